Context: an optimization exercise on an open-source flow, tuned for small area, a short achievable clock period and few clock cycles. The choices shown serve that exercise and are no tape-out recipe. The RTL was checked by simulation tests, not by an equivalence proof against the original design. The runs stand in the order in which they began. Some may have run side by side, so a run need not build on the results above it, and the first need not be the original design. Not every run is shown, and edits may drop behaviour that the tests do not exercise.

==> design.v <==
`timescale 1ns / 1ps
module ALU(
    input [31:0] inA,
    input [31:0] inB,
    input [3:0] op,
    input [4:0] shift,
    output [31:0] result,
    output aluZero
    );
assign result=(op==4'b0000) ? inA + inB :
              (op==4'b0001) ? inA - inB :
              (op==4'b0010) ? inA & inB :
              (op==4'b0011) ? inA | inB :
              (op==4'b0100) ? inA ^ inB :
              (op==4'b0101) ? ~(inA | inB) :
              (op==4'b0110) ? inB << shift :
              (op==4'b0111) ? inB >> shift :
              (op==4'b1000) ? $signed($signed(inB) >>> $signed(shift)) :
              (op==4'b1001) ? inB << 16 :
              (op==4'b1010) ? {31'b0, $signed(inA) < $signed(inB)} : 
              (op==4'b1011) ? {31'b0,inA < inB} : 
              32'b0;
assign aluZero = (result == 0) ? 1 : 0;
endmodule
`timescale 1ns / 1ps
module BC(
    input [5:0] op,
    input [4:0] rt,
    input [31:0] rd1,
    input [31:0] rd2,
    output if_branch
    );
wire _beq = op==6'b000100;
wire _bne = op==6'b000101;
wire _bgez = op==6'b000001 & rt==5'b00001;
wire _bgtz = op==6'b000111;
wire _blez = op==6'b000110;
wire _bltz = op==6'b000001 & rt==5'b00000;
assign if_branch = (_beq & rd1==rd2) |
                  (_bne & rd1!=rd2) |
                  (_bgez & ($signed(rd1)>=$signed(0))) |
                  (_bgtz & ($signed(rd1)>$signed(0))) |
                  (_blez & ($signed(rd1)<=$signed(0))) |
                  (_bltz & ($signed(rd1)<$signed(0)));
endmodule
`timescale 1ns / 1ps
module DM(
    input [31:0] memData,
    input [31:0] address,
    input [31:0] memIn,
    input WE,
    input if_byte,
    input if_half,
    input load_extend,
    output [31:0] memDataRead,
    output [31:0] memTowrite,
    output [3:0] byteen
    );
wire [4:0] shift = {address[1:0],3'b000};
wire [31:0] rdTmp = memData >> shift;
assign memTowrite = memIn << shift;
assign memDataRead = (if_byte == 1) ? (load_extend) ? {{24{rdTmp[7]}},rdTmp[7:0]} : {24'b0,rdTmp[7:0]} :
                      (if_half == 1) ? (load_extend) ? {{16{rdTmp[15]}},rdTmp[15:0]} : {16'b0,rdTmp[15:0]} : 
                      memData;
assign byteen = (WE==0) ? 4'b0000 :
                (if_byte) ? 4'b0001 << address[1:0] :
                (if_half) ? 4'b0011 << address[1:0] :
                4'b1111;
endmodule
`timescale 1ns / 1ps
module Dreg(
  input clk,
  input reset,
  input flush,
  input clear,
  input [31:0] inStr,
  input [31:0] PC,
  output reg [31:0] inStr_out,
  output reg [31:0] PC_out
    );
always @(posedge clk) begin
  if(reset==1) begin
    PC_out<=0;
    inStr_out<=0;
  end
  else if(flush==1) begin
    PC_out<=PC_out;
    inStr_out<=inStr_out;
  end
  else if(clear==1) begin
    PC_out<=0;
    inStr_out<=0;
  end
  else begin
    PC_out<=PC;
    inStr_out<=inStr;
  end
end
endmodule
`timescale 1ns / 1ps
module Ereg(
  input clk,
  input reset,
  input flush,
  input [31:0] PC,
  input [31:0] inStr,
  input [31:0] regOut1,
  input [31:0] regOut2,
  input [31:0] extend,
  input [4:0] shamt,
  output reg [31:0] PC_out,
  output reg [31:0] inStr_out,
  output reg [31:0] regOut1_out,
  output reg [31:0] regOut2_out,
  output reg [31:0] extend_out,
  output reg [4:0] shamt_out
    );
always @(posedge clk) begin
  if(flush==1 || reset==1) begin
    PC_out<=0;
    inStr_out<=0;
    regOut1_out<=0;
    regOut2_out<=0;
    extend_out<=0;
    shamt_out<=0;
  end
  else begin
    PC_out<=PC;
    inStr_out<=inStr;
    regOut1_out<=regOut1;
    regOut2_out<=regOut2;
    extend_out<=extend;
    shamt_out<=shamt;
  end
end
endmodule
`timescale 1ns / 1ps
module GRF(
    input clk,
    input reset,
    input WE,
    input [4:0] A1,
    input [4:0] A2,
    input [4:0] A3,
    input [31:0] WD,
    input [31:0] PC,
    output [31:0] RD1,
    output [31:0] RD2
    );
reg [31:0] grf [0:31];
assign RD1 = (A3!=0 & A1==A3 & WE) ? WD : grf[A1];
assign RD2 = (A3!=0 & A2==A3 & WE) ? WD : grf[A2];
integer i;
always @(posedge clk) begin
  if(reset==1) begin
    for(i=0;i<32;i=i+1) begin
      grf[i]<=32'b0000_0000;
    end
  end
  else begin
    if(WE && A3!=0) begin
      grf[A3] <= WD;
    end
    else begin
      grf[A3] <= grf[A3];
    end
  end
end
endmodule
`timescale 1ns / 1ps
module HLU(
  input clk,
  input reset,
  input [31:0] inA,
  input [31:0] inB,
  input dst,
  input write,
  input [3:0] hluType,
  input unSigned,
  output reg busy,
  output [31:0] result
    );
reg [31:0] HI, LO;
reg [31:0] tmpHI, tmpLO;
reg [9:0] count;
reg [3:0] hl_type;
assign result = dst ? HI : LO;
always @(posedge clk) begin
  if(reset==1) begin
    HI<=0;
    LO<=0;
    busy<=0;
    count<=0;
    hl_type<=0;
    tmpHI<=0;
    tmpLO<=0;
  end
  else if(write==1) begin
    if(dst==1)  HI<=inA;
    else LO<=inA;
  end
  else begin
    if(busy==0) begin
      if(hluType==4'b0001) begin
        hl_type<=hluType;
        busy<=1;
        count<=0;
        if(unSigned) {tmpHI, tmpLO} <= inA * inB;
        else  {tmpHI, tmpLO} <= $signed(inA) * $signed(inB);
      end
      else if(hluType==4'b0010) begin
        hl_type<=hluType;
        busy<=1;
        count<=0;
        if(inB!=0) begin
          if(unSigned) begin
              tmpLO <= inA / inB;
              tmpHI <= inA % inB;
          end
          else begin
              tmpLO <= $signed(inA) / $signed(inB);
              tmpHI <= $signed(inA) % $signed(inB);
          end
        end
        else begin
          tmpLO<=tmpLO;
          tmpHI<=tmpHI;
        end
      end
      else begin
        hl_type<=0;
        busy<=0;
        count<=0;
      end
    end
    else begin
      if(hl_type==4'b0001) begin
        if(count==5) begin
          LO<=tmpLO;
          HI<=tmpHI;
          busy<=0;
          count<=0;
          hl_type<=0;
        end
        else begin
          busy<=1;
          count<=count+1;
        end
      end
      else if(hl_type==4'b0010) begin
        if(count==10) begin
          LO<=tmpLO;
          HI<=tmpHI;
          busy<=0;
          count<=0;
          hl_type<=0;
        end
        else begin
          busy<=1;
          count<=count+1;
        end
      end
      else begin
        hl_type<=0;
        busy<=0;
        count<=0;
      end
    end
  end
end
endmodule
`timescale 1ns / 1ps
module IFU(
    input clk,
    input reset,
    input flush,
    input [31:0] PCnext,
    output reg [31:0] PC
    );
always @(posedge clk) begin
  if(reset==1) begin
    PC <=32'h0000_3000;
  end
  else if(flush==1) begin
    PC <= PC;
  end
  else begin
    PC <= PCnext;
  end
end
endmodule
`timescale 1ns / 1ps
module Mreg(
  input clk,
  input reset,
  input [31:0] PC,
  input [31:0] inStr,
  input [31:0] aluResult,
  input [31:0] hluResult,
  input [31:0] regOut1,
  input [31:0] regOut2,
  output reg [31:0] PC_out,
  output reg [31:0] inStr_out,
  output reg [31:0] aluResult_out,
  output reg [31:0] hluResult_out,
  output reg [31:0] regOut1_out,
  output reg [31:0] regOut2_out
    );
always @(posedge clk) begin
  if(reset==1) begin
    PC_out<=0;
    inStr_out<=0;
    aluResult_out<=0;
    hluResult_out<=0;
    regOut1_out<=0;
    regOut2_out<=0;
  end
  else begin
    PC_out<=PC;
    inStr_out<=inStr;
    aluResult_out<=aluResult;
    hluResult_out<=hluResult;
    regOut1_out<=regOut1;
    regOut2_out<=regOut2;
  end
end
endmodule
`timescale 1ns / 1ps
module NPC(
    input [31:0] D_PC,
    input [31:0] F_PC,
    input [25:0] imm,
    input [15:0] offest,
    input if_branch,
    input if_jump,
    input [31:0] rs,
    input jumpSrc,
    output [31:0] PCnext
    );
wire [31:0] PCadd4 = F_PC + 32'h0000_0004;
wire [31:0] PC_branch = D_PC + 32'h0000_0004 + {{14{offest[15]}},offest,2'b00};
wire [31:0] PC_jump = (jumpSrc==1) ? rs : {D_PC[31:28],imm,2'b00};
assign PCnext = (if_jump == 1) ? PC_jump :
                (if_branch == 1) ? PC_branch : 
                PCadd4;
endmodule
`timescale 1ns / 1ps
module SU(
  input [31:0] D_inStr,
  input [31:0] E_inStr,
  input [31:0] M_inStr,
  input hl_busy,
  output stall
    );
wire [3:0] D_T_use_rt, D_T_use_rs;
wire D_calr, D_cali, D_store, D_load, D_jump_imm, D_jump_reg, D_branch_r, D_branch_i, D_shift_reg, D_shift_shamt;
wire D_cal_hl, D_read_hl, D_write_hl;
wire [4:0] D_rs_addr,D_rt_addr;
wire [4:0] D_rs,D_rt;
ctrl D_classifyer(
  .inStr(D_inStr),
  .rs(D_rs),
  .rt(D_rt),
  .calr(D_calr),
  .cali(D_cali),
  .store(D_store),
  .load(D_load),
  .jump_imm(D_jump_imm),
  .jump_reg(D_jump_reg),
  .branch_r(D_branch_r),
  .branch_i(D_branch_i),
  .shift_reg(D_shift_reg),
  .shift_shamt(D_shift_shamt),
  .cal_hl(D_cal_hl),
  .read_hl(D_read_hl),
  .write_hl(D_write_hl)
);
assign D_T_use_rt = (D_branch_r) ? 4'd0 :
                    (D_calr | D_shift_reg | D_shift_shamt | D_cal_hl) ? 4'd1 :
                    (D_store) ? 4'd2 :
                    4'd3;
assign D_T_use_rs = (D_branch_r | D_branch_i | D_jump_reg) ? 4'd0 :
                    (D_calr | D_cali | D_store | D_load | D_shift_reg | D_cal_hl |D_write_hl) ? 4'd1 :
                    4'd3;
wire [3:0] E_T_new;
wire E_calr, E_cali, E_store, E_load, E_jump_imm, E_jump_reg, E_branch_r, E_branch_i, E_shift_reg, E_shift_shamt;
wire E_cal_hl, E_read_hl, E_write_hl;
wire [4:0] E_rs_addr,E_rt_addr;
wire [4:0] E_dst;
ctrl E_classifyer(
  .inStr(E_inStr),
  .dst(E_dst),
  .calr(E_calr),
  .cali(E_cali),
  .store(E_store),
  .load(E_load),
  .jump_imm(E_jump_imm),
  .jump_reg(E_jump_reg),
  .branch_r(E_branch_r),
  .branch_i(E_branch_i),
  .shift_reg(E_shift_reg),
  .shift_shamt(E_shift_shamt),
  .cal_hl(E_cal_hl),
  .read_hl(E_read_hl),
  .write_hl(E_write_hl)
);
assign E_T_new = (E_calr | E_cali | E_shift_reg | E_shift_shamt | E_read_hl) ? 4'd1 :
                  (E_load) ? 4'd2 :
                  4'd0;
wire [3:0] M_T_new;
wire M_calr, M_cali, M_store, M_load, M_jump_imm, M_jump_reg, M_branch_r, M_branch_i, M_shift_reg, M_shift_shamt;
wire [4:0] M_rs_addr,M_rt_addr;
wire [4:0] M_dst;
ctrl M_classifyer(
  .inStr(M_inStr),
  .dst(M_dst),
  .calr(M_calr),
  .cali(M_cali),
  .store(M_store),
  .load(M_load),
  .jump_imm(M_jump_imm),
  .jump_reg(M_jump_reg),
  .branch_r(M_branch_r),
  .branch_i(M_branch_i),
  .shift_reg(M_shift_reg),
  .shift_shamt(M_shift_shamt)
);
assign M_T_new = (M_load) ? 4'd1 :
                  4'd0;
wire E_stall_rs = (E_dst==D_rs & D_rs!=0) & (E_T_new>D_T_use_rs);
wire E_stall_rt = (E_dst==D_rt & D_rt!=0) & (E_T_new>D_T_use_rt);
wire M_stall_rs = (M_dst==D_rs & D_rs!=0) & (M_T_new>D_T_use_rs);
wire M_stall_rt = (M_dst==D_rt & D_rt!=0) & (M_T_new>D_T_use_rt);
wire E_hl_busy = (D_write_hl | D_read_hl | D_cal_hl) & (E_cal_hl | hl_busy);
assign stall = E_stall_rs | E_stall_rt | M_stall_rs | M_stall_rt | E_hl_busy;
endmodule
`timescale 1ns / 1ps
module Wreg(
  input clk,
  input reset,
  input [31:0] PC,
  input [31:0] inStr,
  input [31:0] memOut,
  input [31:0] aluResult,
  input [31:0] hluResult,
  input [31:0] regOut1,
  input [31:0] regOut2,
  output reg [31:0] PC_out,
  output reg [31:0] inStr_out,
  output reg [31:0] memOut_out,
  output reg [31:0] aluResult_out,
  output reg [31:0] hluResult_out,
  output reg [31:0] regOut1_out,
  output reg [31:0] regOut2_out
    );
always @(posedge clk) begin
  if(reset==1) begin
    PC_out<=0;
    inStr_out<=0;
    memOut_out<=0;
    aluResult_out<=0;
    hluResult_out<=0;
    regOut1_out<=0;
    regOut2_out<=0;
  end
  else begin
    PC_out<=PC;
    inStr_out<=inStr;
    memOut_out<=memOut;
    aluResult_out<=aluResult;
    hluResult_out<=hluResult;
    regOut1_out<=regOut1;
    regOut2_out<=regOut2;
  end
end
endmodule
`timescale 1ns / 1ps
module ctrl(
    input [31:0] inStr,
    output regWrite,
    output regDst,
    output regRa,
    output regSrc,
    output regPc,
    output aluSrc,
    output extendType,
    output shiftSrc,
    output memWrite,
    output jump,
    output jumpSrc,
    output [3:0] aluControl,
    output if_byte,
    output if_half,
    output load_extend,
    output resultSrc,
    output hluDst,
    output hluWrite,
    output hluUnsigned,
    output [3:0] hluControl,
    output [4:0] rs,
    output [4:0] rt,
    output [4:0] rd,
    output [4:0] dst,
    output calr,
    output cali,
    output store,
    output load,
    output jump_imm,
    output jump_reg,
    output branch_r,
    output branch_i,
    output shift_reg,
    output shift_shamt,
    output cal_hl,
    output read_hl,
    output write_hl
    );
wire [5:0] op = inStr[31:26];
wire [5:0] func = inStr[5:0];
assign rd = inStr[15:11];
assign rt = inStr[20:16];
assign rs = inStr[25:21];
wire _add = (op==6'b000000) & (func==6'b100000);
wire _addu = (op==6'b000000) & (func==6'b100001);
wire _sub = (op==6'b000000) & (func==6'b100010);
wire _subu = (op==6'b000000) & (func==6'b100011);
wire _and = (op==6'b000000) & (func==6'b100100);
wire _or = (op==6'b000000) & (func==6'b100101);
wire _xor = (op==6'b000000) & (func==6'b100110);
wire _nor = (op==6'b000000) & (func==6'b100111);
wire _sll = (op==6'b000000) & (func==6'b000000);
wire _sllv = (op==6'b000000) & (func==6'b000100);
wire _srl = (op==6'b000000) & (func==6'b000010);
wire _srlv = (op==6'b000000) & (func==6'b000110);
wire _sra = (op==6'b000000) & (func==6'b000011);
wire _srav = (op==6'b000000) & (func==6'b000111);
wire _slt = (op==6'b000000) & (func==6'b101010);
wire _sltu = (op==6'b000000) & (func==6'b101011);
wire _jr = (op==6'b000000) & (func==6'b001000);
wire _jalr = (op==6'b000000) & (func==6'b001001);
wire _addi = op==6'b001000;
wire _addiu = op==6'b001001;
wire _slti = op==6'b001010;
wire _sltiu = op==6'b001011;
wire _andi = op==6'b001100;
wire _ori = op==6'b001101;
wire _xori = op==6'b001110;
wire _lui = op==6'b001111;
wire _beq = op==6'b000100;
wire _bne = op==6'b000101;
wire _bgez = op==6'b000001;
wire _bgtz = op==6'b000111;
wire _blez = op==6'b000110;
wire _bltz = op==6'b000001;
wire _j = op==6'b000010;
wire _jal = op==6'b000011;
wire _sw = op==6'b101011;
wire _sh = op==6'b101001;
wire _sb = op==6'b101000;
wire _lw = op==6'b100011;
wire _lh = op==6'b100001;
wire _lb = op==6'b100000;
wire _lbu = op==6'b100100;
wire _lhu = op==6'b100101;
wire _mfhi = (op==6'b000000) & (func==6'b010000);
wire _mflo = (op==6'b000000) & (func==6'b010010);
wire _mthi = (op==6'b000000) & (func==6'b010001);
wire _mtlo = (op==6'b000000) & (func==6'b010011);
wire _mult = (op==6'b000000) & (func==6'b011000);
wire _multu = (op==6'b000000) & (func==6'b011001);
wire _div = (op==6'b000000) & (func==6'b011010);
wire _divu = (op==6'b000000) & (func==6'b011011);
assign regWrite = _add | _addu | _sub | _or | _sll |
                  _sllv | _slt | _ori | _lui | _sltu |
                  _jal | _jalr | _lw | _lh | _lb | _subu |
                  _and | _srl | _srlv | _addi | _addiu |
                  _slti | _andi | _xor | _xori | _nor |
                  _sltiu | _sra | _srav | _lbu | _lhu |
                  _mfhi | _mflo;
assign regDst = _add | _addu | _sub | _or | _sll |
                _sllv | _slt | _sltu | _jal | _jalr |
                _subu | _and | _srl | _srlv | _xor |
                _nor | _sra | _srav | _mfhi | _mflo;
assign regRa = _jal;
assign regSrc = _lw | _lh | _lb | _lhu | _lbu;
assign regPc = _jal | _jalr;
assign aluSrc = _ori | _lui | _sw | _sh | _sb |
                _lw | _lh | _lb | _addi | _addiu |
                _slti | _andi | _xori | _sltiu |
                _lhu | _lbu;
assign extendType = _ori | _xori | _andi;
assign shiftSrc = _sll | _srl | _sra;
assign memWrite = _sw | _sh | _sb;
assign jump = _j | _jr | _jal | _jalr;
assign jumpSrc = _jr | _jalr;
assign if_byte = _sb | _lb | _lbu;
assign if_half = _sh | _lh | _lhu;
assign load_extend = _lb | _lh;
assign aluControl = (_add | _addu | _addi | _addiu |
                          _sw | _sh | _sb |
                          _lw | _lh | _lb | _lhu | _lbu) ? 4'b0000 :
                    (_sub | _subu | _beq | _bne) ? 4'b0001 :
                    (_and | _andi) ? 4'b0010 :
                    (_ori | _or) ? 4'b0011 :
                    (_xor | _xori) ? 4'b0100 :
                    (_nor) ? 4'b0101 :
                    (_sll | _sllv) ? 4'b0110 :
                    (_srl | _srlv) ? 4'b0111 :
                    (_sra | _srav) ? 4'b1000 :
                    (_lui) ? 4'b1001 :
                    (_slt | _slti) ? 4'b1010 :
                    (_sltu | _sltiu) ? 4'b1011 :
                    4'b0000;
assign resultSrc = _mfhi | _mflo;
assign hluDst = _mfhi | _mthi;
assign hluWrite = _mthi | _mtlo;
assign hluUnsigned = _multu | _divu;
assign hluControl = (_mult | _multu) ? 4'b0001 :
                    (_div | _divu) ? 4'b0010 :
                    4'b0000;
assign calr = _add | _addu | _sub | _subu | _and |
              _or | _xor | _nor | _slt | _sltu;
assign cali = _addi | _addiu | _slti | _sltiu | _andi |
              _ori | _xori | _lui;
assign store = _sw | _sh | _sb;
assign load = _lw | _lh | _lb | _lhu | _lbu;
assign jump_imm = _j | _jal;
assign jump_reg = _jr | _jalr;
assign branch_r = _beq | _bne;
assign branch_i = _bgez | _bgtz | _blez | _bltz;
assign shift_shamt = _sll | _srl | _sra;
assign shift_reg = _sllv | _srlv | _srav;
assign dst = regRa==1 ? 5'b11111 :
              regDst==1 ? rd :
              regWrite==1 ? rt  :
              5'b00000 ;
assign cal_hl = _mult | _multu | _div | _divu;
assign read_hl = _mfhi | _mflo;
assign write_hl = _mthi | _mtlo;
endmodule
`timescale 1ns / 1ps
module mips(
    input clk,
    input reset,
    input [31:0] i_inst_rdata,
    input [31:0] m_data_rdata,
    output [31:0] i_inst_addr,
    output [31:0] m_data_addr,
    output [31:0] m_data_wdata,
    output [3 :0] m_data_byteen,
    output [31:0] m_inst_addr,
    output w_grf_we,
    output [4:0] w_grf_addr,
    output [31:0] w_grf_wdata,
    output [31:0] w_inst_addr
    );
wire flush;
wire [4:0] E_for_addr, M_for_addr, W_for_addr;
wire [31:0] E_for_data, M_for_data, W_for_data;
wire [31:0] F_PC;
wire [31:0] F_inStr;
wire [31:0] F_PCnext;
assign i_inst_addr = F_PC;
assign F_inStr = i_inst_rdata;
wire [31:0] D_PC;
wire [31:0] D_inStr;
wire [5:0] D_func = D_inStr[5:0];
wire [4:0] D_shamt = D_inStr[10:6];
wire [4:0] D_rd = D_inStr[15:11];
wire [4:0] D_rt = D_inStr[20:16];
wire [4:0] D_rs = D_inStr[25:21];
wire [5:0] D_op = D_inStr[31:26];
wire [15:0] D_offest = D_inStr[15:0];
wire [25:0] D_imm = D_inStr[25:0];
wire [31:0] D_for_data_rs;
wire [31:0] D_for_data_rt;
wire [31:0] D_nextPc;
wire [4:0] D_regAddr1;
wire [4:0] D_regAddr2;
wire [31:0] D_regOut1;
wire [31:0] D_regOut2;
wire D_if_branch;
wire D_if_jump;
wire D_jumpSrc;
wire [31:0] D_PCnext;
wire [31:0] D_extend;
wire D_extendType;
wire [31:0] D_aluIn1;
wire [31:0] D_aluIn2;
wire [31:0] E_for_data_rs;
wire [31:0] E_for_data_rt;
wire [4:0] E_for_addr_rs;
wire [4:0] E_for_addr_rt;
wire [31:0] E_inStr;
wire [31:0] E_PC;
wire [31:0] E_regOut1;
wire [31:0] E_regOut2;
wire [31:0] E_extend;
wire [4:0] E_shamt;
wire [4:0] E_shiftIn;
wire [31:0] E_aluIn1;
wire [31:0] E_aluIn2;
wire [3:0] E_aluOp;
wire [31:0] E_aluResult;
wire E_aluSrc, E_regPc, E_shiftSrc;
wire E_resultSrc;
wire E_hluDst, E_hluWrite, E_hluUsigned;
wire E_hluBusy;
wire [3:0] E_hluControl;
wire [31:0] E_hluIn1;
wire [31:0] E_hluIn2;
wire [31:0] E_hluResult;
wire [31:0] M_for_data_rs;
wire [31:0] M_for_data_rt;
wire [4:0] M_for_addr_rs;
wire [4:0] M_for_addr_rt;
wire [31:0] M_inStr;
wire [31:0] M_PC;
wire [31:0] M_regOut1;
wire [31:0] M_regOut2;
wire [31:0] M_aluResult;
wire [31:0] M_hluResult;
wire M_resultSrc;
wire [31:0] M_memIn;
wire [31:0] M_memTowrite;
wire [31:0] M_memAddr;
wire [31:0] M_memOut;
wire [3:0] M_memByteen;
wire [31:0] M_memRead = m_data_rdata;
wire M_regPc, M_regSrc, M_memWrite;
wire M_if_byte, M_if_half, M_load_extend;
assign m_data_addr = M_memAddr;
assign m_data_wdata = M_memTowrite;
assign m_data_byteen = M_memByteen;
assign m_inst_addr = M_PC;
wire [31:0] W_inStr;
wire [31:0] W_PC;
wire [4:0] W_regAddr;
wire [31:0] W_regData;
wire [31:0] W_memOut;
wire [31:0] W_aluResult;
wire [31:0] W_hluResult;
wire [31:0] W_regOut1;
wire [31:0] W_regOut2;
wire W_resultSrc;
wire W_regWrite, W_regSrc, W_regPc;
assign w_grf_we = W_regWrite;
assign w_grf_addr = W_regAddr;
assign w_grf_wdata = W_regData;
assign w_inst_addr = W_PC;
SU su(
  .D_inStr(D_inStr),
  .E_inStr(E_inStr),
  .M_inStr(M_inStr),
  .hl_busy(E_hluBusy),
  .stall(flush)
);
assign F_PCnext = D_PCnext;
IFU F_IFU(
  .clk(clk),
  .reset(reset),
  .flush(flush),
  .PCnext(F_PCnext),
  .PC(F_PC)
);
Dreg Dreg(
  .clk(clk),
  .reset(reset),
  .flush(flush),
  .clear(1'b0),
  .inStr(F_inStr),
  .PC(F_PC),
  .inStr_out(D_inStr),
  .PC_out(D_PC)
);
ctrl D_ctrl(
  .inStr(D_inStr),
  .extendType(D_extendType),
  .jump(D_if_jump),
  .jumpSrc(D_jumpSrc)
);
assign D_extend = (D_extendType==1) ? {16'b000000,D_offest} : 
                {{16{D_offest[15]}},D_offest};
GRF D_GRF(
  .clk(clk),
  .reset(reset),
  .WE(W_regWrite),
  .A1(D_rs),
  .A2(D_rt),
  .A3(W_regAddr),
  .WD(W_regData),
  .PC(W_PC),
  .RD1(D_regOut1),
  .RD2(D_regOut2)
);
NPC D_NPC(
  .D_PC(D_PC),
  .F_PC(F_PC),
  .imm(D_imm),
  .offest(D_offest),
  .if_branch(D_if_branch),
  .if_jump(D_if_jump),
  .rs(D_for_data_rs),
  .jumpSrc(D_jumpSrc),
  .PCnext(D_PCnext)
);
BC D_BC(
  .op(D_op),
  .rt(D_rt),
  .rd1(D_for_data_rs),
  .rd2(D_for_data_rt),
  .if_branch(D_if_branch)
);
Ereg Ereg(
  .clk(clk),
  .reset(reset),
  .flush(flush),
  .PC(D_PC),
  .inStr(D_inStr),
  .regOut1(D_for_data_rs),
  .regOut2(D_for_data_rt),
  .extend(D_extend),
  .shamt(D_shamt),
  .PC_out(E_PC),
  .inStr_out(E_inStr),
  .regOut1_out(E_regOut1),
  .regOut2_out(E_regOut2),
  .extend_out(E_extend),
  .shamt_out(E_shamt)
);
assign D_for_data_rs = (D_rs==0) ? 32'b0 :
                        (D_rs==E_for_addr) ? E_for_data :
                        (D_rs==M_for_addr) ? M_for_data :
                        D_regOut1;
assign D_for_data_rt = (D_rt==0) ? 32'b0 :
                        (D_rt==E_for_addr) ? E_for_data :
                        (D_rt==M_for_addr) ? M_for_data :
                        D_regOut2;
ctrl E_ctrl(
  .inStr(E_inStr),
  .aluSrc(E_aluSrc),
  .aluControl(E_aluOp),
  .regPc(E_regPc),
  .shiftSrc(E_shiftSrc),
  .resultSrc(E_resultSrc),
  .hluDst(E_hluDst),
  .hluWrite(E_hluWrite),
  .hluUnsigned(E_hluUsigned),
  .hluControl(E_hluControl),
  .dst(E_for_addr),
  .rs(E_for_addr_rs),
  .rt(E_for_addr_rt)
);
ALU E_ALU(
  .inA(E_aluIn1),
  .inB(E_aluIn2),
  .op(E_aluOp),
  .shift(E_shiftIn),
  .result(E_aluResult),
  .aluZero(E_aluZero)
);
HLU E_HLU(
  .clk(clk),
  .reset(reset),
  .inA(E_hluIn1),
  .inB(E_hluIn2),
  .dst(E_hluDst),
  .write(E_hluWrite),
  .hluType(E_hluControl),
  .unSigned(E_hluUsigned),
  .busy(E_hluBusy),
  .result(E_hluResult)
);
Mreg Mreg(
  .clk(clk),
  .reset(reset),
  .PC(E_PC),
  .inStr(E_inStr),
  .aluResult(E_aluResult),
  .hluResult(E_hluResult),
  .regOut1(E_for_data_rs),
  .regOut2(E_for_data_rt),
  .PC_out(M_PC),
  .inStr_out(M_inStr),
  .aluResult_out(M_aluResult),
  .hluResult_out(M_hluResult),
  .regOut1_out(M_regOut1),
  .regOut2_out(M_regOut2)
);
assign E_for_data_rs = (E_for_addr_rs==0) ? 0 :
                        (E_for_addr_rs==M_for_addr) ? M_for_data :
                        (E_for_addr_rs==W_for_addr) ? W_for_data :
                        E_regOut1;
assign E_for_data_rt = (E_for_addr_rt==0) ? 0 :
                        (E_for_addr_rt==M_for_addr) ? M_for_data :
                        (E_for_addr_rt==W_for_addr) ? W_for_data :
                        E_regOut2;
assign E_for_data = E_regPc ? E_PC + 8 :
                    32'b0;
assign E_aluIn1 = E_for_data_rs;
assign E_aluIn2 = (E_aluSrc) ? E_extend : E_for_data_rt;
assign E_shiftIn = (E_shiftSrc==1) ? E_shamt : E_for_data_rs[4:0];
assign E_hluIn1 = E_for_data_rs;
assign E_hluIn2 = E_for_data_rt;
ctrl M_ctrl(
  .inStr(M_inStr),
  .regSrc(M_regSrc),
  .regPc(M_regPc),
  .memWrite(M_memWrite),
  .if_byte(M_if_byte),
  .if_half(M_if_half),
  .load_extend(M_load_extend),
  .resultSrc(M_resultSrc),
  .rs(M_for_addr_rs),
  .rt(M_for_addr_rt),
  .dst(M_for_addr)
);
DM M_DM(
  .memData(M_memRead),
  .address(M_memAddr),
  .memIn(M_memIn),
  .WE(M_memWrite),
  .if_byte(M_if_byte),
  .if_half(M_if_half),
  .load_extend(M_load_extend),
  .memDataRead(M_memOut),
  .memTowrite(M_memTowrite),
  .byteen(M_memByteen)
);
Wreg Wreg(
  .clk(clk),
  .reset(reset),
  .PC(M_PC),
  .inStr(M_inStr),
  .memOut(M_memOut),
  .aluResult(M_aluResult),
  .hluResult(M_hluResult),
  .regOut1(M_for_data_rs),
  .regOut2(M_for_data_rt),
  .PC_out(W_PC),
  .inStr_out(W_inStr),
  .memOut_out(W_memOut),
  .aluResult_out(W_aluResult),
  .hluResult_out(W_hluResult),
  .regOut1_out(W_regOut1),
  .regOut2_out(W_regOut2)
);
assign M_memAddr = M_aluResult;
assign M_memIn = M_for_data_rt;
assign M_for_data_rs = (M_for_addr_rs==0) ? 0 :
                        (M_for_addr_rs==W_for_addr) ? W_for_data :
                        M_regOut1;
assign M_for_data_rt = (M_for_addr_rt==0) ? 0 :
                        (M_for_addr_rt==W_for_addr) ? W_for_data :
                        M_regOut2;
assign M_for_data = M_regPc ? M_PC + 8 :
                    M_resultSrc ? M_hluResult :
                    M_aluResult;
ctrl W_ctrl(
  .inStr(W_inStr),
  .regWrite(W_regWrite),
  .regSrc(W_regSrc),
  .regPc(W_regPc),
  .resultSrc(W_resultSrc),
  .dst(W_for_addr)
);
assign W_regAddr = W_for_addr;
assign W_for_data = W_regData;
assign W_regData = (W_regPc==1) ? W_PC+8 :
                    (W_regSrc==1) ? W_memOut :
                    (W_resultSrc) ? W_hluResult :
                    W_aluResult;
endmodule
==> run.sh <==
#!/bin/bash
# synth_recipe.tcl (not shown) runs the flow's synth.tcl, then flattens the netlist and writes it again
# the make line also repeats each setting of config.mk as NAME=value (left out here)
make -C /OpenROAD-flow-scripts/flow DESIGN_CONFIG=/design/flow/config.mk WORK_HOME=/design/flow/orfs CLKGATE_MAP_FILE= SYNTH_SCRIPT=/design/flow/synth_recipe.tcl finish
==> config.mk <==
export PLATFORM = sky130hd
export DESIGN_NAME = mips
export DESIGN_NICKNAME = mips
export VERILOG_FILES = /design/flow/design.v
export SDC_FILE = /design/flow/constraint.sdc
export NUM_CORES = 4
export LEC_CHECK = 0
export CAP_MARGIN = 20
export CORE_MARGIN = 2
export CORE_UTILIZATION = 40
export SLEW_MARGIN = 20
==> constraint.sdc <==
create_clock -name core_clock -period 110.0 [get_ports {clk}]
set_input_delay 22.0000 -clock core_clock [delete_from_list [all_inputs] [get_ports {clk}]]
set_output_delay 22.0000 -clock core_clock [all_outputs]
set_load 0.01 [all_outputs]
==> flow_summary.yaml, run 1 <==
sta:
  relSlewSlack_pct: 5.14
  skew_ns: 0.107
  hold_violations: 0
  setup_viol_count_final: 0
  tightest_slew_ns: 1.42
  fmaxAchievable_mhz: 9.62
  finalCritPeriodShare_pct: 94.5
  slew_viol_final: 0
  layout_min_cycle_time_ns: 103.92
critical_path:
  crit_cells: 518
  critPathLaunch: "Wreg.inStr_out[30]"
  crit_type: "register to register"
  arrival_ns: 104.73
  crit_path_frequent_cell: "o21a_1"
  slowest_delay_ns: 1.18
  r2r-start: "Wreg.inStr_out[30]"
  critPathCaptureType: "register"
  start_kind: "register"
  r2r_end: "E_HLU.tmpLO[2]"
  crit_family: "compound AO/OA/AOI/OAI gates"
  reg2reg_depth: 518
  ff2ff_setup_slack_ns: 6.08
  worst-path-buf-inv: 66
  crit_fanout: 34
  critPathCapture: "E_HLU.tmpLO[2]"
  crit_path_top_delay_cell: "a211oi_1"
  required_ns: 110.81
layout:
  final_util_pct: 46.9
  fill_cells: 49400
  largest_register_ffs: 1024
  layout-drive-gt1-share_pct: 17.1
  area.growth.synth_to_final_pct: 16.7
  final_nets: 28400
  top_register: "D_GRF.grf"
cts:
  postCtsHoldBufs: 0
  cts.sinks: 1700
  cts_tree: "built"
  clkTransAtPathRegs_ns: 0.06
  cts_inserted_buffers: 199
  htree_levels: 4
  cts_root_buffer: "clkbuf_16"
  cts_buffer_depth: 4
  clk-insertion-delay-late_ns: 0.97
die:
  die_w_um: 720
  die_h_um: 720
  row_count: 262
  die-area_sq_mm: 0.518
  io_pins: 268
  core_area_sq_mm: 0.509
  start_util_pct: 40.2
placed_design:
  dpl.hpwl_um: 826000
  numPortBuffers: 267
  globalplace.congestion: 1.11
synthesis:
  avgSynthCellArea_sq_um: 8.65
  synth-edff-count: 1024
  synth_top_cell_by_area: "edfxtp_1"
  ys_warn_count: 8
  ys_top_cells_by_count: "nor2_1 (3,172), nand2_1 (2,609), inv_1 (1,978), ha_1 (1,626), fa_1 (1,477)"
  synth_cells: 23700
  synth-seq-cells: 1700
  synth_area_sq_mm: 0.205
  synth-seq-area-share_pct: 21.6
  synth_top_area_share_pct: 15.0
  synth_most_common_cell: "nor2_1"
  synth-async-reset-ratio_pct: 0
  synthDistinctLibCells: 126
  synth_ff_type: "edfxtp_1"
  synthTopCellsByArea: "edfxtp_1 (15%), fa_1 (14%), ha_1 (9.9%)"
flow_run:
  cap_viol_max_count: 0
routing:
  dr.pass1.iters: 8
  met3WireLength_um: 138000
  met1Wirelength_um: 405000
  highest_layer: "met5"
  vias: 203000
  wire_per_inst_um: 33.4
  wl_met2_um: 443000
  drc: 0
  drt_iter0_drc: 27600
  postRouteAntennaNets: 0
  wl_um: 1080000
  viasPerCell: 6.27
status:
  outcome: "complete, no violations"
global_routing:
  groute.usage.overall_pct: 40.4
  grt_antenna_before_repair: 148
  gr-total-overflow: 0
  grt_max_degree: 132
  first_global_vias: 192000
  grt_pass1_wl_um: 1480000
worst_hold_path:
  min_from: "E_HLU.tmpLO[4]"
  holdPathStages: 2
  min_to: "E_HLU.tmpLO[4]"
  hold_path_class: "register to register"
metal layers:
layer	up-vias	global-route usage (%)
li1	86100	-
met1	99900	50.9
met2	13400	57.7
met3	3253	13.5
met4	70	28.5
met5	-	0
through the flow:
step                worst slack [ns]  hold slack (ns)  TNS [ns]  cell area (sq um)  std cells
global placement                2.54            0.445         0             231000      31800
CTS                             1.42            0.429         0             238000      32100
global route                  -0.102            0.456    -0.209             239000      32200
finish                          6.08            0.459         0             239000      32300
floorplan                       5.50            0.420         0             205000      23700
detailed placement              2.07            0.447         0             231000      31800
kinds of logic (layout without fill, tap and decap cells):
kind of cell	Yosys count	after routing	share of synthesized area, %
other	1	173	0.00183
AOI/OAI and AO/OA	5016	5017	15.8
DFF	1700	1700	21.6
xor gates and xnor gates	1021	1021	4.38
adders and majority gates	3103	3103	24.4
buffers and inverters	3365	5083	6.28
and+or+nand+nor	8400	8403	18.2
muxes	1080	1080	9.38
cell usage in the layout (no fill, tap or decap), drive strengths merged, types with 167 or more instances in the layout:
master	instances
nor2	3175
nand2	2613
nand3	411
xnor2	665
a21oi	1478
o21ai	1060
edfxtp	1024
clkdlybuf4s50	266
xor2	356
clkbuf	254
buf	2435
a31oi	235
mux2	205
inv	2010
fa	1477
nor2b	334
and3	220
o21a	400
nand2b	167
nand4	168
a211oi	225
mux4	651
dfxtp	676
mux2i	224
a21o	310
nor3	668
ha	1626
o211ai	203
layout make-up:
| class | count | area, sq um | share of cell area, % |
|---|---|---|---|
| diodes | 141 | 353 | 0.148 |
| clock buffers | 251 | 5370 | 2.24 |
| clock inverters | 117 | 1400 | 0.585 |
| inverters | 2011 | 7560 | 3.16 |
| multi-input cells | 18700 | 150000 | 62.8 |
| flip-flops and latches | 1700 | 44300 | 18.5 |
| well taps | 6732 | 8420 | 3.52 |
| repair buffers | 2704 | 21500 | 8.97 |
repair_timing:
| action | CTS | global route |
|---|---|---|
| setup buffers | 0 | 30 |
| gates resized for setup | 0 | 191 |
| setup endpoints to repair | 0 | 64 |
worst max path at each step:
stage,startpoint,slack (ns),end
floorplan,Mreg.inStr_out[29],5.50,E_HLU.tmpLO[29]
global placement,Wreg.inStr_out[29],2.54,E_HLU.tmpHI[27]
global route,Wreg.PC_out[10],-0.10,E_HLU.tmpHI[0]
Testbench counts, summed over its fixed seeds: cycles 72,456.
Power of run 1 is not shown: the default activity estimate is doubtful for this run.
==> run 2, diff against run 1 <==
==> design.v (replaced) <==
`timescale 1ns / 1ps
module ALU(
    input  [31:0] a,
    input  [31:0] b,
    input         sub,        
    input  [1:0]  lop,        
    input         lui,
    input  [4:0]  shamt,
    input         sh_left,
    input         sh_arith,
    input  [31:0] link,
    input  [31:0] hilo,
    input  [6:0]  sel,
    output [31:0] sum,
    output [31:0] result
    );
wire [31:0] bx = b ^ {32{sub}};
wire [32:0] s = {1'b0, a} + {1'b0, bx} + {32'b0, sub};
assign sum = s[31:0];
wire lt_s = (a[31] ^ b[31]) ? a[31] : s[31];
wire lt_u = ~s[32];
reg [31:0] lg;
always @(*) begin
  case (lop)
    2'd0: lg = a & b;
    2'd1: lg = a | b;
    2'd2: lg = a ^ b;
    default: lg = lui ? b : ~(a | b);
  endcase
end
function [31:0] rev32(input [31:0] x);
  integer k;
  for (k = 0; k < 32; k = k + 1) rev32[k] = x[31-k];
endfunction
wire [31:0] sin = sh_left ? rev32(b) : b;
wire [63:0] sx = {{32{sh_arith & b[31]}}, sin} >> shamt;
wire [31:0] sr = sx[31:0];
wire [31:0] shres = sh_left ? rev32(sr) : sr;
assign result = ({32{sel[0]}} & s[31:0])
              | {31'b0, (sel[1] & lt_s) | (sel[2] & lt_u)}
              | ({32{sel[3]}} & lg)
              | ({32{sel[4]}} & shres)
              | ({32{sel[5]}} & link)
              | ({32{sel[6]}} & hilo);
endmodule
`timescale 1ns / 1ps
module GRF(
    input clk,
    input reset,
    input WE,
    input [4:0] A1,
    input [4:0] A2,
    input [4:0] A3,
    input [31:0] WD,
    output [31:0] RD1,
    output [31:0] RD2
    );
reg [31:0] grf [1:31];
reg [31:1] valid;
wire [31:0] vld = {valid, 1'b0};
always @(posedge clk) begin
  if (reset)
    valid <= 31'b0;
  else if (WE && A3 != 5'd0)
    valid[A3] <= 1'b1;
end
always @(posedge clk) begin
  if (WE && A3 != 5'd0)
    grf[A3] <= WD;
end
assign RD1 = grf[A1] & {32{vld[A1]}};
assign RD2 = grf[A2] & {32{vld[A2]}};
endmodule
`timescale 1ns / 1ps
module HLU(
  input clk,
  input reset,
  input start,
  input isdiv,
  input uns,
  input wr_hi,
  input wr_lo,
  input [31:0] a,
  input [31:0] b,
  output busy,
  output reg [31:0] hi,
  output reg [31:0] lo
);
localparam IDLE = 2'd0, MUL = 2'd1, DNORM = 2'd2, DSTEP = 2'd3;
reg [1:0]  st;
reg [5:0]  cnt;
reg [32:0] m;         
reg        hx;        
reg        sg;        
reg        nq, nr;    
assign busy = st != IDLE;
function [5:0] nbits(input [31:0] x);
  integer k;
  begin
    nbits = 6'd0;
    for (k = 0; k < 32; k = k + 1)
      if (x[k]) nbits = k + 1;
  end
endfunction
function [31:0] negc(input [31:0] x, input n);
  integer k;
  reg seen;
  begin
    seen = 1'b0;
    for (k = 0; k < 32; k = k + 1) begin
      negc[k] = x[k] ^ (n & seen);
      seen = seen | x[k];
    end
  end
endfunction
wire        lastm = cnt[1:0] == 2'd1;
wire [8:0]  chunk = {sg & lastm & lo[7], lo[7:0]};
wire [41:0] mt = $signed({hx, hi}) + $signed(m) * $signed(chunk);
wire [31:0] aa = negc(lo, sg & lo[31]);
wire [31:0] ab = negc(m[31:0], sg & m[31]);
wire [6:0]  nqm = {1'b0, nbits(aa)} - {1'b0, nbits(ab)} + 7'd1;    
wire        qzero = nqm[6] | (nqm == 7'd0);
wire [4:0]  rot = nqm[4:0];
wire [63:0] aa2 = {aa, aa} >> rot;
wire [31:0] rr = aa2[31:0];
wire [31:0] lowm = ~(32'hffffffff << (6'd32 - {1'b0, rot}));           
wire [31:0] lowmask = (nqm[5]) ? 32'b0 : lowm;
wire [32:0] rs = {hi, lo[31]};
wire [32:0] df = rs - {1'b0, m[31:0]};
wire        ge = ~df[32];
wire [31:0] rn = ge ? df[31:0] : rs[31:0];
wire [31:0] qn = {lo[30:0], ge};
wire        lastd = cnt == 6'd1;
always @(posedge clk) begin
  if (reset) begin
    st <= IDLE;
    hi <= 32'b0;
    lo <= 32'b0;
  end else begin
    case (st)
      IDLE: begin
        if (wr_hi) hi <= a;
        if (wr_lo) lo <= a;
        if (start) begin
          sg <= ~uns;
          if (isdiv) begin
            st <= DNORM;
            lo <= a;
            m  <= {1'b0, b};
            nq <= ~uns & (a[31] ^ b[31]);
            nr <= ~uns & a[31];
          end else begin
            st  <= MUL;
            m   <= {~uns & a[31], a};
            lo  <= b;
            hi  <= 32'b0;
            hx  <= 1'b0;
            cnt <= 6'd4;
          end
        end
      end
      MUL: begin
        {hx, hi} <= mt[40:8];
        lo <= {mt[7:0], lo[31:8]};
        cnt <= cnt - 6'd1;
        if (lastm) st <= IDLE;
      end
      DNORM: begin
        m <= {1'b0, ab};
        if (qzero) begin
          hi <= lo;
          lo <= 32'b0;
          st <= IDLE;
        end else begin
          hi  <= rr & lowmask;
          lo  <= rr & ~lowmask;
          cnt <= nqm[5:0];
          st  <= DSTEP;
        end
      end
      DSTEP: begin
        hi  <= negc(rn, nr & lastd);
        lo  <= negc(qn, nq & lastd);
        cnt <= cnt - 6'd1;
        if (lastd) st <= IDLE;
      end
    endcase
  end
end
endmodule
`timescale 1ns / 1ps
module mips(
    input clk,
    input reset,
    input [31:0] i_inst_rdata,
    input [31:0] m_data_rdata,
    output [31:0] i_inst_addr,
    output [31:0] m_data_addr,
    output [31:0] m_data_wdata,
    output [3 :0] m_data_byteen,
    output [31:0] m_inst_addr,
    output w_grf_we,
    output [4:0] w_grf_addr,
    output [31:0] w_grf_wdata,
    output [31:0] w_inst_addr
    );
reg [31:2] pcF;
reg [31:0] ir;
reg [31:2] pcX;
reg        vX;
reg [31:0] mRes;
reg [31:0] mSd;
reg [3:0]  mBe;
reg [31:2] pcM;
reg [4:0]  mDst;
reg        mWr;
reg        mLd;
reg        mLb;       
reg        mLh;       
reg        mLs;       
reg [31:0] wData;
reg [4:0]  wDst;
reg        wWe;
reg [31:2] pcW;
assign i_inst_addr   = {pcF, 2'b00};
assign m_data_addr   = mRes;
assign m_data_wdata  = mSd;
assign m_data_byteen = mBe;
assign m_inst_addr   = {pcM, 2'b00};
assign w_grf_we      = wWe;
assign w_grf_addr    = wDst;
assign w_grf_wdata   = wData;
assign w_inst_addr   = {pcW, 2'b00};
wire [5:0] op = ir[31:26];
wire [5:0] fn = ir[5:0];
wire [4:0] rs = ir[25:21];
wire [4:0] rt = ir[20:16];
wire [4:0] rd = ir[15:11];
wire [15:0] imm = ir[15:0];
wire rtype  = op == 6'b000000;
wire r_alu  = rtype & (fn[5:3] == 3'b100);                   
wire r_slt  = rtype & (fn[5:1] == 5'b10101);                 
wire r_sh   = rtype & (fn[5:3] == 3'b000);                   
wire r_jr   = rtype & (fn[5:1] == 5'b00100);                 
wire r_jalr = r_jr & fn[0];
wire r_mf   = rtype & (fn[5:3] == 3'b010) & ~fn[0];          
wire r_mt   = rtype & (fn[5:3] == 3'b010) & fn[0];           
wire r_md   = rtype & (fn[5:2] == 4'b0110);                  
wire i_alu  = op[5:3] == 3'b001;                             
wire i_j    = op[5:1] == 5'b00001;                           
wire i_jal  = i_j & op[0];
wire i_br2  = op[5:1] == 5'b00010;                           
wire i_br1  = (op[5:1] == 5'b00011) | (op == 6'b000001);     
wire i_ld   = (op[5:3] == 3'b100);
wire i_st   = (op[5:3] == 3'b101);
wire use_rs = ~i_j;
wire use_rt = rtype | i_br2 | i_st;
wire wr_rd  = r_alu | r_slt | r_sh | r_jalr | r_mf;
wire wr_rt  = i_alu | i_ld;
wire [4:0] dst = i_jal ? 5'd31 : wr_rd ? rd : rt;
wire writes = (wr_rd | wr_rt | i_jal) & (dst != 5'd0);
wire [31:0] rf1, rf2;
wire fm1 = mWr & (mDst == rs);
wire fm2 = mWr & (mDst == rt);
wire fw1 = wWe & (wDst == rs);
wire fw2 = wWe & (wDst == rt);
wire [31:0] rsv = fm1 ? mRes : fw1 ? wData : rf1;
wire [31:0] rtv = fm2 ? mRes : fw2 ? wData : rf2;
wire md_busy;
wire stall = vX & ((mLd & ((use_rs & fm1) | (use_rt & fm2)))
                 | ((r_md | r_mf | r_mt) & md_busy));
wire go = vX & ~stall;
wire zext = op[5:2] == 4'b0011 & ~(op[1] & op[0]);           
wire [31:0] immx = {{16{imm[15] & ~zext}}, imm};
wire lui = i_alu & (op[2:0] == 3'b111);
wire [31:0] bop = rtype ? rtv : lui ? {imm, 16'b0} : immx;
wire sub = (r_alu & fn[1]) | r_slt | (i_alu & (op[2:1] == 2'b01));
wire [1:0] lop = rtype ? fn[1:0] : op[1:0];
wire sel_as  = r_alu & ~fn[2] | i_alu & (op[2:1] == 2'b00) | i_ld | i_st;
wire sel_slt = (r_slt & ~fn[0]) | (i_alu & (op[2:0] == 3'b010));
wire sel_sltu= (r_slt &  fn[0]) | (i_alu & (op[2:0] == 3'b011));
wire sel_lg  = r_alu & fn[2] | i_alu & op[2];
wire sel_sh  = r_sh;
wire sel_lk  = r_jalr | i_jal;
wire sel_hl  = r_mf;
wire [31:2] link = pcX + 30'd2;
wire [31:0] hi, lo;
wire [31:0] sum, result;
ALU alu(
  .a(rsv),
  .b(bop),
  .sub(sub),
  .lop(lop),
  .lui(lui),
  .shamt(fn[2] ? rsv[4:0] : ir[10:6]),
  .sh_left(~fn[1]),
  .sh_arith(fn[0]),
  .link({link, 2'b00}),
  .hilo(fn[1] ? lo : hi),
  .sel({sel_hl, sel_lk, sel_sh, sel_lg, sel_sltu, sel_slt, sel_as}),
  .sum(sum),
  .result(result)
);
wire eq = rsv == rtv;
wire rs_z = rsv == 32'b0;
reg  br_c;
always @(*) begin
  case (op[2:0])
    3'b100: br_c = eq;
    3'b101: br_c = ~eq;
    3'b110: br_c = rsv[31] | rs_z;
    3'b111: br_c = ~rsv[31] & ~rs_z;
    default: br_c = rt[0] ^ rsv[31];        
  endcase
end
wire taken = (i_br2 | i_br1) & br_c;
wire [31:2] br_tgt = pcX + {{14{imm[15]}}, imm} + 30'd1;
wire [31:2] pcF1 = pcF + 30'd1;
reg [31:2] npc;
always @(*) begin
  if (vX & i_j)        npc = {pcX[31:28], ir[25:0]};
  else if (vX & r_jr)  npc = rsv[31:2];
  else if (vX & taken) npc = br_tgt;
  else                 npc = pcF1;
end
wire [1:0] al = sum[1:0];
wire st_b = ~op[1] & ~op[0];
wire st_h = ~op[1] &  op[0];
wire [31:0] sdata = st_b ? {4{rtv[7:0]}} : st_h ? {2{rtv[15:0]}} : rtv;
wire [3:0] be = st_b ? (4'b0001 << al) : st_h ? (al[1] ? 4'b1100 : 4'b0011) : 4'b1111;
HLU hlu(
  .clk(clk),
  .reset(reset),
  .start(go & r_md),
  .isdiv(fn[1]),
  .uns(fn[0]),
  .wr_hi(go & r_mt & ~fn[1]),
  .wr_lo(go & r_mt & fn[1]),
  .a(rsv),
  .b(rtv),
  .busy(md_busy),
  .hi(hi),
  .lo(lo)
);
always @(posedge clk) begin
  if (reset) begin
    pcF <= 30'h00000c00;
    vX  <= 1'b0;
  end else if (!stall) begin
    pcF <= npc;
    vX  <= 1'b1;
  end
end
always @(posedge clk) begin
  if (!stall) begin
    ir  <= i_inst_rdata;
    pcX <= pcF;
  end
end
always @(posedge clk) begin
  if (reset) begin
    mWr <= 1'b0;
    mLd <= 1'b0;
    mBe <= 4'b0;
  end else begin
    mWr <= go & writes;
    mLd <= go & i_ld;
    mBe <= (go & i_st) ? be : 4'b0;
  end
end
always @(posedge clk) begin
  mRes <= result;
  mSd  <= sdata;
  pcM  <= pcX;
  mDst <= dst;
  mLb  <= ~op[0] & ~op[1];
  mLh  <= op[0] & ~op[1];
  mLs  <= ~op[2];
end
wire [1:0] la = mRes[1:0];
wire [15:0] half = la[1] ? m_data_rdata[31:16] : m_data_rdata[15:0];
wire [7:0]  bytev = la[0] ? half[15:8] : half[7:0];
wire [31:0] ldv = mLb ? {{24{mLs & bytev[7]}}, bytev} :
                  mLh ? {{16{mLs & half[15]}}, half} :
                  m_data_rdata;
always @(posedge clk) begin
  if (reset) wWe <= 1'b0;
  else       wWe <= mWr;
end
always @(posedge clk) begin
  wData <= mLd ? ldv : mRes;
  wDst  <= mDst;
  pcW   <= pcM;
end
GRF grf(
  .clk(clk),
  .reset(reset),
  .WE(wWe),
  .A1(rs),
  .A2(rt),
  .A3(wDst),
  .WD(wData),
  .RD1(rf1),
  .RD2(rf2)
);
endmodule
==> run 2 against run 1 <==
Net effect:
- worst hold slack worse by 0.11 ns
- critical path type is now register to output port
- register-to-register slack better by 94 ns
- core utilization is 1.4 points lower
- cell count is 62% lower
- clock skew is 0.044 ns lower
- still clean
- critical path depth is 517 lower
- worst setup slack better by 79 ns
- non-clock buffer count is 2090 lower
- design area is 55% lower
- global-route usage is 4.6 points lower
==> flow_summary.yaml, run 2 <==
status:
  outcome: "complete, no violations"
placed_design:
  placed_area_sq_mm: 0.102
  globalplace.congestion: 1.04
  numPortBuffers: 261
  dpl.hpwl_um: 307000
worst_hold_path:
  hold_path_class: "register to register"
die:
  row_count: 178
  die_w_um: 491
  start_util_pct: 40.3
  io_pins: 268
  die_h_um: 491
  core_area_sq_mm: 0.236
  die-area_sq_mm: 0.241
layout:
  fill_cells: 21800
  layout-drive-gt1-share_pct: 13.1
  largest_register_ffs: 992
  area.growth.synth_to_final_pct: 13.0
  layout_commonest_cell: "edfxtp_1"
  final_area_sq_mm: 0.107
  final_cell_mix: "edfxtp_1 (1,097), nand2_1 (767), nor2_1 (609)"
  reg.largest.list: "grf.grf (992), hlu.m (33)"
  final_nets: 9472
  top_register: "grf.grf"
global_routing:
  met2_usage_pct: 52.8
  grt_use_met3_pct: 10.3
  grtUsageMet1_pct: 45.3
  groute.usage.overall_pct: 35.8
  grt_max_degree: 89
  gr-total-overflow: 0
  top_usage_layer: "met2"
  grt_pass1_wl_um: 613000
  first_global_vias: 78600
  grt_antenna_before_repair: 49
critical_path:
  required_ns: 88.00
  critPathCaptureType: "output port"
  crit_path_top_delay_cell: "dfxtp_1"
  ff2ff_setup_slack_ns: 99.77
  slowest_delay_ns: 0.86
  critPathCapture: "m_data_addr[26]"
  crit_type: "register to output port"
  crit_fanout: 5
  r2r-start: "hlu.m[0]"
  cp_cell_sequence: "clkdlybuf4s50_1"
  start_kind: "register"
  reg2reg_depth: 27
  r2r_end: "hlu.hi[2]"
  crit_family: "flip-flops"
  critPathLaunch: "mRes[26]"
  crit_cells: 1
  arrival_ns: 2.49
  worst-path-buf-inv: 1
cts:
  cts_buffer_depth: 3
  cts_tree: "built"
  clkTransAtPathRegs_ns: 0.07
  cts.sinks: 1411
  postCtsHoldBufs: 0
  cts_inserted_buffers: 155
  cts_root_buffer: "clkbuf_16"
  postCtsSetupRepairBufs: 0
  htree_levels: 4
  cts_resized: 0
  clk-insertion-delay-late_ns: 0.88
synthesis:
  synth_most_common_cell: "edfxtp_1"
  avgSynthCellArea_sq_um: 10.9
  synth_cells: 8735
  synth-edff-count: 1097
  ys_top_cells_by_count: "edfxtp_1 (1,097), nand2_1 (768), nor2_1 (614), a21oi_1 (557), mux2i_1 (471)"
  synthTopCellsByArea: "edfxtp_1 (35%), mux4_2 (9.7%), dfxtp_1 (6.6%)"
  synthDistinctLibCells: 99
  synth_ff_type: "edfxtp_1"
  synth_area_sq_mm: 0.0950
  synth-seq-area-share_pct: 41.3
  ys_warn_count: 4
  synth-seq-cells: 1411
  synth_top_cell_by_area: "edfxtp_1"
  synth_top_area_share_pct: 34.7
  synth-async-reset-ratio_pct: 0
sta:
  whs_ns: 0.349
  setup_viol_count_final: 0
  setup_tns_ns: 0
  fmaxAchievable_mhz: 40.8
  layout_min_cycle_time_ns: 24.49
  hold_violations: 0
  slew_viol_final: 0
  tightest_slew_ns: 1.39
  finalCritPeriodShare_pct: 22.3
  skew_ns: 0.0635
  rsz0062_at_grt: "false"
  relSlewSlack_pct: 7.01
routing:
  drc: 0
  viasPerCell: 6.70
  vias: 81600
  wl_um: 444000
  wire_per_inst_um: 36.4
  postRouteAntennaNets: 0
  dr.pass1.iters: 8
  drt_iter0_drc: 12500
flow_run:
  cap_viol_max_count: 0
==> run 2: logic make-up after synthesis <==
family	count (synthesis)	synth area share [%]
multiplexers	928	15.3
flip-flops	1411	41.3
other	1	0.00395
buffers and inverters	1103	4.69
XOR/XNOR	368	3.39
AO/OA/AOI/OAI	2207	15.5
adder cells (fa/ha/maj)	556	9.49
AND/OR/NAND/NOR	2161	10.4
==> run 2: worst min path at each step <==
stage,start,end,slack (ns),cells after the start
after CTS,pcM[22],pcW[22],0.35,0
final,pcM[17],pcW[17],0.35,0
after global routing,pcM[17],pcW[17],0.35,0
after floorplan,pcX[2],pcM[2],0.37,0
after detailed placement,pcM[22],pcW[22],0.34,0
after global placement,pcM[19],pcW[19],0.33,0
==> run 2: routing by layer <==
layer / up-vias / wire, um
li1: 33200 / -
met1: 41100 / 164000
met2: 5880 / 191000
met3: 1425 / 52500
met4: 10 / 35700
met5: - / 205
==> run 2: metrics by stage <==
step | util (%) | std cells | worst slack (ns)
after floorplan | - | 8740 | 85.80
after global placement | 43.2 | 11800 | 85.52
after detailed placement | 43.2 | 11800 | 85.51
after CTS | 45.5 | 12100 | 85.31
after global routing | 45.5 | 12200 | 85.54
final | 45.6 | 12200 | 85.51
==> run 2: final cells by class <==
class,instances,area (sq um),share of cell area (%)
Antenna cell,46,115,0.107
Inverter,443,1670,1.55
Timing Repair Buffer,614,5330,4.97
Tap cell,3150,3940,3.67
Clock buffer,201,4130,3.85
Sequential cell,1411,39300,36.6
Clock inverter,84,1190,1.11
Multi-Input combinational cell,6226,51700,48.2
Testbench counts for the RTL of run 2, summed over its fixed seeds: cycles 61,135.
Power of run 2 is not shown: the default activity estimate is doubtful for this run.
==> run 3, diff against run 2 <==
--- a/design.v
+++ b/design.v
@@ -8,6 +8,9 @@
     input  [4:0]  shamt,
     input         sh_left,
     input         sh_arith,
+    input         sh_rot,     
+    input  [31:0] shin,       
+    output [31:0] shres,
     input  [31:0] link,
     input  [31:0] hilo,
     input  [6:0]  sel,
@@ -15,7 +18,8 @@
     output [31:0] result
     );
 wire [31:0] bx = b ^ {32{sub}};
-wire [32:0] s = {1'b0, a} + {1'b0, bx} + {32'b0, sub};
+wire [32:0] s;
+radd #(32) add(.a(a), .b(bx), .ci(sub), .s(s[31:0]), .co(s[32]));
 assign sum = s[31:0];
 wire lt_s = (a[31] ^ b[31]) ? a[31] : s[31];
 wire lt_u = ~s[32];
@@ -28,14 +32,17 @@
     default: lg = lui ? b : ~(a | b);
   endcase
 end
-function [31:0] rev32(input [31:0] x);
-  integer k;
-  for (k = 0; k < 32; k = k + 1) rev32[k] = x[31-k];
-endfunction
-wire [31:0] sin = sh_left ? rev32(b) : b;
-wire [63:0] sx = {{32{sh_arith & b[31]}}, sin} >> shamt;
-wire [31:0] sr = sx[31:0];
-wire [31:0] shres = sh_left ? rev32(sr) : sr;
+wire [31:0] sin = sh_rot ? shin : b;
+wire [4:0]  ra = sh_left ? (5'd0 - shamt) : shamt;
+wire [31:0] r0 = ra[0] ? {sin[0],     sin[31:1]}  : sin;
+wire [31:0] r1 = ra[1] ? {r0[1:0],    r0[31:2]}   : r0;
+wire [31:0] r2 = ra[2] ? {r1[3:0],    r1[31:4]}   : r1;
+wire [31:0] r3 = ra[3] ? {r2[7:0],    r2[31:8]}   : r2;
+wire [31:0] r4 = ra[4] ? {r3[15:0],   r3[31:16]}  : r3;
+wire [31:0] keep = sh_rot ? 32'hffffffff :
+                   sh_left ? (32'hffffffff << shamt) : (32'hffffffff >> shamt);
+wire        fill = sh_arith & b[31] & ~sh_left;
+assign shres = (r4 & keep) | (~keep & {32{fill}});
 assign result = ({32{sel[0]}} & s[31:0])
               | {31'b0, (sel[1] & lt_s) | (sel[2] & lt_u)}
               | ({32{sel[3]}} & lg)
@@ -43,33 +50,83 @@
               | ({32{sel[5]}} & link)
               | ({32{sel[6]}} & hilo);
 endmodule
-`timescale 1ns / 1ps
-module GRF(
-    input clk,
-    input reset,
-    input WE,
-    input [4:0] A1,
-    input [4:0] A2,
-    input [4:0] A3,
-    input [31:0] WD,
-    output [31:0] RD1,
-    output [31:0] RD2
+module radd #(parameter W = 32) (
+    input  [W-1:0] a,
+    input  [W-1:0] b,
+    input          ci,
+    output [W-1:0] s,
+    output         co
     );
+wire [W:0] c;
+assign c[0] = ci;
+genvar i;
+generate
+  for (i = 0; i < W; i = i + 1) begin : bit_
+    assign s[i]   = a[i] ^ b[i] ^ c[i];
+    assign c[i+1] = (a[i] & b[i]) | (c[i] & (a[i] ^ b[i]));
+  end
+endgenerate
+assign co = c[W];
+endmodule
+module rinc #(parameter W = 30) (
+    input  [W-1:0] a,
+    input          ci,
+    output [W-1:0] s
+    );
+wire [W:0] c;
+assign c[0] = ci;
+genvar i;
+generate
+  for (i = 0; i < W; i = i + 1) begin : bit_
+    assign s[i]   = a[i] ^ c[i];
+    assign c[i+1] = a[i] & c[i];
+  end
+endgenerate
+endmodule
+module cadd #(parameter W = 33, parameter K = 16) (
+    input  [W-1:0] a,
+    input  [W-1:0] b,
+    input          ci,
+    output [W-1:0] s,
+    output         co
+    );
+wire         cl;
+wire [K-1:0] sl;
+radd #(K) lo_(.a(a[K-1:0]), .b(b[K-1:0]), .ci(ci), .s(sl), .co(cl));
+wire [W-K-1:0] s0, s1;
+wire           c0, c1;
+radd #(W-K) h0_(.a(a[W-1:K]), .b(b[W-1:K]), .ci(1'b0), .s(s0), .co(c0));
+radd #(W-K) h1_(.a(a[W-1:K]), .b(b[W-1:K]), .ci(1'b1), .s(s1), .co(c1));
+assign s  = {cl ? s1 : s0, sl};
+assign co = cl ? c1 : c0;
+endmodule
+`timescale 1ns / 1ps
+module GRF(input clk, input reset, input WE, input [4:0] A1, input [4:0] A2, input [4:0] A3,
+    input [31:0] WD, output [31:0] RD1, output [31:0] RD2);
 reg [31:0] grf [1:31];
 reg [31:1] valid;
 wire [31:0] vld = {valid, 1'b0};
 always @(posedge clk) begin
-  if (reset)
-    valid <= 31'b0;
-  else if (WE && A3 != 5'd0)
-    valid[A3] <= 1'b1;
+  if (reset) valid <= 31'b0;
+  else if (WE && A3 != 5'd0) valid[A3] <= 1'b1;
 end
-always @(posedge clk) begin
-  if (WE && A3 != 5'd0)
-    grf[A3] <= WD;
-end
-assign RD1 = grf[A1] & {32{vld[A1]}};
-assign RD2 = grf[A2] & {32{vld[A2]}};
+always @(posedge clk) if (WE && A3 != 5'd0) grf[A3] <= WD;
+wire [31:0] oh1 = 32'b1 << A1;
+wire [31:0] oh2 = 32'b1 << A2;
+wire [31:1] s1 = vld[31:1] & oh1[31:1];
+wire [31:1] s2 = vld[31:1] & oh2[31:1];
+genvar b, k;
+generate for (b = 0; b < 32; b = b + 1) begin : bit_
+  wire [31:1] col;
+  for (k = 1; k < 32; k = k + 1) begin : r_
+    assign col[k] = grf[k][b];
+  end
+  rsel p1(.s(s1), .d(col), .y(RD1[b]));
+  rsel p2(.s(s2), .d(col), .y(RD2[b]));
+end endgenerate
+endmodule
+module rsel(input [31:1] s, input [31:1] d, output y);
+assign y = |(s & d);
 endmodule
 `timescale 1ns / 1ps
 module HLU(
@@ -82,17 +139,22 @@
   input wr_lo,
   input [31:0] a,
   input [31:0] b,
-  output busy,
-  output reg [31:0] hi,
-  output reg [31:0] lo
+  output [31:0] aa,         
+  output [4:0]  rot,        
+  input  [31:0] rr,         
+  input  rdlo,              
+  output [31:0] hl,         
+  output busy
 );
-localparam IDLE = 2'd0, MUL = 2'd1, DNORM = 2'd2, DSTEP = 2'd3;
+localparam IDLE = 2'd0, MUL = 2'd1, DSTEP = 2'd3;
 reg [1:0]  st;
 reg [5:0]  cnt;
+reg [31:0] hi, lo;
 reg [32:0] m;         
 reg        hx;        
+reg        bq;        
 reg        sg;        
-reg        nq, nr;    
+reg        hn, ln;    
 assign busy = st != IDLE;
 function [5:0] nbits(input [31:0] x);
   integer k;
@@ -113,74 +175,91 @@
     end
   end
 endfunction
+assign hl = rdlo ? negc(lo, ln) : negc(hi, hn);
 wire        lastm = cnt[1:0] == 2'd1;
-wire [8:0]  chunk = {sg & lastm & lo[7], lo[7:0]};
-wire [41:0] mt = $signed({hx, hi}) + $signed(m) * $signed(chunk);
-wire [31:0] aa = negc(lo, sg & lo[31]);
-wire [31:0] ab = negc(m[31:0], sg & m[31]);
-wire [6:0]  nqm = {1'b0, nbits(aa)} - {1'b0, nbits(ab)} + 7'd1;    
+wire [35:0] acc [0:4];
+wire [7:0]  mlow;
+wire [8:0]  bx9 = {lo[7:0], bq};
+assign acc[0] = {hx, hx, hx, hx, hi};
+genvar j;
+generate
+  for (j = 0; j < 4; j = j + 1) begin : row_
+    wire x0 = bx9[2*j];
+    wire x1 = bx9[2*j+1];
+    wire x2 = bx9[2*j+2];
+    wire one = x1 ^ x0;
+    wire two = (x2 & ~x1 & ~x0) | (~x2 & x1 & x0);
+    wire [35:0] mm = {{3{m[32]}}, m};
+    wire [35:0] pp;
+    bsel bs[35:0] (.one(one), .two(two), .neg(x2), .m1(mm), .m2({mm[34:0], 1'b0}), .p(pp));
+    wire [35:0] sm;
+    wire        co;
+    radd #(36) r(.a(acc[j]), .b(pp), .ci(x2), .s(sm), .co(co));
+    assign mlow[2*j+1:2*j] = sm[1:0];
+    assign acc[j+1] = {sm[35], sm[35], sm[35:2]};
+  end
+endgenerate
+wire        fix = ~sg & lastm & lo[7];
+wire [32:0] mf;
+wire        mfc;
+radd #(33) rfix(.a(acc[4][32:0]), .b({33{fix}} & m), .ci(1'b0), .s(mf), .co(mfc));
+wire dv = start & isdiv;
+wire sa = ~uns & dv & a[31];
+wire sb = ~uns & b[31];
+assign aa = negc(a, sa);
+wire [31:0] bx = b ^ {32{sb}};
+wire [6:0]  nqm = {1'b0, nbits(aa)} - {1'b0, nbits(bx)} + 7'd1;    
 wire        qzero = nqm[6] | (nqm == 7'd0);
-wire [4:0]  rot = nqm[4:0];
-wire [63:0] aa2 = {aa, aa} >> rot;
-wire [31:0] rr = aa2[31:0];
-wire [31:0] lowm = ~(32'hffffffff << (6'd32 - {1'b0, rot}));           
-wire [31:0] lowmask = (nqm[5]) ? 32'b0 : lowm;
-wire [32:0] rs = {hi, lo[31]};
-wire [32:0] df = rs - {1'b0, m[31:0]};
-wire        ge = ~df[32];
-wire [31:0] rn = ge ? df[31:0] : rs[31:0];
-wire [31:0] qn = {lo[30:0], ge};
+wire        dsteps = dv & ~qzero;
+wire [5:0]  n2 = nqm[5] ? 6'd32 : nqm[5:0] + {5'b0, nqm[0]};
+assign rot = dsteps ? n2[4:0] : 5'd0;
+wire [31:0] lowm = ~(32'hffffffff << (6'd32 - {1'b0, n2[4:0]}));   
+wire [31:0] lowmask = dsteps ? (n2[5] ? 32'b0 : lowm) :
+                      (dv | wr_hi) ? 32'hffffffff : 32'b0;
+wire [32:0] dn = m[32] ? m : ~m;
+wire [32:0] rs1 = {hi, lo[31]};
+wire [32:0] df1;
+wire        ge1;
+cadd #(33, 16) dsub1(.a(rs1), .b(dn), .ci(~m[32]), .s(df1), .co(ge1));
+wire [31:0] r1 = ge1 ? df1[31:0] : rs1[31:0];
+wire [32:0] rs2 = {r1, lo[30]};
+wire [32:0] df2;
+wire        ge2;
+cadd #(33, 16) dsub2(.a(rs2), .b(dn), .ci(~m[32]), .s(df2), .co(ge2));
+wire [31:0] rn = ge2 ? df2[31:0] : rs2[31:0];
+wire [31:0] qn = {lo[29:0], ge1, ge2};
 wire        lastd = cnt == 6'd1;
 always @(posedge clk) begin
   if (reset) begin
     st <= IDLE;
     hi <= 32'b0;
     lo <= 32'b0;
+    hn <= 1'b0;
+    ln <= 1'b0;
   end else begin
     case (st)
       IDLE: begin
-        if (wr_hi) hi <= a;
-        if (wr_lo) lo <= a;
+        if (start | wr_hi) begin hi <= rr & lowmask; hn <= sa; end
+        if (start | wr_lo) begin lo <= rr & ~lowmask; ln <= dv & (sa ^ sb); end
         if (start) begin
-          sg <= ~uns;
-          if (isdiv) begin
-            st <= DNORM;
-            lo <= a;
-            m  <= {1'b0, b};
-            nq <= ~uns & (a[31] ^ b[31]);
-            nr <= ~uns & a[31];
-          end else begin
-            st  <= MUL;
-            m   <= {~uns & a[31], a};
-            lo  <= b;
-            hi  <= 32'b0;
-            hx  <= 1'b0;
-            cnt <= 6'd4;
-          end
+          m   <= {sb, b};
+          sg  <= ~uns;
+          hx  <= 1'b0;
+          bq  <= 1'b0;
+          cnt <= isdiv ? {1'b0, n2[5:1]} : 6'd4;
+          st  <= ~isdiv ? MUL : dsteps ? DSTEP : IDLE;
         end
       end
       MUL: begin
-        {hx, hi} <= mt[40:8];
-        lo <= {mt[7:0], lo[31:8]};
+        {hx, hi} <= mf;
+        lo <= {mlow, lo[31:8]};
+        bq <= lo[7];
         cnt <= cnt - 6'd1;
         if (lastm) st <= IDLE;
       end
-      DNORM: begin
-        m <= {1'b0, ab};
-        if (qzero) begin
-          hi <= lo;
-          lo <= 32'b0;
-          st <= IDLE;
-        end else begin
-          hi  <= rr & lowmask;
-          lo  <= rr & ~lowmask;
-          cnt <= nqm[5:0];
-          st  <= DSTEP;
-        end
-      end
-      DSTEP: begin
-        hi  <= negc(rn, nr & lastd);
-        lo  <= negc(qn, nq & lastd);
+      default: begin
+        hi  <= rn;
+        lo  <= qn;
         cnt <= cnt - 6'd1;
         if (lastd) st <= IDLE;
       end
@@ -188,6 +267,9 @@
   end
 end
 endmodule
+module bsel(input one, input two, input neg, input m1, input m2, output p);
+assign p = ((one & m1) | (two & m2)) ^ neg;
+endmodule
 `timescale 1ns / 1ps
 module mips(
     input clk,
@@ -209,6 +291,7 @@
 reg [31:2] pcX;
 reg        vX;
 reg [31:0] mRes;
+reg [31:0] mAddr;     
 reg [31:0] mSd;
 reg [3:0]  mBe;
 reg [31:2] pcM;
@@ -222,8 +305,11 @@
 reg [4:0]  wDst;
 reg        wWe;
 reg [31:2] pcW;
+reg [31:0] rfData;
+reg [4:0]  rfDst;
+reg        rfWe;
 assign i_inst_addr   = {pcF, 2'b00};
-assign m_data_addr   = mRes;
+assign m_data_addr   = mAddr;
 assign m_data_wdata  = mSd;
 assign m_data_byteen = mBe;
 assign m_inst_addr   = {pcM, 2'b00};
@@ -262,10 +348,10 @@
 wire [31:0] rf1, rf2;
 wire fm1 = mWr & (mDst == rs);
 wire fm2 = mWr & (mDst == rt);
-wire fw1 = wWe & (wDst == rs);
-wire fw2 = wWe & (wDst == rt);
-wire [31:0] rsv = fm1 ? mRes : fw1 ? wData : rf1;
-wire [31:0] rtv = fm2 ? mRes : fw2 ? wData : rf2;
+wire fw1 = rfWe & (rfDst == rs);
+wire fw2 = rfWe & (rfDst == rt);
+wire [31:0] rsv = fm1 ? mRes : fw1 ? rfData : rf1;
+wire [31:0] rtv = fm2 ? mRes : fw2 ? rfData : rf2;
 wire md_busy;
 wire stall = vX & ((mLd & ((use_rs & fm1) | (use_rt & fm2)))
                  | ((r_md | r_mf | r_mt) & md_busy));
@@ -283,20 +369,27 @@
 wire sel_sh  = r_sh;
 wire sel_lk  = r_jalr | i_jal;
 wire sel_hl  = r_mf;
-wire [31:2] link = pcX + 30'd2;
-wire [31:0] hi, lo;
-wire [31:0] sum, result;
+wire [31:2] link;
+rinc #(29) lnk(.a(pcX[31:3]), .ci(1'b1), .s(link[31:3]));
+assign link[2] = pcX[2];
+wire [31:0] hl;
+wire [31:0] sum, result, shres;
+wire [31:0] d_aa;
+wire [4:0]  d_rot;
 ALU alu(
   .a(rsv),
   .b(bop),
   .sub(sub),
   .lop(lop),
   .lui(lui),
-  .shamt(fn[2] ? rsv[4:0] : ir[10:6]),
+  .shamt((r_md | r_mt) ? d_rot : fn[2] ? rsv[4:0] : ir[10:6]),
   .sh_left(~fn[1]),
   .sh_arith(fn[0]),
+  .sh_rot(r_md | r_mt),
+  .shin(d_aa),
+  .shres(shres),
   .link({link, 2'b00}),
-  .hilo(fn[1] ? lo : hi),
+  .hilo(hl),
   .sel({sel_hl, sel_lk, sel_sh, sel_lg, sel_sltu, sel_slt, sel_as}),
   .sum(sum),
   .result(result)
@@ -314,8 +407,10 @@
   endcase
 end
 wire taken = (i_br2 | i_br1) & br_c;
-wire [31:2] br_tgt = pcX + {{14{imm[15]}}, imm} + 30'd1;
-wire [31:2] pcF1 = pcF + 30'd1;
+wire [31:2] br_tgt, pcF1;
+wire        br_co;
+radd #(30) bta(.a(pcX), .b({{14{imm[15]}}, imm}), .ci(1'b1), .s(br_tgt), .co(br_co));
+rinc #(30) pci(.a(pcF), .ci(1'b1), .s(pcF1));
 reg [31:2] npc;
 always @(*) begin
   if (vX & i_j)        npc = {pcX[31:28], ir[25:0]};
@@ -338,9 +433,12 @@
   .wr_lo(go & r_mt & fn[1]),
   .a(rsv),
   .b(rtv),
-  .busy(md_busy),
-  .hi(hi),
-  .lo(lo)
+  .aa(d_aa),
+  .rot(d_rot),
+  .rr(shres),
+  .rdlo(fn[1]),
+  .hl(hl),
+  .busy(md_busy)
 );
 always @(posedge clk) begin
   if (reset) begin
@@ -369,6 +467,9 @@
   end
 end
 always @(posedge clk) begin
+  if (go & (i_ld | i_st)) mAddr <= sum;
+end
+always @(posedge clk) begin
   mRes <= result;
   mSd  <= sdata;
   pcM  <= pcX;
@@ -383,23 +484,31 @@
 wire [31:0] ldv = mLb ? {{24{mLs & bytev[7]}}, bytev} :
                   mLh ? {{16{mLs & half[15]}}, half} :
                   m_data_rdata;
+wire [31:0] wd = mLd ? ldv : mRes;
 always @(posedge clk) begin
   if (reset) wWe <= 1'b0;
   else       wWe <= mWr;
 end
 always @(posedge clk) begin
-  wData <= mLd ? ldv : mRes;
-  wDst  <= mDst;
-  pcW   <= pcM;
+  if (mWr) begin
+    wData <= wd;
+    wDst  <= mDst;
+    pcW   <= pcM;
+  end
+end
+always @(posedge clk) begin
+  rfWe   <= mWr;
+  rfData <= wd;
+  rfDst  <= mDst;
 end
 GRF grf(
   .clk(clk),
   .reset(reset),
-  .WE(wWe),
+  .WE(rfWe),
   .A1(rs),
   .A2(rt),
-  .A3(wDst),
-  .WD(wData),
+  .A3(rfDst),
+  .WD(rfData),
   .RD1(rf1),
   .RD2(rf2)
 );
==> flow/run.sh (new file) <==
#!/bin/bash
# The standard layout (standard.sh: ORFS with the standard flow's synthesis script and
# steps) with two changes:
#  - Yosys's abc maps the logic for area (flow/abc_area.script: strash, dch, amap,
#    then downsizing) in place of ORFS's delay-driven abc_speed.script. The
#    registers come from dfflibmap before abc and are the standard ones.
#  - the port buffers that global placement inserts are buf_2 cells instead of
#    the default delay-buffer cell.
# ORFS's scripts are copied here with only abc_speed.script replaced. make's full
# output goes to standard.log here; ORFS keeps each step's log under orfs/logs.
set -euo pipefail
here=$(pwd)
rm -rf "$here/scripts"
cp -r "$FLOW_HOME/scripts" "$here/scripts"
cp "$here/flow/abc_area.script" "$here/scripts/abc_speed.script"
export SCRIPTS_DIR="$here/scripts"
export BUFFER_PORTS_ARGS="-buffer_cell sky130_fd_sc_hd__buf_2"
bash standard.sh > standard.log 2>&1
==> flow/abc_area.script (new file) <==
strash
dch
amap
topo
stime -c
dnsize -c
==> standard.sh (new file) <==
#!/bin/bash
# synth_recipe.tcl (not shown) runs the flow's synth.tcl, then flattens the netlist and writes it again
# the make line also repeats each setting of config.mk as NAME=value (left out here)
make -C /OpenROAD-flow-scripts/flow DESIGN_CONFIG=/design/flow/config.mk WORK_HOME=/design/flow/orfs CLKGATE_MAP_FILE= SYNTH_SCRIPT=/design/flow/synth_recipe.tcl "${@:-finish}"
--- a/config.mk
+++ b/config.mk
@@ -7,5 +7,5 @@
 export LEC_CHECK = 0
 export CAP_MARGIN = 20
 export CORE_MARGIN = 2
-export CORE_UTILIZATION = 40
+export CORE_UTILIZATION = 50
 export SLEW_MARGIN = 20
removed: run.sh
==> run 3 against run 2 <==
Net effect:
- still clean
- core utilization is 13 points higher
- worst setup slack worse by 3.9 ns
- wire length is 9.1% lower
- via count is 2.9% lower
- fmax is 14% lower
- worst hold slack better by 0.085 ns
- register-to-register slack worse by 18 ns
- synthesized area is 13% lower
- flip-flop and latch count is 61 higher
- clock-buffer cell count is 2 higher
==> flow_summary.yaml, run 3 <==
sta:
  hold_violations: 0
  setup_tns_ns: 0
  tightest_slew_ns: 1.41
  finalCritPeriodShare_pct: 25.8
  layout_min_cycle_time_ns: 28.42
  fmaxAchievable_mhz: 35.2
  skew_ns: 0.0704
  setup_viol_count_final: 0
  relSlewSlack_pct: 6.25
  rsz0062_at_grt: "false"
  slew_viol_final: 0
synthesis:
  synth-compound-area-share_pct: 20.9
  synth-seq-area-share_pct: 50.4
  ys_warn_count: 4
  synthTopCellsByArea: "edfxtp_1 (44%), clkinv_1 (7.1%), fa_1 (7.0%)"
  avgSynthCellArea_sq_um: 10.0
  yosys.area_share.simple_pct: 12.0
  synthAdderAreaFrac_pct: 9.45
  synth_ff_type: "edfxtp_1"
  synthDistinctLibCells: 55
  synth_top_family_by_area: "compound AO/OA/AOI/OAI gates"
  synth_cells: 8207
  synth-async-reset-ratio_pct: 0
  synth_area_sq_mm: 0.0822
  synth_top_cell_by_area: "edfxtp_1"
  synth_most_common_cell: "clkinv_1"
  synth_mux_area_share_pct: 0
  synth_top_area_share_pct: 43.6
  synth-seq-cells: 1472
  synth-edff-count: 1195
  ys_top_cells_by_count: "clkinv_1 (1,559), nor2_1 (1,269), edfxtp_1 (1,195), o22ai_1 (912), a21oi_1 (358)"
  synthXorXnorAreaFrac_pct: 0.0107
cts:
  cts.sinks: 1472
  clk-insertion-delay-late_ns: 0.87
  htree_levels: 4
  cts_resized: 0
  cts_inserted_buffers: 157
  cts_tree: "built"
  clkTransAtPathRegs_ns: 0.06
  postCtsHoldBufs: 0
  postCtsSetupRepairBufs: 0
  cts_buffer_depth: 3
  cts_root_buffer: "clkbuf_16"
routing:
  postRouteAntennaNets: 0
  dr.pass1.iters: 9
  viasPerCell: 7.01
  drt_iter0_drc: 15500
  drc: 0
  wire_per_inst_um: 35.7
  vias: 79200
  wl_um: 403000
layout:
  final_nets: 9490
  largest_register_ffs: 992
  reg.largest.list: "grf.grf (992), hlu.m (33)"
  top_register: "grf.grf"
  final_cell_mix: "clkinv_1 (1,576), nor2_1 (1,228), edfxtp_1 (1,195)"
  area.growth.synth_to_final_pct: 15.6
  layout_commonest_cell: "clkinv_1"
  layout-drive-gt1-share_pct: 11.3
critical_path:
  ff2ff_setup_slack_ns: 81.58
  crit_fanout: 52
  crit_path_top_delay_cell: "clkinv_1"
  slowest_delay_ns: 0.59
  required_ns: 110.70
  r2r-start: "hlu.m[32]"
  start_kind: "register"
  reg2reg_depth: 88
  crit_type: "register to register"
  critPathCaptureType: "register"
  arrival_ns: 29.12
  crit_path_frequent_cell: "fa_1"
  r2r_end: "hlu.hi[26]"
die:
  core_area_sq_mm: 0.163
  row_count: 148
  start_util_pct: 50.5
  die-area_sq_mm: 0.168
  io_pins: 268
  die_h_um: 410
  die_w_um: 410
global_routing:
  gr-total-overflow: 0
  grt_pass1_wl_um: 554000
  grt_antenna_before_repair: 41
  first_global_vias: 72800
  grt_max_degree: 72
  groute.usage.overall_pct: 47.0
flow_run:
  cap_viol_max_count: 0
placed_design:
  globalplace.congestion: 1.06
  numPortBuffers: 261
  dpl.hpwl_um: 276000
worst_hold_path:
  min_from: "pcM[6]"
  hold_path_class: "register to register"
  min_to: "pcW[6]"
  holdPathStages: 0
status:
  outcome: "complete, no violations"
[run 3: cell types whose count changed in the layout (fill, tap and decap cells not counted), moves of 428 or more]
cell	before	now
nor2_1	609	1228
inv_1	428	0
mux2i_1	469	0
clkinv_1	29	1576
o22ai_1	60	909
nand2_1	767	243
[run 3: how the worst max path moves through the flow]
stage,startpoint,end,slack [ns],cells after the start
floorplan,hlu.m[32],hlu.hi[10],80.40,84
global placement,hlu.m[32],hlu.hi[14],81.36,87
detailed placement,hlu.m[32],hlu.hi[2],81.33,87
CTS,hlu.m[32],hlu.hi[2],81.29,87
global route,hlu.m[32],hlu.hi[20],80.49,88
finish,hlu.m[32],hlu.hi[26],81.58,88
[run 3: kinds of logic (layout without fill, tap and decap cells)]
family | after synthesis | count (layout)
flops | 1472 | 1472
xor+xnor | 1 | 1
simple gates | 2197 | 2197
other cells | 1 | 28
compound gates | 2520 | 2520
buf+inv | 1568 | 2463
fa+ha+maj | 448 | 448
[run 3: through the flow]
step	std cells	hold WS, ns	setup slack [ns]	instance area [sq um]	util, %
after global placement	11000	0.411	81.36	89700	55.0
after detailed placement	11000	0.416	81.33	89700	55.0
after floorplan	8212	0.363	80.40	82200	-
after CTS	11300	0.437	81.29	94900	58.2
after global routing	11300	0.451	80.49	95000	58.3
final	11300	0.434	81.58	95000	58.3
[run 3: final cells by class]
type	instances	area [sq um]
fillers	14100	67900
flip-flops and latches	1472	41400
multi-input cells	5172	35700
inverters	1559	5850
clock buffers	203	4340
repair buffers	614	4010
well taps	2175	2720
clock inverters	87	888
diodes	22	55.1
[run 3: per-layer routing]
layer | up-vias | global-route usage, % | part of all wire [%]
met5 | - | 0.948 | 0.093
li1 | 32200 | - | -
met3 | 1339 | 21.4 | 18
met1 | 38300 | 64.8 | 37
met2 | 7313 | 61.5 | 38
met4 | 30 | 23.7 | 6.2
[run 3: critical path, delay by kind of cell, from the launching register on]
kind / cells / cell delay (ns)
compound gates: 10 / 1.71
flops: 1 / 0.37
buf+inv: 17 / 3.37
simple gates: 2 / 0.20
fa+ha+maj: 59 / 22.64
Testbench counts for the RTL of run 3, summed over its fixed seeds: cycles 57,956.
Power of run 3 is not shown: the default activity estimate is doubtful for this run.
==> run 4, diff against run 3 <==
--- a/design.v
+++ b/design.v
@@ -155,32 +155,43 @@
 reg        bq;        
 reg        sg;        
 reg        hn, ln;    
+reg        hv, lv;    
 assign busy = st != IDLE;
 function [5:0] nbits(input [31:0] x);
-  integer k;
+  reg [15:0] y1;
+  reg [7:0]  y2;
+  reg [3:0]  y3;
+  reg [1:0]  y4;
+  reg b4, b3, b2, b1;
   begin
-    nbits = 6'd0;
-    for (k = 0; k < 32; k = k + 1)
-      if (x[k]) nbits = k + 1;
+    b4 = |x[31:16];  y1 = b4 ? x[31:16] : x[15:0];
+    b3 = |y1[15:8];  y2 = b3 ? y1[15:8] : y1[7:0];
+    b2 = |y2[7:4];   y3 = b2 ? y2[7:4]  : y2[3:0];
+    b1 = |y3[3:2];   y4 = b1 ? y3[3:2]  : y3[1:0];
+    nbits = (x == 32'b0) ? 6'd0 : {1'b0, b4, b3, b2, b1, y4[1]} + 6'd1;
   end
 endfunction
 function [31:0] negc(input [31:0] x, input n);
   integer k;
+  reg [8:0] blk;      
   reg seen;
   begin
-    seen = 1'b0;
+    blk[0] = 1'b0;
+    for (k = 0; k < 8; k = k + 1)
+      blk[k+1] = blk[k] | (|x[4*k +: 4]);
     for (k = 0; k < 32; k = k + 1) begin
+      if (k % 4 == 0) seen = blk[k/4];
       negc[k] = x[k] ^ (n & seen);
       seen = seen | x[k];
     end
   end
 endfunction
-assign hl = rdlo ? negc(lo, ln) : negc(hi, hn);
+assign hl = rdlo ? (negc(lo, ln) & {32{lv}}) : (negc(hi, hn) & {32{hv}});
 wire        lastm = cnt[1:0] == 2'd1;
-wire [35:0] acc [0:4];
-wire [7:0]  mlow;
 wire [8:0]  bx9 = {lo[7:0], bq};
-assign acc[0] = {hx, hx, hx, hx, hi};
+wire [35:0] mm = {{3{m[32]}}, m};
+wire [35:0] pp [0:3];
+wire [3:0]  ng;
 genvar j;
 generate
   for (j = 0; j < 4; j = j + 1) begin : row_
@@ -189,20 +200,28 @@
     wire x2 = bx9[2*j+2];
     wire one = x1 ^ x0;
     wire two = (x2 & ~x1 & ~x0) | (~x2 & x1 & x0);
-    wire [35:0] mm = {{3{m[32]}}, m};
-    wire [35:0] pp;
-    bsel bs[35:0] (.one(one), .two(two), .neg(x2), .m1(mm), .m2({mm[34:0], 1'b0}), .p(pp));
-    wire [35:0] sm;
-    wire        co;
-    radd #(36) r(.a(acc[j]), .b(pp), .ci(x2), .s(sm), .co(co));
-    assign mlow[2*j+1:2*j] = sm[1:0];
-    assign acc[j+1] = {sm[35], sm[35], sm[35:2]};
+    wire [35:0] p;
+    bsel bs[35:0] (.one(one), .two(two), .neg(x2), .m1(mm), .m2({mm[34:0], 1'b0}), .p(p));
+    assign pp[j] = p;
+    assign ng[j] = x2;
   end
 endgenerate
 wire        fix = ~sg & lastm & lo[7];
-wire [32:0] mf;
-wire        mfc;
-radd #(33) rfix(.a(acc[4][32:0]), .b({33{fix}} & m), .ci(1'b0), .s(mf), .co(mfc));
+wire [32:0] fm = {33{fix}} & m;
+wire [41:0] t0 = {{9{hx}}, hx, hi};
+wire [41:0] t1 = {{6{pp[0][35]}}, pp[0]};
+wire [41:0] t2 = {{4{pp[1][35]}}, pp[1], 1'b0, ng[0]};
+wire [41:0] t3 = {{2{pp[2][35]}}, pp[2], 4'b0};
+wire [41:0] t4 = {pp[3], 1'b0, ng[2], 1'b0, ng[1], 2'b0};
+wire [41:0] t5 = {fm[32], fm, 1'b0, ng[3], 6'b0};
+wire [41:0] s1, c1, s2, c2, s3, c3, s4, c4;
+csa #(42) ca(.a(t0), .b(t1), .c(t2), .s(s1), .co(c1));
+csa #(42) cb(.a(t3), .b(t4), .c(t5), .s(s2), .co(c2));
+csa #(42) cc(.a(s1), .b({c1[40:0], 1'b0}), .c(s2), .s(s3), .co(c3));
+csa #(42) cd(.a(s3), .b({c3[40:0], 1'b0}), .c({c2[40:0], 1'b0}), .s(s4), .co(c4));
+wire [41:0] mt;
+wire        mtc;
+cadd #(42, 21) mfin(.a(s4), .b({c4[40:0], 1'b0}), .ci(1'b0), .s(mt), .co(mtc));
 wire dv = start & isdiv;
 wire sa = ~uns & dv & a[31];
 wire sb = ~uns & b[31];
@@ -232,44 +251,60 @@
 always @(posedge clk) begin
   if (reset) begin
     st <= IDLE;
-    hi <= 32'b0;
-    lo <= 32'b0;
-    hn <= 1'b0;
-    ln <= 1'b0;
+    hv <= 1'b0;
+    lv <= 1'b0;
   end else begin
     case (st)
       IDLE: begin
-        if (start | wr_hi) begin hi <= rr & lowmask; hn <= sa; end
-        if (start | wr_lo) begin lo <= rr & ~lowmask; ln <= dv & (sa ^ sb); end
-        if (start) begin
-          m   <= {sb, b};
-          sg  <= ~uns;
-          hx  <= 1'b0;
-          bq  <= 1'b0;
-          cnt <= isdiv ? {1'b0, n2[5:1]} : 6'd4;
-          st  <= ~isdiv ? MUL : dsteps ? DSTEP : IDLE;
-        end
-      end
-      MUL: begin
-        {hx, hi} <= mf;
-        lo <= {mlow, lo[31:8]};
-        bq <= lo[7];
-        cnt <= cnt - 6'd1;
-        if (lastm) st <= IDLE;
-      end
-      default: begin
-        hi  <= rn;
-        lo  <= qn;
-        cnt <= cnt - 6'd1;
-        if (lastd) st <= IDLE;
+        if (start | wr_hi) hv <= 1'b1;
+        if (start | wr_lo) lv <= 1'b1;
+        if (start) st <= ~isdiv ? MUL : dsteps ? DSTEP : IDLE;
       end
+      MUL:     if (lastm) st <= IDLE;
+      default: if (lastd) st <= IDLE;
     endcase
   end
 end
+always @(posedge clk) begin
+  case (st)
+    IDLE: begin
+      if (start | wr_hi) begin hi <= rr & lowmask; hn <= sa; end
+      if (start | wr_lo) begin lo <= rr & ~lowmask; ln <= dv & (sa ^ sb); end
+      if (start) begin
+        m   <= {sb, b};
+        sg  <= ~uns;
+        hx  <= 1'b0;
+        bq  <= 1'b0;
+        cnt <= isdiv ? {1'b0, n2[5:1]} : 6'd4;
+      end
+    end
+    MUL: begin
+      {hx, hi} <= mt[40:8];
+      lo  <= {mt[7:0], lo[31:8]};
+      bq  <= lo[7];
+      cnt <= cnt - 6'd1;
+    end
+    default: begin
+      hi  <= rn;
+      lo  <= qn;
+      cnt <= cnt - 6'd1;
+    end
+  endcase
+end
 endmodule
 module bsel(input one, input two, input neg, input m1, input m2, output p);
 assign p = ((one & m1) | (two & m2)) ^ neg;
 endmodule
+module csa #(parameter W = 42) (
+    input  [W-1:0] a,
+    input  [W-1:0] b,
+    input  [W-1:0] c,
+    output [W-1:0] s,
+    output [W-1:0] co
+    );
+assign s  = a ^ b ^ c;
+assign co = (a & b) | (c & (a ^ b));
+endmodule
 `timescale 1ns / 1ps
 module mips(
     input clk,
@@ -456,18 +491,12 @@
   end
 end
 always @(posedge clk) begin
-  if (reset) begin
-    mWr <= 1'b0;
-    mLd <= 1'b0;
-    mBe <= 4'b0;
-  end else begin
-    mWr <= go & writes;
-    mLd <= go & i_ld;
-    mBe <= (go & i_st) ? be : 4'b0;
-  end
+  mWr <= go & writes;
+  mLd <= go & i_ld;
+  mBe <= (go & i_st) ? be : 4'b0;
 end
 always @(posedge clk) begin
-  if (go & (i_ld | i_st)) mAddr <= sum;
+  mAddr <= sum;
 end
 always @(posedge clk) begin
   mRes <= result;
@@ -478,23 +507,37 @@
   mLh  <= op[0] & ~op[1];
   mLs  <= ~op[2];
 end
-wire [1:0] la = mRes[1:0];
-wire [15:0] half = la[1] ? m_data_rdata[31:16] : m_data_rdata[15:0];
-wire [7:0]  bytev = la[0] ? half[15:8] : half[7:0];
-wire [31:0] ldv = mLb ? {{24{mLs & bytev[7]}}, bytev} :
-                  mLh ? {{16{mLs & half[15]}}, half} :
-                  m_data_rdata;
-wire [31:0] wd = mLd ? ldv : mRes;
+wire [1:0]  la = mRes[1:0];
+wire [31:0] dr = m_data_rdata;
+wire ld_w  = mLd & ~mLb & ~mLh;
+wire ld_h0 = mLd & mLh & ~la[1];
+wire ld_h1 = mLd & mLh &  la[1];
+wire [3:0] ld_b = {4{mLd & mLb}} & (4'b0001 << la);
+wire b0_0 = ld_w | ld_h0 | ld_b[0];
+wire b0_1 = ld_b[1];
+wire b0_2 = ld_h1 | ld_b[2];
+wire b0_3 = ld_b[3];
+wire b1_1 = ld_w | ld_h0;
+wire b1_3 = ld_h1;
+wire sx_b = mLs & mLb;
+wire sx_h = mLs & mLh;
+wire sgn = (sx_b & ld_b[0] & dr[7]) | (sx_h & ld_h0 & dr[15]) | (sx_b & ld_b[1] & dr[15]) |
+           (sx_b & ld_b[2] & dr[23]) | (sx_h & ld_h1 & dr[31]) | (sx_b & ld_b[3] & dr[31]);
+wire nold = ~mLd;
+wire [31:0] wd;
+assign wd[7:0]   = ({8{b0_0}} & dr[7:0]) | ({8{b0_1}} & dr[15:8]) | ({8{b0_2}} & dr[23:16]) |
+                   ({8{b0_3}} & dr[31:24]) | ({8{nold}} & mRes[7:0]);
+assign wd[15:8]  = ({8{b1_1}} & dr[15:8]) | ({8{b1_3}} & dr[31:24]) | {8{sgn & mLb}} |
+                   ({8{nold}} & mRes[15:8]);
+assign wd[31:16] = ({16{ld_w}} & dr[31:16]) | {16{sgn}} | ({16{nold}} & mRes[31:16]);
 always @(posedge clk) begin
   if (reset) wWe <= 1'b0;
   else       wWe <= mWr;
 end
 always @(posedge clk) begin
-  if (mWr) begin
-    wData <= wd;
-    wDst  <= mDst;
-    pcW   <= pcM;
-  end
+  wData <= wd & {32{mWr}};
+  wDst  <= mDst & {5{mWr}};
+  pcW   <= pcM;
 end
 always @(posedge clk) begin
   rfWe   <= mWr;
==> flow/run.sh (replaced) <==
#!/bin/bash
# The standard layout (standard.sh: ORFS with the standard flow's synthesis script and
# steps) with these changes:
#  - Yosys's abc maps the logic for area (flow/abc_area.script: strash, dch, amap,
#    then downsizing) in place of ORFS's delay-driven abc_speed.script. The
#    registers come from dfflibmap before abc and are the standard ones.
#  - the port buffers that global placement inserts are buf_2 cells instead of
#    the default delay-buffer cell.
#  - clock tree synthesis uses clkbuf_8 buffers and no dummy loads (a balanced
#    tree as before, of smaller buffers).
# ORFS's scripts are copied here with only abc_speed.script replaced. make's full
# output goes to standard.log here; ORFS keeps each step's log under orfs/logs.
set -euo pipefail
here=$(pwd)
rm -rf "$here/scripts"
cp -r "$FLOW_HOME/scripts" "$here/scripts"
cp "$here/flow/abc_area.script" "$here/scripts/abc_speed.script"
export SCRIPTS_DIR="$here/scripts"
export BUFFER_PORTS_ARGS="-buffer_cell sky130_fd_sc_hd__buf_2"
export CTS_ARGS="-sink_clustering_enable -repair_clock_nets -buf_list sky130_fd_sc_hd__clkbuf_8 -dont_use_dummy_load"
bash standard.sh > standard.log 2>&1
--- a/config.mk
+++ b/config.mk
@@ -7,5 +7,6 @@
 export LEC_CHECK = 0
 export CAP_MARGIN = 20
 export CORE_MARGIN = 2
-export CORE_UTILIZATION = 50
+export CORE_UTILIZATION = 40
 export SLEW_MARGIN = 20
+export SYNTH_HIERARCHICAL = 1
==> run 4 against run 3 <==
Net effect:
- synthesized cell count decreased by 16%
- worst setup slack improved by 4.6 ns
- flip-flop and latch count increased by 2
- global-route usage decreased by 11 points
- sequential share of layout area increased by 1.2 points
- largest cell class unchanged
- clock skew increased by 0.077 ns
- critical endpoint is now w_grf_wdata[6]
- wire length decreased by 7.4%
- first-iteration DRC count decreased by 18%
- critical path depth decreased by 87
- via count decreased by 8.8%
==> flow_summary.yaml, run 4 <==
die:
  start_util_pct: 40.2
  io_pins: 268
  die-area_sq_mm: 0.204
  die_h_um: 451
  die_w_um: 451
  core_area_sq_mm: 0.199
  row_count: 164
layout:
  final_cell_mix: "edfxtp_1 (1,162), a22oi_1 (930), clkinv_1 (645)"
  area.growth.synth_to_final_pct: 14.7
  final_nets: 8432
  multi_input_comb_area_sq_mm: 0.0374
  final_area_sq_mm: 0.0919
  layout-drive-gt1-share_pct: 13.0
  largest_register_ffs: 992
  top_register: "grf.grf"
  fill_cells: 18400
  seq_area_sq_mm: 0.0411
  stdcell_count: 10500
  reg.largest.list: "grf.grf (992), hlu.m (33)"
  layout_commonest_cell: "edfxtp_1"
cts:
  cts_buffer_depth: 3
  clk-insertion-delay-late_ns: 1.04
  htree_levels: 4
  postCtsSetupRepairBufs: 0
  clkTransAtPathRegs_ns: 0.05
  cts_resized: 0
  cts.sinks: 1474
  cts_root_buffer: "clkbuf_8"
  cts_tree: "built"
  cts_inserted_buffers: 241
  postCtsHoldBufs: 0
critical_path:
  worst-path-buf-inv: 1
  slowest_delay_ns: 0.62
  crit_type: "register to output port"
  crit_fanout: 2
  required_ns: 88.00
  crit_path_top_delay_cell: "dfxtp_1"
  start_kind: "register"
  critPathCaptureType: "output port"
  arrival_ns: 1.81
  crit_family: "flip-flops"
  cp_cell_sequence: "buf_2"
global_routing:
  grt_use_met3_pct: 11.6
  grt_pass1_wl_um: 516000
  grtUsageMet1_pct: 43.3
  grt_antenna_before_repair: 71
  first_global_vias: 67300
  grt_max_degree: 84
  gr-total-overflow: 0
  met2_usage_pct: 52.0
  groute.usage.overall_pct: 35.6
  top_usage_layer: "met2"
worst_hold_path:
  hold_path_class: "register to register"
sta:
  setup_viol_count_final: 0
  slew_viol_final: 0
  whs_ns: 0.327
  setup_tns_ns: 0
  layout_min_cycle_time_ns: 23.81
  rsz0062_at_grt: "false"
  relSlewSlack_pct: 7.28
  skew_ns: 0.147
  hold_violations: 0
  fmaxAchievable_mhz: 42.0
  tightest_slew_ns: 1.37
  finalCritPeriodShare_pct: 21.6
routing:
  dr.pass1.iters: 14
  wl_um: 374000
  drt_iter0_drc: 12700
  postRouteAntennaNets: 0
  viasPerCell: 6.86
  vias: 72300
  drc: 0
  wire_per_inst_um: 35.5
synthesis:
  synth_cells: 6921
  ys_warn_count: 10
  synth_area_sq_mm: 0.0801
  avgSynthCellArea_sq_um: 11.6
placed_design:
  globalplace.congestion: 1.08
  placed_area_sq_mm: 0.0884
  dpl.hpwl_um: 260000
  dp.cells: 10200
  numPortBuffers: 261
flow_run:
  cap_viol_max_count: 0
status:
  outcome: "complete, no violations"
## run 4: path summary, 6_finish.rpt
kind         slack [ns]  cells after the start        endpoint      from
max               86.19                      1  w_grf_wdata[6]  wData[6]
min                0.33                      0         pcW[16]   pcM[16]
max reg2reg       88.52                     73       hlu.hi[8]    ir[24]
min reg2reg        0.33                      0         pcW[16]   pcM[16]
## run 4: final cells by class
class                   instances  share of cell area (%)
inverters                     647                    2.65
clock buffers                 241                    3.61
well taps                    2656                    3.62
repair buffers                634                    4.48
diodes                         58                   0.158
flip-flops and latches       1474                    44.8
multi-input cells            4824                    40.7
## run 4: routing by layer
layer  routed length, um  share of wire (%)
met3               50300                 13
met1              128000                 34
met4               34800                9.3
met2              160000                 43
met5                 429               0.11
## run 4: stage by stage
step	utilization (%)	setup WS, ns
floorplan	-	85.47
global placement	44.3	85.46
detailed placement	44.3	85.40
CTS	46.0	86.14
global route	46.1	86.22
finish	46.1	86.19
Testbench counts for the RTL of run 4, summed over its fixed seeds: cycles 57,956.
Power of run 4 is not shown: the default activity estimate is doubtful for this run.
==> run 5, diff against run 4 <==
--- a/design.v
+++ b/design.v
@@ -187,9 +187,11 @@
   end
 endfunction
 assign hl = rdlo ? (negc(lo, ln) & {32{lv}}) : (negc(hi, hn) & {32{hv}});
-wire        lastm = cnt[1:0] == 2'd1;
-wire [8:0]  bx9 = {lo[7:0], bq};
-wire [35:0] mm = {{3{m[32]}}, m};
+wire        mst = start & ~isdiv;
+wire [32:0] mop = mst ? {~uns & b[31], b} : m;
+wire        lastm = ~mst & (cnt[1:0] == 2'd1);
+wire [8:0]  bx9 = mst ? {a[7:0], 1'b0} : {lo[7:0], bq};
+wire [35:0] mm = {{3{mop[32]}}, mop};
 wire [35:0] pp [0:3];
 wire [3:0]  ng;
 genvar j;
@@ -208,7 +210,8 @@
 endgenerate
 wire        fix = ~sg & lastm & lo[7];
 wire [32:0] fm = {33{fix}} & m;
-wire [41:0] t0 = {{9{hx}}, hx, hi};
+wire [32:0] acc0 = {33{~mst}} & {hx, hi};
+wire [41:0] t0 = {{9{acc0[32]}}, acc0};
 wire [41:0] t1 = {{6{pp[0][35]}}, pp[0]};
 wire [41:0] t2 = {{4{pp[1][35]}}, pp[1], 1'b0, ng[0]};
 wire [41:0] t3 = {{2{pp[2][35]}}, pp[2], 4'b0};
@@ -268,14 +271,20 @@
 always @(posedge clk) begin
   case (st)
     IDLE: begin
-      if (start | wr_hi) begin hi <= rr & lowmask; hn <= sa; end
-      if (start | wr_lo) begin lo <= rr & ~lowmask; ln <= dv & (sa ^ sb); end
+      if (mst) begin
+        {hx, hi} <= mt[40:8];
+        lo  <= {mt[7:0], a[31:8]};
+        bq  <= a[7];
+      end else begin
+        if (start | wr_hi) hi <= rr & lowmask;
+        if (start | wr_lo) lo <= rr & ~lowmask;
+      end
+      if (start | wr_hi) hn <= sa;
+      if (start | wr_lo) ln <= dv & (sa ^ sb);
       if (start) begin
         m   <= {sb, b};
         sg  <= ~uns;
-        hx  <= 1'b0;
-        bq  <= 1'b0;
-        cnt <= isdiv ? {1'b0, n2[5:1]} : 6'd4;
+        cnt <= isdiv ? {1'b0, n2[5:1]} : 6'd3;
       end
     end
     MUL: begin
==> run 5 against run 4 <==
Net effect:
- still clean on timing, DRC and antenna
- global-route usage up 0.11 points
- clock skew fell by 0.016 ns
- die area increased by 1.2%
- cell count rose by 1.6%
- synthesized cell count is 3.0% higher
- critical path depth is the same
- flip-flop and latch count is the same
- largest cell class unchanged
==> flow_summary.yaml, run 5 <==
status:
  outcome: "complete, no violations"
critical_path:
  crit_path_top_delay_cell: "dfxtp_1"
  crit_fanout: 2
  critPathCaptureType: "output port"
  reg2reg_depth: 75
  cp_cell_sequence: "buf_2"
  worst-path-buf-inv: 1
  arrival_ns: 1.74
  required_ns: 88.00
  start_kind: "register"
  crit_family: "flip-flops"
  crit_type: "register to output port"
  ff2ff_setup_slack_ns: 89.91
  crit_cells: 1
  slowest_delay_ns: 0.53
sta:
  tightest_slew_ns: 1.37
  rsz0062_at_grt: "false"
  setup_tns_ns: 0
  fmaxAchievable_mhz: 42.1
  setup_viol_count_final: 0
  layout_min_cycle_time_ns: 23.74
  relSlewSlack_pct: 7.28
  hold_violations: 0
  whs_ns: 0.302
  slew_viol_final: 0
  setup_ws_ns: 86.26
  skew_ns: 0.131
  finalCritPeriodShare_pct: 21.6
die:
  die_h_um: 454
  die_w_um: 454
  core_area_sq_mm: 0.202
  row_count: 165
  io_pins: 268
  die-area_sq_mm: 0.206
  start_util_pct: 40.2
synthesis:
  ys_warn_count: 10
  synth_cells: 7128
  avgSynthCellArea_sq_um: 11.4
  synth_area_sq_mm: 0.0810
worst_hold_path:
  hold_path_class: "register to register"
  holdPathStages: 0
global_routing:
  grt_antenna_before_repair: 48
  groute.usage.overall_pct: 35.7
  first_global_vias: 69400
  gr-total-overflow: 0
  top_usage_layer: "met2"
  grtUsageMet1_pct: 44.2
  grt_pass1_wl_um: 526000
  met2_usage_pct: 54.0
  grt_use_met3_pct: 10.1
  grt_max_degree: 139
layout:
  multi_input_comb_area_sq_mm: 0.0386
  top_register: "grf.grf"
  layout-drive-gt1-share_pct: 12.8
  largest_register_ffs: 992
  fill_cells: 18500
  final_cell_mix: "edfxtp_1 (1,162), a22oi_1 (960), clkinv_1 (623)"
  reg.largest.list: "grf.grf (992), hlu.m (33)"
  area.growth.synth_to_final_pct: 14.6
  final_nets: 8621
  layout_commonest_cell: "edfxtp_1"
  seq_area_sq_mm: 0.0411
routing:
  viasPerCell: 6.84
  wire_per_inst_um: 35.1
  postRouteAntennaNets: 0
  vias: 73200
  dr.pass1.iters: 10
  wl_um: 376000
  drt_iter0_drc: 11700
  drc: 0
cts:
  clkTransAtPathRegs_ns: 0.06
  postCtsHoldBufs: 0
  cts_inserted_buffers: 237
  cts.sinks: 1474
  htree_levels: 4
  cts_resized: 0
  postCtsSetupRepairBufs: 0
  clk-insertion-delay-late_ns: 1.04
  cts_tree: "built"
  cts_root_buffer: "clkbuf_8"
  cts_buffer_depth: 3
flow_run:
  cap_viol_max_count: 0
placed_design:
  pre_cts_slack_ns: 85.83
  globalplace.congestion: 1.07
  numPortBuffers: 261
  dpl.hpwl_um: 262000
-- run 5: metal layers --
metal / wire, um / up-vias
met4: 32200 / 30
met2: 163000 / 5550
met3: 46200 / 1159
met5: 195 / -
li1: - / 30400
met1: 134000 / 36000
-- run 5: final timing paths --
check                  from         endpoint
hold reg to reg     pcM[18]          pcW[18]
hold / removal      pcM[18]          pcW[18]
setup / recovery  wData[24]  w_grf_wdata[24]
setup reg to reg     ir[23]        hlu.hi[7]
-- run 5: final cells by class --
| cell class | count | share of cell area [%] |
|---|---|---|
| Tap cell | 2672 | 3.60 |
| Timing Repair Buffer | 620 | 4.35 |
| Clock buffer | 237 | 3.51 |
| Inverter | 629 | 2.55 |
| Sequential cell | 1474 | 44.3 |
| Multi-Input combinational cell | 5049 | 41.6 |
| Antenna cell | 19 | 0.0512 |
-- run 5: per-stage QoR --
step | util (%) | area [sq um] | std cells
after floorplan | - | 81200 | 7165
after global placement | 44.3 | 89400 | 10400
after detailed placement | 44.3 | 89400 | 10400
after CTS | 46.0 | 92700 | 10700
after global routing | 46.0 | 92800 | 10700
final | 46.0 | 92800 | 10700
Testbench counts for the RTL of run 5, summed over its fixed seeds: cycles 56,579.
Power of run 5 is not shown: the default activity estimate is doubtful for this run.
==> run 6, diff against run 5 <==
--- a/flow/run.sh
+++ b/flow/run.sh
@@ -6,7 +6,7 @@
 #    registers come from dfflibmap before abc and are the standard ones.
 #  - the port buffers that global placement inserts are buf_2 cells instead of
 #    the default delay-buffer cell.
-#  - clock tree synthesis uses clkbuf_8 buffers and no dummy loads (a balanced
+#  - clock tree synthesis uses clkbuf_4 buffers and no dummy loads (a balanced
 #    tree as before, of smaller buffers).
 # ORFS's scripts are copied here with only abc_speed.script replaced. make's full
 # output goes to standard.log here; ORFS keeps each step's log under orfs/logs.
@@ -17,5 +17,5 @@
 cp "$here/flow/abc_area.script" "$here/scripts/abc_speed.script"
 export SCRIPTS_DIR="$here/scripts"
 export BUFFER_PORTS_ARGS="-buffer_cell sky130_fd_sc_hd__buf_2"
-export CTS_ARGS="-sink_clustering_enable -repair_clock_nets -buf_list sky130_fd_sc_hd__clkbuf_8 -dont_use_dummy_load"
+export CTS_ARGS="-sink_clustering_enable -repair_clock_nets -buf_list sky130_fd_sc_hd__clkbuf_4 -dont_use_dummy_load"
 bash standard.sh > standard.log 2>&1
==> run 6 against run 5 <==
Net effect:
- core utilization fell by 0.13 points
- fmax is 2.2% lower
- non-clock buffer count did not move
- global-route usage is 0.14 points higher
==> flow_summary.yaml, run 6 <==
sta:
  setup_ws_ns: 85.73
  setup_tns_ns: 0
  hold_violations: 0
  tightest_slew_ns: 1.30
  finalCritPeriodShare_pct: 22.1
  whs_ns: 0.331
  layout_min_cycle_time_ns: 24.27
  rsz0062_at_grt: "false"
  fmaxAchievable_mhz: 41.2
  slew_viol_final: 0
  relSlewSlack_pct: 12.9
  setup_viol_count_final: 0
  skew_ns: 0.146
cts:
  cts.sinks: 1474
  cts_resized: 0
  postCtsSetupRepairBufs: 0
  cts_buffer_depth: 4
  htree_levels: 5
  clk-insertion-delay-late_ns: 1.44
  postCtsHoldBufs: 0
  cts_root_buffer: "clkbuf_4"
  cts_inserted_buffers: 398
  cts_tree: "built"
  clkTransAtPathRegs_ns: 0.07
routing:
  viasPerCell: 6.81
  wl_um: 377000
  dr.pass1.iters: 10
  wire_per_inst_um: 34.7
  drt_iter0_drc: 11800
  drc: 0
  vias: 74000
  postRouteAntennaNets: 0
placed_design:
  numPortBuffers: 261
  globalplace.congestion: 1.07
  dp.cells: 10400
  pre_cts_slack_ns: 85.83
  dpl.hpwl_um: 262000
critical_path:
  crit_path_top_delay_cell: "dfxtp_1"
  worst-path-buf-inv: 1
  cp_cell_sequence: "buf_2"
  r2r_end: "hlu.hi[7]"
  crit_fanout: 1
  crit_family: "flip-flops"
  start_kind: "register"
  reg2reg_depth: 75
  arrival_ns: 2.27
  slowest_delay_ns: 0.60
  required_ns: 88.00
  crit_type: "register to output port"
  ff2ff_setup_slack_ns: 89.87
  critPathCaptureType: "output port"
  r2r-start: "ir[23]"
die:
  die_h_um: 454
  row_count: 165
  die_w_um: 454
  io_pins: 268
  die-area_sq_mm: 0.206
  core_area_sq_mm: 0.202
  start_util_pct: 40.2
synthesis:
  ys_warn_count: 10
  synth_area_sq_mm: 0.0810
  synth_cells: 7128
  avgSynthCellArea_sq_um: 11.4
layout:
  layout-drive-gt1-share_pct: 14.5
  final_cell_mix: "edfxtp_1 (1,162), a22oi_1 (960), clkinv_1 (623)"
  area.growth.synth_to_final_pct: 14.2
  largest_register_ffs: 992
  final_nets: 8782
  layout_commonest_cell: "edfxtp_1"
  reg.largest.list: "grf.grf (992), hlu.m (33)"
  top_register: "grf.grf"
  stdcell_count: 10900
global_routing:
  grt_max_degree: 139
  grt_antenna_before_repair: 45
  grt_pass1_wl_um: 528000
  gr-total-overflow: 0
  first_global_vias: 70800
  groute.usage.overall_pct: 35.9
status:
  outcome: "complete, no violations"
flow_run:
  cap_viol_max_count: 0
worst_hold_path:
  min_to: "pcW[28]"
  holdPathStages: 0
  min_from: "pcM[28]"
  hold_path_class: "register to register"
-- run 6: through the flow --
| stage | area [sq um] | util [%] |
|---|---|---|
| CTS | 92400 | 45.8 |
| global placement | 89400 | 44.3 |
| global route | 92500 | 45.9 |
| finish | 92600 | 45.9 |
| floorplan | 81200 | - |
| detailed placement | 89400 | 44.3 |
-- run 6: layer usage --
metal  GRT usage [%]  vias to the layer above  share of wire, %
met4            25.6                       24               8.6
met2            53.8                     5760                43
li1                -                    30800                 -
met3            11.0                     1165                13
met5           0.560                        -             0.074
met1            43.8                    36300                35
-- run 6: layout make-up --
class / count / area [sq um]
Inverter: 629 / 2360
Fill cell: 18700 / 109000
Antenna cell: 25 / 62.6
Tap cell: 2672 / 3340
Multi-Input combinational cell: 5049 / 38600
Timing Repair Buffer: 620 / 4030
Clock buffer: 398 / 2990
Sequential cell: 1474 / 41100
-- run 6: worst max path at each step --
stage | from | end | slack [ns] | cells after the start
after floorplan | ir[24] | hlu.hi[31] | 83.39 | 40
after global placement | reset | pcF[5] | 85.84 | 5
after detailed placement | reset | pcF[10] | 85.83 | 5
after CTS | wData[24] | w_grf_wdata[24] | 85.77 | 1
after global routing | wData[24] | w_grf_wdata[24] | 85.74 | 1
final | wData[24] | w_grf_wdata[24] | 85.73 | 1
Power of run 6 is not shown: the default activity estimate is doubtful for this run.
==> run 7, diff against run 6 <==
--- a/design.v
+++ b/design.v
@@ -144,6 +144,7 @@
   input  [31:0] rr,         
   input  rdlo,              
   output [31:0] hl,         
+  output rdok,              
   output busy
 );
 localparam IDLE = 2'd0, MUL = 2'd1, DSTEP = 2'd3;
@@ -186,7 +187,6 @@
     end
   end
 endfunction
-assign hl = rdlo ? (negc(lo, ln) & {32{lv}}) : (negc(hi, hn) & {32{hv}});
 wire        mst = start & ~isdiv;
 wire [32:0] mop = mst ? {~uns & b[31], b} : m;
 wire        lastm = ~mst & (cnt[1:0] == 2'd1);
@@ -225,6 +225,11 @@
 wire [41:0] mt;
 wire        mtc;
 cadd #(42, 21) mfin(.a(s4), .b({c4[40:0], 1'b0}), .ci(1'b0), .s(mt), .co(mtc));
+wire        fin = (st == MUL) & (cnt[1:0] == 2'd1);
+wire [31:0] hi_e = fin ? mt[39:8] : hi;
+wire [31:0] lo_e = fin ? {mt[7:0], lo[31:8]} : lo;
+assign rdok = (st == IDLE) | fin;
+assign hl = rdlo ? (negc(lo_e, ln) & {32{lv}}) : (negc(hi_e, hn) & {32{hv}});
 wire dv = start & isdiv;
 wire sa = ~uns & dv & a[31];
 wire sb = ~uns & b[31];
@@ -396,9 +401,9 @@
 wire fw2 = rfWe & (rfDst == rt);
 wire [31:0] rsv = fm1 ? mRes : fw1 ? rfData : rf1;
 wire [31:0] rtv = fm2 ? mRes : fw2 ? rfData : rf2;
-wire md_busy;
+wire md_busy, md_rdok;
 wire stall = vX & ((mLd & ((use_rs & fm1) | (use_rt & fm2)))
-                 | ((r_md | r_mf | r_mt) & md_busy));
+                 | ((r_md | r_mt) & md_busy) | (r_mf & ~md_rdok));
 wire go = vX & ~stall;
 wire zext = op[5:2] == 4'b0011 & ~(op[1] & op[0]);           
 wire [31:0] immx = {{16{imm[15] & ~zext}}, imm};
@@ -482,6 +487,7 @@
   .rr(shres),
   .rdlo(fn[1]),
   .hl(hl),
+  .rdok(md_rdok),
   .busy(md_busy)
 );
 always @(posedge clk) begin
--- a/flow/run.sh
+++ b/flow/run.sh
@@ -6,7 +6,7 @@
 #    registers come from dfflibmap before abc and are the standard ones.
 #  - the port buffers that global placement inserts are buf_2 cells instead of
 #    the default delay-buffer cell.
-#  - clock tree synthesis uses clkbuf_4 buffers and no dummy loads (a balanced
+#  - clock tree synthesis uses clkbuf_8 buffers and no dummy loads (a balanced
 #    tree as before, of smaller buffers).
 # ORFS's scripts are copied here with only abc_speed.script replaced. make's full
 # output goes to standard.log here; ORFS keeps each step's log under orfs/logs.
@@ -17,5 +17,5 @@
 cp "$here/flow/abc_area.script" "$here/scripts/abc_speed.script"
 export SCRIPTS_DIR="$here/scripts"
 export BUFFER_PORTS_ARGS="-buffer_cell sky130_fd_sc_hd__buf_2"
-export CTS_ARGS="-sink_clustering_enable -repair_clock_nets -buf_list sky130_fd_sc_hd__clkbuf_4 -dont_use_dummy_load"
+export CTS_ARGS="-sink_clustering_enable -repair_clock_nets -buf_list sky130_fd_sc_hd__clkbuf_8 -dont_use_dummy_load"
 bash standard.sh > standard.log 2>&1
==> run 7 against run 6 <==
Net effect:
- critical endpoint is now w_grf_wdata[25]
- flip-flop and latch count unchanged
- clock-buffer cell count decreased by 119
- wire length increased by 2.5%
- core utilization increased by 0.40 points
- highest routed layer unchanged
- design area increased by 1.2%
==> flow_summary.yaml, run 7 <==
critical_path:
  crit_fanout: 1
  crit_path_top_delay_cell: "dfxtp_1"
  start_kind: "register"
  slowest_delay_ns: 0.61
  critPathCapture: "w_grf_wdata[25]"
  required_ns: 88.00
  r2r_end: "mRes[31]"
  critPathCaptureType: "output port"
  worst-path-buf-inv: 1
  crit_family: "flip-flops"
  ff2ff_setup_slack_ns: 88.37
  critPathLaunch: "wData[25]"
  crit_cells: 1
  reg2reg_depth: 61
  arrival_ns: 1.91
  cp_cell_sequence: "buf_2"
  r2r-start: "ir[27]"
  crit_type: "register to output port"
die:
  die_h_um: 455
  io_pins: 268
  die_w_um: 455
  row_count: 165
  die-area_sq_mm: 0.207
  start_util_pct: 40.3
  core_area_sq_mm: 0.202
layout:
  final_cell_mix: "edfxtp_1 (1,162), a22oi_1 (961), clkinv_1 (649)"
  reg.largest.list: "grf.grf (992), hlu.m (33)"
  largest_register_ffs: 992
  area.growth.synth_to_final_pct: 15.0
  final_nets: 8680
  layout-drive-gt1-share_pct: 13.1
  top_register: "grf.grf"
  fill_cells: 18700
  layout_commonest_cell: "edfxtp_1"
sta:
  hold_violations: 0
  layout_min_cycle_time_ns: 23.91
  rsz0062_at_grt: "false"
  skew_ns: 0.126
  setup_tns_ns: 0
  tightest_slew_ns: 1.37
  setup_viol_count_final: 0
  fmaxAchievable_mhz: 41.8
  slew_viol_final: 0
  finalCritPeriodShare_pct: 21.7
  relSlewSlack_pct: 7.27
cts:
  htree_levels: 5
  cts_root_buffer: "clkbuf_8"
  postCtsHoldBufs: 0
  cts_tree: "built"
  clk-insertion-delay-late_ns: 1.08
  cts.sinks: 1474
  clkTransAtPathRegs_ns: 0.06
  cts_inserted_buffers: 279
  postCtsSetupRepairBufs: 0
  cts_buffer_depth: 4
  cts_resized: 0
routing:
  vias: 74100
  wl_um: 386000
  wire_per_inst_um: 35.9
  dr.pass1.iters: 9
  viasPerCell: 6.88
  drt_iter0_drc: 11300
  postRouteAntennaNets: 0
  drc: 0
placed_design:
  globalplace.congestion: 1.07
  numPortBuffers: 261
  dpl.hpwl_um: 270000
flow_run:
  cap_viol_max_count: 0
status:
  outcome: "complete, no violations"
synthesis:
  synth_cells: 7145
  ys_warn_count: 10
  avgSynthCellArea_sq_um: 11.4
  synth_area_sq_mm: 0.0814
global_routing:
  grt_antenna_before_repair: 36
  gr-total-overflow: 0
  first_global_vias: 70200
  grt_pass1_wl_um: 535000
  grt_max_degree: 79
  groute.usage.overall_pct: 36.4
worst_hold_path:
  hold_path_class: "register to register"
  min_from: "pcM[25]"
[run 7: cell type report]
class	count	area [sq um]	area share, %
sequential	1474	41100	43.9
multi-input combinational	5040	38800	41.4
timing repair buffer	620	4020	4.29
clock buffer	279	3840	4.10
tap	2672	3340	3.57
inverter	655	2460	2.63
antenna	18	45.0	0.0481
[run 7: worst min-delay path by stage]
stage | endpoint | slack (ns) | depth (start not counted)
2_1_floorplan | rfDst[1] | 0.34 | 0
4_1_cts | rfDst[4] | 0.33 | 0
3_3_place_gp | pcW[7] | 0.33 | 0
6_report | pcW[25] | 0.34 | 0
5_1_grt | pcW[25] | 0.34 | 0
3_5_place_dp | pcW[25] | 0.33 | 0
[run 7: routing by layer]
metal	global-route usage [%]	routed length [um]
met4	27.3	35200
met3	11.3	49700
met1	44.9	137000
met5	0.0919	146
met2	53.5	164000
[run 7: per-stage QoR]
stage | hold WS [ns] | instances | area [sq um] | util, % | setup WS (ns)
floorplan | 0.338 | 7182 | 81600 | - | 81.39
global placement | 0.332 | 10500 | 89700 | 44.3 | 85.63
detailed placement | 0.330 | 10500 | 89700 | 44.4 | 85.66
CTS | 0.330 | 10700 | 93600 | 46.3 | 86.16
global route | 0.344 | 10700 | 93600 | 46.3 | 86.13
finish | 0.335 | 10800 | 93700 | 46.3 | 86.09
Testbench counts for the RTL of run 7, summed over its fixed seeds: cycles 56,122.
Power of run 7 is not shown: the default activity estimate is doubtful for this run.

-- afterwards: timing with drivers on the ports --
The flow's constraints put no driver on any port. The routed layouts listed below were extracted and timed again, unchanged, in two steps. Step 1 assumes that a clkbuf_16 drives the clock port and a buf_2 every other input. Step 2 also shifts input and output timing later by t, the mid clock arrival at the registers, as if the neighbouring blocks saw the same clock. a / b / c = no drivers / after step 1 / after step 2; a / b = the first two.
| run | shift t [ns] | slack for setup (ns) | hold WS [ns] | latest minus earliest clock arrival (ns) | pins driven straight from the clock port |
|---|---|---|---|---|---|
| run 1 | 1.026 | 6.077 / 6.077 / 6.077 | 0.459 / 0.459 / 0.459 | 0.113 / 0.113 | 1 |
| run 2 | 0.941 | 85.515 / 85.421 / 85.372 | 0.349 / 0.349 / 0.349 | 0.068 / 0.068 | 1 |
| run 3 | 0.921 | 81.584 / 81.584 / 81.584 | 0.434 / 0.434 / 0.434 | 0.072 / 0.073 | 1 |
| run 4 | 1.050 | 86.194 / 86.109 / 85.262 | 0.327 / 0.327 / 0.327 | 0.158 / 0.158 | 1 |
| run 5 | 1.056 | 86.258 / 86.176 / 85.669 | 0.302 / 0.302 / 0.302 | 0.130 / 0.131 | 1 |
| run 6 | 1.446 | 85.725 / 85.646 / 85.723 | 0.331 / 0.331 / 0.331 | 0.145 / 0.146 | 1 |
| run 7 | 1.103 | 86.086 / 86.009 / 85.429 | 0.335 / 0.335 / 0.335 | 0.135 / 0.136 | 1 |
After both steps every run listed still meets setup and hold. The setup slack of run 4, which loses most, moves by -0.085 ns with the drivers and by -0.932 ns with both steps.
